Context: an optimization exercise on an open-source flow, tuned for a short achievable clock period and few clock cycles. The choices shown serve that exercise and are no tape-out recipe. RTL that was checked went through simulation tests only; none was proved equivalent to the original. The runs stand in the order in which they began. Some may have run side by side, so a run need not build on the results above it, and the first need not be the original design. Some runs may be left out. An edit can pass the tests and still lose a function that they never use. Function not checked in run 2: the RTL went through the layout flow alone.

===== flow/run.sh =====
#!/bin/bash
# synth_recipe.tcl (not shown) runs the flow's synth.tcl, then flattens the netlist and writes it again
# the make line also repeats each setting of config.mk as NAME=value (left out here)
make -C /OpenROAD-flow-scripts/flow DESIGN_CONFIG=/design/flow/config.mk WORK_HOME=/design/flow/orfs CLKGATE_MAP_FILE= SYNTH_SCRIPT=/design/flow/synth_recipe.tcl finish

===== flow/config.mk =====
export PLATFORM = sky130hd
export DESIGN_NAME = CPU_wrapper
export DESIGN_NICKNAME = CPU_wrapper
export VERILOG_FILES = /design/flow/design.v
export SDC_FILE = /design/flow/constraint.sdc
export NUM_CORES = 4
export LEC_CHECK = 0
export CAP_MARGIN = 20
export CORE_MARGIN = 2
export CORE_UTILIZATION = 30
export SLEW_MARGIN = 20

===== flow/constraint.sdc =====
create_clock -name core_clock -period 11.0 [get_ports {clk}]
set_input_delay 2.2000 -clock core_clock [delete_from_list [all_inputs] [get_ports {clk}]]
set_output_delay 2.2000 -clock core_clock [all_outputs]
set_load 0.01 [all_outputs]

===== flow/design.v =====
module CPU_wrapper (
    input clk,   
    input rst,  
    output logic [4-1:0] AWID_M0,
    output logic [32-1:0] AWADDR_M0,
    output logic [4-1:0] AWLEN_M0,
    output logic [3-1:0] AWSIZE_M0,
    output logic [1:0] AWBURST_M0,
    output logic AWVALID_M0,
    input AWREADY_M0,
    output logic [32-1:0] WDATA_M0,
    output logic [4-1:0] WSTRB_M0,
    output logic WLAST_M0,
    output logic WVALID_M0,
    input WREADY_M0,
    input [4-1:0] BID_M0,
    input [1:0] BRESP_M0,
    input BVALID_M0,
    output logic BREADY_M0,
    output logic [4-1:0] AWID_M1,
    output logic [32-1:0] AWADDR_M1,
    output logic [4-1:0] AWLEN_M1,
    output logic [3-1:0] AWSIZE_M1,
    output logic [1:0] AWBURST_M1,
    output logic AWVALID_M1,
    input AWREADY_M1,
    output logic [32-1:0] WDATA_M1,
    output logic [4-1:0] WSTRB_M1,
    output logic WLAST_M1,
    output logic WVALID_M1,
    input WREADY_M1,
    input [4-1:0] BID_M1,
    input [1:0] BRESP_M1,
    input BVALID_M1,
    output logic BREADY_M1,
    output logic [4-1:0] ARID_M0,
    output logic [32-1:0] ARADDR_M0,
    output logic [4-1:0] ARLEN_M0,
    output logic [3-1:0] ARSIZE_M0,
    output logic [1:0] ARBURST_M0,
    output logic ARVALID_M0,
    input ARREADY_M0,
    input [4-1:0] RID_M0,
    input [32-1:0] RDATA_M0,
    input [1:0] RRESP_M0,
    input RLAST_M0,
    input RVALID_M0,
    output logic RREADY_M0,
    output logic [4-1:0] ARID_M1,
    output logic [32-1:0] ARADDR_M1,
    output logic [4-1:0] ARLEN_M1,
    output logic [3-1:0] ARSIZE_M1,
    output logic [1:0] ARBURST_M1,
    output logic ARVALID_M1,
    input ARREADY_M1,
    input [4-1:0] RID_M1,
    input [32-1:0] RDATA_M1,
    input [1:0] RRESP_M1,
    input RLAST_M1,
    input RVALID_M1,
    output logic RREADY_M1
);
    assign AWID_M0    = 4'b0;
    assign AWADDR_M0  = 32'b0;
    assign AWLEN_M0   = 4'b0;
    assign AWSIZE_M0  = 3'b0;
    assign AWBURST_M0 = 2'b0;
    assign AWVALID_M0 = 1'b0;
    assign WDATA_M0   = 32'b0;
    assign WSTRB_M0   = 4'b0;
    assign WLAST_M0   = 1'b0;
    assign WVALID_M0  = 1'b0;
    assign BREADY_M0  = 1'b0;
    assign ARID_M0    = 4'b0;
    assign ARLEN_M0   = 4'b0;
    assign ARSIZE_M0  = 3'b010;
    assign ARBURST_M0 = 2'h1;
    assign RREADY_M0  = 1'b1;
    assign ARID_M1    = 4'b0;
    assign ARLEN_M1   = 4'b0;
    assign ARSIZE_M1  = 3'b010;
    assign ARBURST_M1 = 2'h1;
    assign RREADY_M1  = 1'b1;
    assign AWID_M1    = 4'b0;
    assign AWLEN_M1   = 4'b0;
    assign AWSIZE_M1  = 3'b010;
    assign AWBURST_M1 = 2'h1;
    assign WLAST_M1   = 1'b1;
    assign BREADY_M1  = 1'b1;
    logic        e_valid, e_fixed;
    logic [31:0] e_pc4, e_pcimm, e_imm, e_a, e_b, e_pre;
    logic        e_fa_m, e_fa_w, e_fb_m, e_fb_w;
    logic [4:0]  e_rd;
    logic        e_rw, e_ld, e_st, e_br, e_jal, e_jalr, e_bimm, e_usepre, e_alt, e_pt;
    logic [2:0]  e_f3;
    logic [29:0] e_pcw;     
    logic        m_valid, m_rw, m_ld, m_st, m_ar_done, m_aw_done, m_w_done;
    logic [4:0]  m_rd;
    logic [2:0]  m_f3;
    logic [31:0] m_result, m_addr, m_wdata;
    logic [3:0]  m_strb;
    logic        w_valid, w_rw, w_ld, w_got;
    logic [4:0]  w_rd;
    logic [2:0]  w_f3;
    logic [1:0]  w_off;
    logic [31:0] w_result, w_ldbuf;
    logic        mem_stall;
    logic        redirect_e, redirect_d;
    logic [31:0] e_tgt, d_tgt;
    logic        f_arvalid, f_junk;
    logic [31:0] f_addr, f_redir;
    logic [3:0]  f_inflight, f_drop;
    logic [2:0]  ib_alloc, ib_fill, ib_head;
    logic [31:0] ib_ins [0:3];
    logic [31:0] ib_pc  [0:3];
    logic [3:0]  ib_pt;
    logic [7:0]  bt_v;
    logic [26:0] bt_tag [0:7];
    logic [31:0] bt_tgt [0:7];
    assign ARVALID_M0 = f_arvalid;
    assign ARADDR_M0  = f_addr;
    logic        f_ar_hs, f_r_hs, f_r_junk, flush;
    logic [31:0] flush_tgt;
    logic        bt_hit;
    logic [31:0] bt_pred;
    logic [2:0]  ib_count;
    logic        d_adv;
    assign f_ar_hs  = f_arvalid & ARREADY_M0;
    assign f_r_hs   = RVALID_M0;
    assign f_r_junk = (f_drop != 4'd0);
    assign flush    = redirect_e | redirect_d;
    assign flush_tgt = redirect_e ? e_tgt : d_tgt;
    assign bt_hit   = bt_v[f_addr[4:2]] & (bt_tag[f_addr[4:2]] == f_addr[31:5]);
    assign bt_pred  = bt_hit ? bt_tgt[f_addr[4:2]] : (f_addr + 32'd4);
    assign ib_count = ib_alloc - ib_head;
    logic [3:0] f_inflight_n;
    assign f_inflight_n = f_inflight + {3'b0, f_ar_hs} - {3'b0, f_r_hs};
    always_ff @(posedge clk or negedge rst) begin
        if (!rst) begin
            f_arvalid  <= 1'b0;
            f_junk     <= 1'b0;
            f_addr     <= 32'd0;
            f_redir    <= 32'd0;
            f_inflight <= 4'd0;
            f_drop     <= 4'd0;
            ib_alloc   <= 3'd0;
            ib_fill    <= 3'd0;
            ib_head    <= 3'd0;
        end else begin
            f_inflight <= f_inflight_n;
            if (flush) begin
                f_drop <= f_inflight_n;
                if (redirect_e) begin
                    ib_alloc <= 3'd0;
                    ib_fill  <= 3'd0;
                    ib_head  <= 3'd0;
                end else begin
                    ib_alloc <= ib_head + 3'd1;
                    ib_fill  <= ib_head + 3'd1;
                    ib_head  <= ib_head + {2'b0, d_adv};
                end
                if (f_arvalid & ~ARREADY_M0) begin
                    f_junk  <= 1'b1;
                    f_redir <= flush_tgt;
                end else begin
                    f_junk    <= 1'b0;
                    f_addr    <= flush_tgt;
                    f_arvalid <= 1'b1;
                end
            end else begin
                f_drop <= f_drop - {3'b0, f_r_hs & f_r_junk} + {3'b0, f_ar_hs & f_junk};
                if (f_r_hs & ~f_r_junk) ib_fill <= ib_fill + 3'd1;
                if (d_adv) ib_head <= ib_head + 3'd1;
                if (f_ar_hs) begin
                    if (f_junk) begin
                        f_junk    <= 1'b0;
                        f_addr    <= f_redir;
                        f_arvalid <= 1'b1;
                    end else begin
                        ib_alloc  <= ib_alloc + 3'd1;
                        f_addr    <= bt_pred;
                        f_arvalid <= (ib_count < 3'd3);
                    end
                end else if (!f_arvalid) begin
                    f_arvalid <= (ib_count < 3'd4);
                end
            end
        end
    end
    always_ff @(posedge clk) begin
        if (f_ar_hs & ~f_junk & ~flush) begin
            ib_pc[ib_alloc[1:0]] <= f_addr;
        end
        if (f_r_hs & ~f_r_junk & ~flush) begin
            ib_ins[ib_fill[1:0]] <= RDATA_M0;
        end
    end
    always_ff @(posedge clk or negedge rst) begin
        if (!rst) begin
            ib_pt <= 4'b0;
        end else begin
            if (f_ar_hs & ~f_junk & ~flush)
                ib_pt[ib_alloc[1:0]] <= bt_hit;
            if (redirect_d & ~redirect_e)
                ib_pt[ib_head[1:0]] <= ~ib_pt[ib_head[1:0]];
        end
    end
    logic        d_valid;
    logic [31:0] d_ins, d_pc;
    logic        d_pt;
    assign d_valid = (ib_fill != ib_head);
    assign d_ins   = ib_ins[ib_head[1:0]];
    assign d_pc    = ib_pc[ib_head[1:0]];
    assign d_pt    = ib_pt[ib_head[1:0]];
    logic [6:0] d_op;
    logic [4:0] d_rd, d_rs1, d_rs2;
    logic [2:0] d_f3;
    assign d_op  = d_ins[6:0];
    assign d_rd  = d_ins[11:7];
    assign d_f3  = d_ins[14:12];
    assign d_rs1 = d_ins[19:15];
    assign d_rs2 = d_ins[24:20];
    logic d_lui, d_auipc, d_jal, d_jalr, d_br, d_ld, d_st, d_opi, d_opr;
    assign d_lui   = (d_op == 7'b0110111);
    assign d_auipc = (d_op == 7'b0010111);
    assign d_jal   = (d_op == 7'b1101111);
    assign d_jalr  = (d_op == 7'b1100111);
    assign d_br    = (d_op == 7'b1100011);
    assign d_ld    = (d_op == 7'b0000011);
    assign d_st    = (d_op == 7'b0100011);
    assign d_opi   = (d_op == 7'b0010011);
    assign d_opr   = (d_op == 7'b0110011);
    logic d_use1, d_use2, d_rw;
    assign d_use1 = d_jalr | d_br | d_ld | d_st | d_opi | d_opr;
    assign d_use2 = d_br | d_st | d_opr;
    assign d_rw   = (d_lui | d_auipc | d_jal | d_jalr | d_ld | d_opi | d_opr) & (d_rd != 5'd0);
    logic [31:0] d_imm;
    always_comb begin
        if (d_lui | d_auipc)
            d_imm = {d_ins[31:12], 12'b0};
        else if (d_jal)
            d_imm = {{12{d_ins[31]}}, d_ins[19:12], d_ins[20], d_ins[30:21], 1'b0};
        else if (d_br)
            d_imm = {{20{d_ins[31]}}, d_ins[7], d_ins[30:25], d_ins[11:8], 1'b0};
        else if (d_st)
            d_imm = {{21{d_ins[31]}}, d_ins[30:25], d_ins[11:7]};
        else
            d_imm = {{21{d_ins[31]}}, d_ins[30:20]};
    end
    logic [31:0] d_pcimm, d_pc4;
    assign d_pcimm = d_pc + d_imm;
    assign d_pc4   = d_pc + 32'd4;
    logic d_taken;
    assign d_taken    = d_jal | (d_br & (d_pt | d_ins[31]));
    assign redirect_d = d_valid & ~redirect_e & (d_taken != d_pt);
    assign d_tgt      = d_taken ? d_pcimm : d_pc4;
    logic d_haz;
    assign d_haz = (e_valid & e_ld & e_rw & ((d_use1 & (d_rs1 == e_rd)) | (d_use2 & (d_rs2 == e_rd)))) |
                   (m_valid & m_ld & m_rw & ((d_use1 & (d_rs1 == m_rd)) | (d_use2 & (d_rs2 == m_rd))));
    assign d_adv = d_valid & ~d_haz & ~mem_stall & ~redirect_e;
    logic [31:0] rf [1:31];
    logic        w_we;
    logic [31:0] w_wdata;
    logic [31:0] d_a, d_b;
    assign d_a = (d_rs1 == 5'd0) ? 32'd0 : ((w_we & (w_rd == d_rs1)) ? w_wdata : rf[d_rs1]);
    assign d_b = (d_rs2 == 5'd0) ? 32'd0 : ((w_we & (w_rd == d_rs2)) ? w_wdata : rf[d_rs2]);
    logic [31:0] e_ra, e_rb, e_op2;
    assign e_ra  = e_fa_m ? m_result : (e_fa_w ? w_result : e_a);
    assign e_rb  = e_fb_m ? m_result : (e_fb_w ? w_result : e_b);
    assign e_op2 = e_bimm ? e_imm : e_rb;
    logic [31:0] e_sum, e_diff;
    logic        e_borrow, e_eq, e_ltu, e_lt;
    assign e_sum = e_ra + e_op2;
    assign {e_borrow, e_diff} = {1'b0, e_ra} - {1'b0, e_op2};
    assign e_eq  = (e_ra == e_op2);
    assign e_ltu = e_borrow;
    assign e_lt  = (e_ra[31] ^ e_op2[31]) ? e_ra[31] : e_diff[31];
    logic signed [31:0] e_ra_s;
    logic [31:0] e_sra;
    assign e_ra_s = e_ra;
    assign e_sra = e_ra_s >>> e_op2[4:0];
    logic [31:0] e_alu;
    always_comb begin
        case (e_f3)
            3'b000: e_alu = e_alt ? e_diff : e_sum;
            3'b001: e_alu = e_ra << e_op2[4:0];
            3'b010: e_alu = {31'b0, e_lt};
            3'b011: e_alu = {31'b0, e_ltu};
            3'b100: e_alu = e_ra ^ e_op2;
            3'b101: e_alu = e_alt ? e_sra : (e_ra >> e_op2[4:0]);
            3'b110: e_alu = e_ra | e_op2;
            default: e_alu = e_ra & e_op2;
        endcase
    end
    logic e_cond;
    always_comb begin
        case (e_f3)
            3'b000: e_cond = e_eq;
            3'b001: e_cond = ~e_eq;
            3'b100: e_cond = e_lt;
            3'b101: e_cond = ~e_lt;
            3'b110: e_cond = e_ltu;
            default: e_cond = ~e_ltu;
        endcase
    end
    logic e_br_mis, e_jalr_mis;
    assign e_br_mis   = e_br & (e_cond != e_pt);
    assign e_jalr_mis = e_jalr & (e_sum[31:1] != e_pc4[31:1]);
    assign redirect_e = e_valid & ~e_fixed & (e_br_mis | e_jalr_mis);
    assign e_tgt      = e_jalr ? {e_sum[31:1], 1'b0} : (e_cond ? e_pcimm : e_pc4);
    logic [31:0] e_result;
    assign e_result = e_usepre ? e_pre : e_alu;
    logic [3:0]  e_strb;
    logic [31:0] e_wdata;
    always_comb begin
        case (e_f3[1:0])
            2'b00: begin
                e_strb  = 4'b0001 << e_sum[1:0];
                e_wdata = {4{e_rb[7:0]}};
            end
            2'b01: begin
                e_strb  = e_sum[1] ? 4'b1100 : 4'b0011;
                e_wdata = {2{e_rb[15:0]}};
            end
            default: begin
                e_strb  = 4'b1111;
                e_wdata = e_rb;
            end
        endcase
    end
    always_ff @(posedge clk or negedge rst) begin
        if (!rst) bt_v <= 8'b0;
        else if (e_valid & ((e_br & e_cond) | e_jal)) bt_v[e_pcw[2:0]] <= 1'b1;
    end
    always_ff @(posedge clk) begin
        if (e_valid & ((e_br & e_cond) | e_jal)) begin
            bt_tag[e_pcw[2:0]] <= e_pcw[29:3];
            bt_tgt[e_pcw[2:0]] <= e_pcimm;
        end
    end
    logic [2:0] wr_out;
    logic       m_ar_hs, m_aw_hs, m_w_hs, m_wait;
    assign ARVALID_M1 = m_valid & m_ld & ~m_ar_done;
    assign ARADDR_M1  = m_addr;
    assign AWVALID_M1 = m_valid & m_st & ~m_aw_done & (wr_out != 3'd4);
    assign AWADDR_M1  = m_addr;
    assign WVALID_M1  = m_valid & m_st & ~m_w_done;
    assign WDATA_M1   = m_wdata;
    assign WSTRB_M1   = m_strb;
    assign m_ar_hs = ARVALID_M1 & ARREADY_M1;
    assign m_aw_hs = AWVALID_M1 & AWREADY_M1;
    assign m_w_hs  = WVALID_M1 & WREADY_M1;
    assign m_wait  = m_valid & ((m_ld & ~m_ar_done & ~ARREADY_M1) |
                                (m_st & (~(m_aw_done | m_aw_hs) | ~(m_w_done | WREADY_M1))));
    always_ff @(posedge clk or negedge rst) begin
        if (!rst) wr_out <= 3'd0;
        else wr_out <= wr_out + {2'b0, m_aw_hs} - {2'b0, BVALID_M1};
    end
    logic        w_wait;
    logic [31:0] w_raw, w_sh, w_lval;
    assign w_wait = w_valid & w_ld & ~w_got & ~RVALID_M1;
    assign w_raw  = w_got ? w_ldbuf : RDATA_M1;
    assign w_sh   = w_raw >> {w_off, 3'b000};
    always_comb begin
        case (w_f3)
            3'b000: w_lval = {{24{w_sh[7]}}, w_sh[7:0]};
            3'b001: w_lval = {{16{w_sh[15]}}, w_sh[15:0]};
            3'b100: w_lval = {24'b0, w_sh[7:0]};
            3'b101: w_lval = {16'b0, w_sh[15:0]};
            default: w_lval = w_raw;
        endcase
    end
    assign w_wdata = w_ld ? w_lval : w_result;
    assign w_we    = w_valid & w_rw;
    assign mem_stall = w_wait | m_wait;
    always_ff @(posedge clk) begin
        if (w_we & ~w_wait) rf[w_rd] <= w_wdata;
    end
    always_ff @(posedge clk or negedge rst) begin
        if (!rst) begin
            e_valid <= 1'b0;
            e_fixed <= 1'b0;
            m_valid <= 1'b0;
            m_ar_done <= 1'b0;
            m_aw_done <= 1'b0;
            m_w_done  <= 1'b0;
            w_valid <= 1'b0;
            w_got   <= 1'b0;
        end else if (mem_stall) begin
            if (redirect_e) e_fixed <= 1'b1;
            if (m_ar_hs) m_ar_done <= 1'b1;
            if (m_aw_hs) m_aw_done <= 1'b1;
            if (m_w_hs)  m_w_done  <= 1'b1;
            if (w_valid & w_ld & ~w_got & RVALID_M1) w_got <= 1'b1;
        end else begin
            e_valid <= d_adv;
            e_fixed <= 1'b0;
            m_valid <= e_valid;
            m_ar_done <= 1'b0;
            m_aw_done <= 1'b0;
            m_w_done  <= 1'b0;
            w_valid <= m_valid;
            w_got   <= 1'b0;
        end
    end
    always_ff @(posedge clk) begin
        if (mem_stall) begin
            if (~w_got) w_ldbuf <= RDATA_M1;
        end else begin
            e_pc4   <= d_pc4;
            e_pcimm <= d_pcimm;
            e_imm   <= d_imm;
            e_a     <= d_a;
            e_b     <= d_b;
            e_pre   <= d_lui ? d_imm : (d_auipc ? d_pcimm : d_pc4);
            e_usepre <= d_lui | d_auipc | d_jal | d_jalr;
            e_fa_m  <= e_valid & e_rw & (e_rd == d_rs1);
            e_fa_w  <= ~(e_valid & e_rw & (e_rd == d_rs1)) & m_valid & m_rw & (m_rd == d_rs1);
            e_fb_m  <= e_valid & e_rw & (e_rd == d_rs2);
            e_fb_w  <= ~(e_valid & e_rw & (e_rd == d_rs2)) & m_valid & m_rw & (m_rd == d_rs2);
            e_rd    <= d_rd;
            e_rw    <= d_rw;
            e_ld    <= d_ld;
            e_st    <= d_st;
            e_br    <= d_br;
            e_jal   <= d_jal;
            e_jalr  <= d_jalr;
            e_bimm  <= ~(d_br | d_opr);
            e_alt   <= d_ins[30] & (d_opr | (d_opi & (d_f3 == 3'b101)));
            e_f3    <= d_f3;
            e_pt    <= d_taken;
            e_pcw   <= d_pc[31:2];
            m_rw     <= e_rw;
            m_ld     <= e_ld;
            m_st     <= e_st;
            m_rd     <= e_rd;
            m_f3     <= e_f3;
            m_result <= e_result;
            m_addr   <= e_sum;
            m_wdata  <= e_wdata;
            m_strb   <= e_strb;
            w_rw     <= m_rw;
            w_ld     <= m_ld;
            w_rd     <= m_rd;
            w_f3     <= m_f3;
            w_off    <= m_addr[1:0];
            w_result <= m_result;
        end
    end
endmodule

==> key figures, run 1 <==
Outcome
  • Status: no timing/DRC/antenna violations

Place
  • Port Buf Inserts: 208
  • Placed Instances: between 10k and 15k
  • DP HPWL: 257 mm
  • Area after DPL: around 120000 um2
  • Final Wtd Congestion: slightly below 1

Flow run
  • Total of max-cap violations: 0

Route
  • Post-DRT Antenna Nets: 0
  • Vias/cell: 5.53
  • Vias: between 70k and 80k
  • # DRC: 0
  • DR iter-0 viols: 9497
  • Pre-antenna DRT Iters: 7
  • WL final: around 380 mm
  • WL per Instance: between 20 and 30 um

Clocking
  • TritonCTS Buffers: between 200 and 250
  • CTS Hold Bufs: 0
  • CTS resizes: 0
  • Deepest clock path buffer count: 4
  • Clk latency of the worst-skew pair: approximately 0.94 ns
  • Root Buffer: clkbuf_16
  • Clk sinks: between 2k and 2.5k
  • CTS tree: yes
  • Htree depth: 4
  • Postcts setup bufs: 0
  • Reg clk slew, reported paths: about 0.070 ns

STA
  • Endpoints failing setup: 0
  • Worst-margin pin slew: 1.28 ns
  • RSZ-0062 raised after global routing: no
  • Period utilization: 0.875
  • Slew Limit Fails: 0
  • Worst clock skew: between 0.09 and 0.1 ns
  • Rel. slew slack: 0.144
  • Achievable frequency: just over 100 MHz
  • Endpoints failing hold: 0
  • Final min period: slightly below 10 ns
  • Setup TNS: 0 ns

GRT
  • Initial antenna violation count: 51
  • First-pass GRT wire length: 535 mm
  • Aggregate global routing overflow: 0
  • Largest net degree at the start of global routing: ~170
  • Vias in the first global route: just over 70k
  • All-Layer GR Usage: 0.195

Setup path
  • Max incr delay on CP: ~0.92 ns
  • WP buf/inv: 2
  • Largest delay share family, worst path: compound AO/OA/AOI/OAI gates
  • Worst Path Required: about 11 ns
  • Setup crit start kind: flop
  • Worst Path Arrival: around 10 ns
  • Critical-path maximum fanout: 32
  • Crit Path Class: reg2reg
  • Critical Path Sink Type: flop
  • Slowest CP cell: edfxtp_1

Synth
  • Number of synthesized flops with an enable pin: ~2.2k
  • Syn Area/Cell: 14.5 um2
  • Count of cell types in the netlist: a little over 90
  • Part of the Yosys area used for sequential elements: 0.597
  • Ys flop type: edfxtp_1
  • Ys Warns: 1
  • Synthesized flop and latch total: between 2k and 2.5k
  • Mapped Area: about 110000 um2
  • Gate Count Post-Synth: slightly below 8k
  • Async SR Flop Fraction: 0.0470

Floorplan
  • Die X: between 600 and 700 um
  • Cell Rows: about 230
  • Core Box Area: 375000 um2
  • Initial core utilization: 0.301
  • Die area: between 300000 and 400000 um2
  • Die Y: just over 600 um
  • IO Pins: 366

Final layout
  • Syn-to-layout area delta: 13.7%
  • Share of cells above drive strength 1: 0.181
  • Finished Cell Area: 128000 um2
  • Fillers: between 30k and 40k
  • Post-Layout Cell Count: between 10k and 15k
  • # nets final: roughly 8.1k

Worst hold path
  • Hold WC Path Type: reg2reg
-- cell families after synthesis --
family	share of synthesized area
buffers and inverters	0.0369
DFF	0.597
xor gates and xnor gates	0.0187
AOI/OAI and AO/OA	0.0810
and+or+nand+nor	0.0577
muxes	0.190
adders and majority gates	0.0192
other	0.0000666
-- flip-flops by register name, indices dropped and copies added (netlist names), 128 cells and up --
signal  cells
bt_tag    216
bt_tgt    256
ib_ins    128
rf        992
ib_pc     128
-- synth_stat cells (10+ instances only) --
cell,instances,area [um2]
edfxtp_1,2151,64600
mux4_2,724,16300
nand2_1,577,2170
nor2_1,466,1750
mux2i_1,434,4340
o21ai_0,427,2140
a21oi_1,390,1950
clkbuf_1,353,1330
inv_1,233,875
buf_4,166,1250
xnor2_1,164,1440
ha_1,160,2000
a211oi_1,120,901
dfrtp_1,106,2650
buf_1,98,368
o211ai_1,98,736
nand3_1,93,465
xor2_1,71,622
nor3_1,68,340
mux2_2,67,754
buf_2,59,295
nor2b_1,56,350
o21a_1,54,405
a31oi_1,53,332
a22oi_1,50,375
and3_1,45,282
a21o_1,38,285
nand2b_1,32,200
o22ai_1,29,181
nor4_1,28,175
and2_1,24,150
nand4_1,22,138
o31ai_1,22,165
o221ai_1,18,158
o21bai_1,15,113
or3_1,15,93.8
a211o_1,11,96.3
a21boi_0,11,82.6
a221o_1,11,110
a221oi_1,10,87.6
o2111ai_1,10,87.6
-- through the flow --
step / utilization / setup slack (ns) / hold WS (ns)
after CTS: 0.342 / 1.45 / 0.426
final: 0.342 / 1.37 / 0.427
after detailed placement: 0.321 / 1.60 / 0.406
after floorplan: - / -0.0557 / 0.400
after global routing: 0.342 / 0.880 / 0.436
after global placement: 0.321 / 1.61 / 0.409
-- cell type report --
| type | count | area (um2) | area share |
|---|---|---|---|
| timing repair buffer | 413 | 3820 | 0.0298 |
| antenna | 12 | 30.0 | 0.000234 |
| tap | 4994 | 6250 | 0.0488 |
| inverter | 243 | 916 | 0.00715 |
| multi-input combinational | 4696 | 42300 | 0.330 |
| clock inverter | 146 | 1380 | 0.0108 |
| sequential | 2257 | 67300 | 0.525 |
| clock buffer | 292 | 6220 | 0.0485 |
-- layout by cell type (no fill, tap or decap), types with 98 or more instances in the layout --
| master | synthesis | layout |
|---|---|---|
| a211oi_1 | 120 | 119 |
| buf_4 | 166 | 188 |
| o211ai_1 | 98 | 98 |
| nand2_1 | 577 | 575 |
| edfxtp_1 | 2151 | 2151 |
| clkdlybuf4s50_1 | 0 | 207 |
| dfrtp_1 | 106 | 99 |
| ha_1 | 160 | 160 |
| conb_1 | 2 | 128 |
| mux4_2 | 724 | 720 |
| nor2_1 | 466 | 430 |
| mux2i_1 | 434 | 432 |
| a21oi_1 | 390 | 389 |
| xnor2_1 | 164 | 163 |
| inv_1 | 233 | 232 |
| o21ai_0 | 427 | 424 |
| clkbuf_16 | 0 | 237 |
-- path summary, 6_finish.rpt --
check,from,end,slack [ns],cells after the start
setup / recovery,e_fa_w$_DFFE_PP_,ib_pc[0][16]$_DFFE_PP_,1.37,26
hold / removal,m_f3[2]$_DFFE_PP_,w_f3[2]$_DFFE_PP_,0.43,0
setup reg to reg,e_fa_w$_DFFE_PP_,ib_pc[0][16]$_DFFE_PP_,1.37,26
hold reg to reg,m_f3[2]$_DFFE_PP_,w_f3[2]$_DFFE_PP_,0.43,0
max in group asynchronous,rst,ib_head[0]$_DFFE_PN0P_,8.36,2
min in group asynchronous,rst,bt_v[5]$_DFFE_PN0P_,1.22,1
-- per-layer routing --
metal	global-route usage	vias up	wire length, um
li1	-	30300	-
met1	0.250	37100	146000
met2	0.320	3930	182000
met3	0.0312	786	31800
met4	0.0959	10	21600
met5	0	-	69
Testbench counts, summed over its fixed seeds: cycles 65,946.
Power of run 1 is not shown: the default activity estimate is doubtful for this run.
==> inputs of run 2 (changes only) <==
==> flow/design.v (replaced) <==
module ks_add32 (
    input  logic [31:0] a,
    input  logic [31:0] b,
    input  logic        cin,
    output logic [31:0] s
);
    logic [31:0] p0, g0;
    logic [31:0] p1, g1, p2, g2, p3, g3, p4, g4, g5;
    assign p0 = a ^ b;
    assign g0 = {a[31:1] & b[31:1], (a[0] & b[0]) | (p0[0] & cin)};
    genvar i;
    generate
        for (i = 0; i < 32; i = i + 1) begin : g_l1
            if (i >= 1) begin : g_c
                assign g1[i] = g0[i] | (p0[i] & g0[i-1]);
                assign p1[i] = p0[i] & p0[i-1];
            end else begin : g_p
                assign g1[i] = g0[i];
                assign p1[i] = p0[i];
            end
        end
        for (i = 0; i < 32; i = i + 1) begin : g_l2
            if (i >= 2) begin : g_c
                assign g2[i] = g1[i] | (p1[i] & g1[i-2]);
                assign p2[i] = p1[i] & p1[i-2];
            end else begin : g_p
                assign g2[i] = g1[i];
                assign p2[i] = p1[i];
            end
        end
        for (i = 0; i < 32; i = i + 1) begin : g_l3
            if (i >= 4) begin : g_c
                assign g3[i] = g2[i] | (p2[i] & g2[i-4]);
                assign p3[i] = p2[i] & p2[i-4];
            end else begin : g_p
                assign g3[i] = g2[i];
                assign p3[i] = p2[i];
            end
        end
        for (i = 0; i < 32; i = i + 1) begin : g_l4
            if (i >= 8) begin : g_c
                assign g4[i] = g3[i] | (p3[i] & g3[i-8]);
                assign p4[i] = p3[i] & p3[i-8];
            end else begin : g_p
                assign g4[i] = g3[i];
                assign p4[i] = p3[i];
            end
        end
        for (i = 0; i < 32; i = i + 1) begin : g_l5
            if (i >= 16) begin : g_c
                assign g5[i] = g4[i] | (p4[i] & g4[i-16]);
            end else begin : g_p
                assign g5[i] = g4[i];
            end
        end
    endgenerate
    assign s = p0 ^ {g5[30:0], cin};
endmodule
module CPU_wrapper (
    input clk,   
    input rst,  
    output logic [4-1:0] AWID_M0,
    output logic [32-1:0] AWADDR_M0,
    output logic [4-1:0] AWLEN_M0,
    output logic [3-1:0] AWSIZE_M0,
    output logic [1:0] AWBURST_M0,
    output logic AWVALID_M0,
    input AWREADY_M0,
    output logic [32-1:0] WDATA_M0,
    output logic [4-1:0] WSTRB_M0,
    output logic WLAST_M0,
    output logic WVALID_M0,
    input WREADY_M0,
    input [4-1:0] BID_M0,
    input [1:0] BRESP_M0,
    input BVALID_M0,
    output logic BREADY_M0,
    output logic [4-1:0] AWID_M1,
    output logic [32-1:0] AWADDR_M1,
    output logic [4-1:0] AWLEN_M1,
    output logic [3-1:0] AWSIZE_M1,
    output logic [1:0] AWBURST_M1,
    output logic AWVALID_M1,
    input AWREADY_M1,
    output logic [32-1:0] WDATA_M1,
    output logic [4-1:0] WSTRB_M1,
    output logic WLAST_M1,
    output logic WVALID_M1,
    input WREADY_M1,
    input [4-1:0] BID_M1,
    input [1:0] BRESP_M1,
    input BVALID_M1,
    output logic BREADY_M1,
    output logic [4-1:0] ARID_M0,
    output logic [32-1:0] ARADDR_M0,
    output logic [4-1:0] ARLEN_M0,
    output logic [3-1:0] ARSIZE_M0,
    output logic [1:0] ARBURST_M0,
    output logic ARVALID_M0,
    input ARREADY_M0,
    input [4-1:0] RID_M0,
    input [32-1:0] RDATA_M0,
    input [1:0] RRESP_M0,
    input RLAST_M0,
    input RVALID_M0,
    output logic RREADY_M0,
    output logic [4-1:0] ARID_M1,
    output logic [32-1:0] ARADDR_M1,
    output logic [4-1:0] ARLEN_M1,
    output logic [3-1:0] ARSIZE_M1,
    output logic [1:0] ARBURST_M1,
    output logic ARVALID_M1,
    input ARREADY_M1,
    input [4-1:0] RID_M1,
    input [32-1:0] RDATA_M1,
    input [1:0] RRESP_M1,
    input RLAST_M1,
    input RVALID_M1,
    output logic RREADY_M1
);
    assign AWID_M0    = 4'b0;
    assign AWADDR_M0  = 32'b0;
    assign AWLEN_M0   = 4'b0;
    assign AWSIZE_M0  = 3'b0;
    assign AWBURST_M0 = 2'b0;
    assign AWVALID_M0 = 1'b0;
    assign WDATA_M0   = 32'b0;
    assign WSTRB_M0   = 4'b0;
    assign WLAST_M0   = 1'b0;
    assign WVALID_M0  = 1'b0;
    assign BREADY_M0  = 1'b0;
    assign ARID_M0    = 4'b0;
    assign ARLEN_M0   = 4'b0;
    assign ARSIZE_M0  = 3'b010;
    assign ARBURST_M0 = 2'h1;
    assign RREADY_M0  = 1'b1;
    assign ARID_M1    = 4'b0;
    assign ARLEN_M1   = 4'b0;
    assign ARSIZE_M1  = 3'b010;
    assign ARBURST_M1 = 2'h1;
    assign RREADY_M1  = 1'b1;
    assign AWID_M1    = 4'b0;
    assign AWLEN_M1   = 4'b0;
    assign AWSIZE_M1  = 3'b010;
    assign AWBURST_M1 = 2'h1;
    assign WLAST_M1   = 1'b1;
    assign BREADY_M1  = 1'b1;
    logic        e_valid, e_fixed;
    logic [1:0]  e_skip;         
    logic [31:0] e_pc4, e_pcimm, e_pre;
    logic [31:0] e_a, e_b, e_s;  
    logic        e_fa_m, e_fa_w, e_fb_m, e_fb_w, e_fs_m, e_fs_w;
    logic [4:0]  e_rd;
    logic        e_rw, e_ld, e_st, e_jal, e_jalr, e_pt, e_short;
    logic [1:0]  e_k;
    logic [1:0]  e_sz;           
    logic        e_uns;          
    logic [29:0] e_pcw;          
    logic        e_s_add, e_s_sub, e_s_sll, e_s_slt, e_s_sltu, e_s_xor, e_s_srl, e_s_sra,
                 e_s_or, e_s_and, e_s_pre;
    logic        e_b_eq, e_b_ne, e_b_lt, e_b_ge, e_b_ltu, e_b_geu;
    logic        m_valid, m_rw, m_ld, m_jalr, m_jmis, m_fixed;
    logic        m_arv, m_need_aw, m_awv, m_wv;
    logic [4:0]  m_rd;
    logic [2:0]  m_f3;
    logic [31:0] m_result, m_addr, m_wdata;
    logic [3:0]  m_strb;
    logic        w_valid, w_rw, w_ld, w_needr, w_got;
    logic [4:0]  w_rd;
    logic [2:0]  w_f3;
    logic [1:0]  w_off;
    logic [31:0] w_result, w_ldbuf;
    logic        mem_stall;
    logic        redirect_m, redirect_e, redirect_d;
    logic [31:0] e_tgt, d_tgt;
    logic        e_live;
    logic        f_arvalid, f_junk;
    logic [31:0] f_addr, f_redir;
    logic [3:0]  f_inflight, f_drop;
    logic [2:0]  ib_na, ib_nf;   
    logic [31:0] ib_ins [0:3];
    logic [31:0] ib_pc  [0:3];
    logic [3:0]  ib_pt;          
    logic [7:0]  bt_v;
    logic [26:0] bt_tag [0:7];
    logic [31:0] bt_tgt [0:7];
    assign ARVALID_M0 = f_arvalid;
    assign ARADDR_M0  = f_addr;
    logic        f_ar_hs, f_r_hs, f_r_junk, flush, flush_me;
    logic [31:0] flush_tgt;
    logic        bt_hit;
    logic [31:0] f_addr4, bt_pred;
    logic        d_adv, d_taken;
    logic [2:0]  ib_na_p, ib_nf_p;
    logic        ib_alloc, ib_fillw;
    assign f_ar_hs   = f_arvalid & ARREADY_M0;
    assign f_r_hs    = RVALID_M0;
    assign f_r_junk  = (f_drop != 4'd0);
    assign flush_me  = redirect_m | redirect_e;
    assign flush     = flush_me | redirect_d;
    assign flush_tgt = redirect_m ? {m_addr[31:1], 1'b0} : (redirect_e ? e_tgt : d_tgt);
    assign bt_hit    = bt_v[f_addr[4:2]] & (bt_tag[f_addr[4:2]] == f_addr[31:5]);
    ks_add32 u_fadd (.a(f_addr), .b(32'd4), .cin(1'b0), .s(f_addr4));
    assign bt_pred   = bt_hit ? bt_tgt[f_addr[4:2]] : f_addr4;
    logic d_pop;
    assign ib_na_p  = d_pop ? ib_na - 3'd1 : ib_na;
    assign ib_nf_p  = d_pop ? ib_nf - 3'd1 : ib_nf;
    assign ib_alloc = f_ar_hs & ~f_junk;
    assign ib_fillw = f_r_hs & ~f_r_junk;
    logic [3:0] f_inflight_n;
    assign f_inflight_n = f_inflight + {3'b0, f_ar_hs} - {3'b0, f_r_hs};
    always_ff @(posedge clk or negedge rst) begin
        if (!rst) begin
            f_arvalid  <= 1'b0;
            f_junk     <= 1'b0;
            f_addr     <= 32'd0;
            f_redir    <= 32'd0;
            f_inflight <= 4'd0;
            f_drop     <= 4'd0;
            ib_na      <= 3'd0;
            ib_nf      <= 3'd0;
        end else begin
            f_inflight <= f_inflight_n;
            if (flush) begin
                f_drop <= f_inflight_n;
                if (flush_me | d_pop) begin
                    ib_na <= 3'd0;
                    ib_nf <= 3'd0;
                end else begin
                    ib_na <= 3'd1;
                    ib_nf <= 3'd1;
                end
                if (f_arvalid & ~ARREADY_M0) begin
                    f_junk  <= 1'b1;
                    f_redir <= flush_tgt;
                end else begin
                    f_junk    <= 1'b0;
                    f_addr    <= flush_tgt;
                    f_arvalid <= 1'b1;
                end
            end else begin
                f_drop <= f_drop - {3'b0, f_r_hs & f_r_junk} + {3'b0, f_ar_hs & f_junk};
                ib_na  <= ib_na_p + {2'b0, ib_alloc};
                ib_nf  <= ib_nf_p + {2'b0, ib_fillw};
                if (f_ar_hs) begin
                    if (f_junk) begin
                        f_junk    <= 1'b0;
                        f_addr    <= f_redir;
                        f_arvalid <= 1'b1;
                    end else begin
                        f_addr    <= bt_pred;
                        f_arvalid <= (ib_na < 3'd3);
                    end
                end else if (!f_arvalid) begin
                    f_arvalid <= (ib_na < 3'd4);
                end
            end
        end
    end
    genvar gq;
    generate
        for (gq = 0; gq < 4; gq = gq + 1) begin : g_ib
            always_ff @(posedge clk) begin
                if (ib_fillw & (d_pop ? (ib_nf == gq + 1) : (ib_nf == gq))) ib_ins[gq] <= RDATA_M0;
                else if (d_pop) ib_ins[gq] <= ib_ins[(gq + 1) % 4];
                if (ib_alloc & (d_pop ? (ib_na == gq + 1) : (ib_na == gq))) ib_pc[gq] <= f_addr;
                else if (d_pop) ib_pc[gq] <= ib_pc[(gq + 1) % 4];
            end
            always_ff @(posedge clk or negedge rst) begin
                if (!rst) ib_pt[gq] <= 1'b0;
                else if (ib_alloc & (d_pop ? (ib_na == gq + 1) : (ib_na == gq))) ib_pt[gq] <= bt_hit;
                else if (d_pop) ib_pt[gq] <= ib_pt[(gq + 1) % 4];
                else if ((gq == 0) & redirect_d) ib_pt[gq] <= d_taken;
            end
        end
    endgenerate
    logic        d_valid;
    logic [31:0] d_ins, d_pc;
    logic        d_pt;
    assign d_valid = (ib_nf != 3'd0);
    assign d_ins   = ib_ins[0];
    assign d_pc    = ib_pc[0];
    assign d_pt    = ib_pt[0];
    logic [6:0] d_op;
    logic [4:0] d_rd, d_rs1, d_rs2;
    logic [2:0] d_f3;
    assign d_op  = d_ins[6:0];
    assign d_rd  = d_ins[11:7];
    assign d_f3  = d_ins[14:12];
    assign d_rs1 = d_ins[19:15];
    assign d_rs2 = d_ins[24:20];
    logic d_lui, d_auipc, d_jal, d_jalr, d_br, d_ld, d_st, d_opi, d_opr;
    assign d_lui   = (d_op == 7'b0110111);
    assign d_auipc = (d_op == 7'b0010111);
    assign d_jal   = (d_op == 7'b1101111);
    assign d_jalr  = (d_op == 7'b1100111);
    assign d_br    = (d_op == 7'b1100011);
    assign d_ld    = (d_op == 7'b0000011);
    assign d_st    = (d_op == 7'b0100011);
    assign d_opi   = (d_op == 7'b0010011);
    assign d_opr   = (d_op == 7'b0110011);
    logic d_use1, d_use2, d_rw;
    assign d_use1 = d_jalr | d_br | d_ld | d_st | d_opi | d_opr;
    assign d_use2 = d_br | d_st | d_opr;
    assign d_rw   = (d_lui | d_auipc | d_jal | d_jalr | d_ld | d_opi | d_opr) & (d_rd != 5'd0);
    logic [31:0] d_imm;
    always_comb begin
        if (d_lui | d_auipc)
            d_imm = {d_ins[31:12], 12'b0};
        else if (d_jal)
            d_imm = {{12{d_ins[31]}}, d_ins[19:12], d_ins[20], d_ins[30:21], 1'b0};
        else if (d_br)
            d_imm = {{20{d_ins[31]}}, d_ins[7], d_ins[30:25], d_ins[11:8], 1'b0};
        else if (d_st)
            d_imm = {{21{d_ins[31]}}, d_ins[30:25], d_ins[11:7]};
        else
            d_imm = {{21{d_ins[31]}}, d_ins[30:20]};
    end
    logic [31:0] d_pcimm, d_pc4;
    ks_add32 u_dadd (.a(d_pc), .b(d_imm), .cin(1'b0), .s(d_pcimm));
    ks_add32 u_dinc (.a(d_pc), .b(32'd4), .cin(1'b0), .s(d_pc4));
    logic       d_fwd_small;
    logic [2:0] d_offs;
    logic       d_short;
    assign d_offs      = d_imm[4:2];
    assign d_fwd_small = (d_imm[31:5] == 27'd0) & (d_imm[1:0] == 2'd0);
    assign d_short     = d_fwd_small & ((d_offs == 3'd1) | (d_offs == 3'd2) | (d_offs == 3'd3) |
                                        ((d_offs == 3'd4) & d_br));
    assign d_taken    = (d_jal & (~d_short | d_pt)) | (d_br & (d_pt | d_ins[31]));
    assign redirect_d = d_valid & (d_taken != d_pt);
    assign d_tgt      = d_taken ? d_pcimm : d_pc4;
    logic d_haz;
    assign d_haz = (e_live & e_ld & e_rw & ((d_use1 & (d_rs1 == e_rd)) | (d_use2 & (d_rs2 == e_rd)))) |
                   (m_valid & m_ld & m_rw & ((d_use1 & (d_rs1 == m_rd)) | (d_use2 & (d_rs2 == m_rd))));
    assign d_pop = d_valid & ~d_haz & ~mem_stall;
    assign d_adv = d_pop & ~flush_me;
    logic [31:0] rf [1:31];
    logic        w_we;
    logic [31:0] w_wdata;
    logic [31:0] d_a, d_b;
    assign d_a = (d_rs1 == 5'd0) ? 32'd0 : ((w_we & (w_rd == d_rs1)) ? w_wdata : rf[d_rs1]);
    assign d_b = (d_rs2 == 5'd0) ? 32'd0 : ((w_we & (w_rd == d_rs2)) ? w_wdata : rf[d_rs2]);
    logic d_bimm;
    assign d_bimm = ~(d_br | d_opr);
    logic d_fm1, d_fw1, d_fm2, d_fw2;
    assign d_fm1 = e_live & e_rw & (e_rd == d_rs1);
    assign d_fw1 = ~d_fm1 & m_valid & m_rw & (m_rd == d_rs1);
    assign d_fm2 = e_live & e_rw & (e_rd == d_rs2);
    assign d_fw2 = ~d_fm2 & m_valid & m_rw & (m_rd == d_rs2);
    logic [31:0] e_ra, e_op2, e_rs;
    assign e_ra  = e_fa_m ? m_result : (e_fa_w ? w_result : e_a);
    assign e_op2 = e_fb_m ? m_result : (e_fb_w ? w_result : e_b);
    assign e_rs  = e_fs_m ? m_result : (e_fs_w ? w_result : e_s);
    logic [31:0] e_sum, e_diff;
    ks_add32 u_eadd (.a(e_ra), .b(e_op2), .cin(1'b0), .s(e_sum));
    ks_add32 u_esub (.a(e_ra), .b(~e_op2), .cin(1'b1), .s(e_diff));
    logic        e_eq, e_ltu, e_lt;
    logic [30:0] c0_lt, c0_eq;
    logic [15:0] c1_lt, c1_eq;
    logic [7:0]  c2_lt, c2_eq;
    logic [3:0]  c3_lt, c3_eq;
    logic [1:0]  c4_lt, c4_eq;
    logic        c5_lt, c5_eq;
    assign c0_lt = ~e_ra[30:0] & e_op2[30:0];
    assign c0_eq = ~(e_ra[30:0] ^ e_op2[30:0]);
    genvar gi;
    generate
        for (gi = 0; gi < 15; gi = gi + 1) begin : g_c1
            assign c1_lt[gi] = c0_lt[2*gi+1] | (c0_eq[2*gi+1] & c0_lt[2*gi]);
            assign c1_eq[gi] = c0_eq[2*gi+1] & c0_eq[2*gi];
        end
        for (gi = 0; gi < 8; gi = gi + 1) begin : g_c2
            assign c2_lt[gi] = c1_lt[2*gi+1] | (c1_eq[2*gi+1] & c1_lt[2*gi]);
            assign c2_eq[gi] = c1_eq[2*gi+1] & c1_eq[2*gi];
        end
        for (gi = 0; gi < 4; gi = gi + 1) begin : g_c3
            assign c3_lt[gi] = c2_lt[2*gi+1] | (c2_eq[2*gi+1] & c2_lt[2*gi]);
            assign c3_eq[gi] = c2_eq[2*gi+1] & c2_eq[2*gi];
        end
        for (gi = 0; gi < 2; gi = gi + 1) begin : g_c4
            assign c4_lt[gi] = c3_lt[2*gi+1] | (c3_eq[2*gi+1] & c3_lt[2*gi]);
            assign c4_eq[gi] = c3_eq[2*gi+1] & c3_eq[2*gi];
        end
    endgenerate
    assign c1_lt[15] = c0_lt[30];
    assign c1_eq[15] = c0_eq[30];
    assign c5_lt = c4_lt[1] | (c4_eq[1] & c4_lt[0]);
    assign c5_eq = c4_eq[1] & c4_eq[0];
    assign e_eq  = c5_eq & ~(e_ra[31] ^ e_op2[31]);
    assign e_ltu = (~e_ra[31] & e_op2[31]) | (~(e_ra[31] ^ e_op2[31]) & c5_lt);
    assign e_lt  = (e_ra[31] & ~e_op2[31]) | (~(e_ra[31] ^ e_op2[31]) & c5_lt);
    logic signed [31:0] e_ra_s;
    logic [31:0] e_sll, e_srl, e_sra;
    assign e_ra_s = e_ra;
    assign e_sll  = e_ra << e_op2[4:0];
    assign e_srl  = e_ra >> e_op2[4:0];
    assign e_sra  = e_ra_s >>> e_op2[4:0];
    logic [31:0] e_result;
    assign e_result = ({32{e_s_add}}  & e_sum) |
                      ({32{e_s_sub}}  & e_diff) |
                      ({32{e_s_sll}}  & e_sll) |
                      ({32{e_s_slt}}  & {31'b0, e_lt}) |
                      ({32{e_s_sltu}} & {31'b0, e_ltu}) |
                      ({32{e_s_xor}}  & (e_ra ^ e_op2)) |
                      ({32{e_s_srl}}  & e_srl) |
                      ({32{e_s_sra}}  & e_sra) |
                      ({32{e_s_or}}   & (e_ra | e_op2)) |
                      ({32{e_s_and}}  & (e_ra & e_op2)) |
                      ({32{e_s_pre}}  & e_pre);
    logic e_killed, e_taken;
    assign e_live     = e_valid & (e_skip == 2'd0);
    assign e_killed   = e_valid & (e_skip != 2'd0);
    assign e_taken    = (e_b_eq & e_eq) | (e_b_ne & ~e_eq) | (e_b_lt & e_lt) | (e_b_ge & ~e_lt) |
                        (e_b_ltu & e_ltu) | (e_b_geu & ~e_ltu) | e_jal;
    assign redirect_e = e_valid & ~e_fixed & ~redirect_m &
                        (e_killed ? e_pt : (e_pt ? ~e_taken : (e_taken & ~e_short)));
    assign e_tgt      = (e_killed | e_pt) ? e_pc4 : e_pcimm;
    logic [3:0]  e_strb;
    logic [31:0] e_wdata;
    always_comb begin
        case (e_sz)
            2'b00: begin
                e_strb  = 4'b0001 << e_sum[1:0];
                e_wdata = {4{e_rs[7:0]}};
            end
            2'b01: begin
                e_strb  = e_sum[1] ? 4'b1100 : 4'b0011;
                e_wdata = {2{e_rs[15:0]}};
            end
            default: begin
                e_strb  = 4'b1111;
                e_wdata = e_rs;
            end
        endcase
    end
    always_ff @(posedge clk or negedge rst) begin
        if (!rst) bt_v <= 8'b0;
        else if (e_live & e_taken) bt_v[e_pcw[2:0]] <= 1'b1;
    end
    always_ff @(posedge clk) begin
        if (e_live & e_taken) begin
            bt_tag[e_pcw[2:0]] <= e_pcw[29:3];
            bt_tgt[e_pcw[2:0]] <= e_pcimm;
        end
    end
    logic [2:0] wr_out, wr_out_n;
    logic       m_aw_hs;
    assign ARVALID_M1 = m_arv;
    assign ARADDR_M1  = m_addr;
    assign AWVALID_M1 = m_awv;
    assign AWADDR_M1  = m_addr;
    assign WVALID_M1  = m_wv;
    assign WDATA_M1   = m_wdata;
    assign WSTRB_M1   = m_strb;
    assign m_aw_hs    = m_awv & AWREADY_M1;
    assign wr_out_n   = wr_out + {2'b0, m_aw_hs} - {2'b0, BVALID_M1};
    assign redirect_m = m_valid & m_jalr & m_jmis & ~m_fixed;
    always_ff @(posedge clk or negedge rst) begin
        if (!rst) wr_out <= 3'd0;
        else wr_out <= wr_out_n;
    end
    logic        w_wait;
    logic [31:0] w_raw, w_sh, w_lval;
    assign w_wait = w_needr & ~RVALID_M1;
    assign w_raw  = w_got ? w_ldbuf : RDATA_M1;
    assign w_sh   = w_raw >> {w_off, 3'b000};
    always_comb begin
        case (w_f3)
            3'b000: w_lval = {{24{w_sh[7]}}, w_sh[7:0]};
            3'b001: w_lval = {{16{w_sh[15]}}, w_sh[15:0]};
            3'b100: w_lval = {24'b0, w_sh[7:0]};
            3'b101: w_lval = {16'b0, w_sh[15:0]};
            default: w_lval = w_raw;
        endcase
    end
    assign w_wdata = w_ld ? w_lval : w_result;
    assign w_we    = w_valid & w_rw;
    assign mem_stall = (m_arv & ~ARREADY_M1) | (m_need_aw & ~m_aw_hs) | (m_wv & ~WREADY_M1) | w_wait;
    always_ff @(posedge clk) begin
        if (w_we & ~w_wait) rf[w_rd] <= w_wdata;
    end
    logic e_go;      
    assign e_go = e_live & ~redirect_m;
    always_ff @(posedge clk or negedge rst) begin
        if (!rst) begin
            e_valid   <= 1'b0;
            e_fixed   <= 1'b0;
            e_skip    <= 2'd0;
            m_valid   <= 1'b0;
            m_fixed   <= 1'b0;
            m_arv     <= 1'b0;
            m_need_aw <= 1'b0;
            m_awv     <= 1'b0;
            m_wv      <= 1'b0;
            w_valid   <= 1'b0;
            w_needr   <= 1'b0;
            w_got     <= 1'b0;
        end else if (mem_stall) begin
            if (redirect_e) e_fixed <= 1'b1;
            if (redirect_m) begin
                m_fixed <= 1'b1;
                e_valid <= 1'b0;
                e_skip  <= 2'd0;
            end
            m_arv     <= m_arv & ~ARREADY_M1;
            m_need_aw <= m_need_aw & ~m_aw_hs;
            m_awv     <= m_need_aw & ~m_aw_hs & (wr_out_n != 3'd4);
            m_wv      <= m_wv & ~WREADY_M1;
            if (w_needr & RVALID_M1) begin
                w_needr <= 1'b0;
                w_got   <= 1'b1;
            end
        end else begin
            e_valid <= d_adv;
            e_fixed <= 1'b0;
            if (redirect_m)
                e_skip <= 2'd0;
            else if (e_killed)
                e_skip <= e_skip - 2'd1;
            else if (e_live & ~e_pt & e_taken & e_short)
                e_skip <= e_k;
            m_valid   <= e_go;
            m_fixed   <= 1'b0;
            m_arv     <= e_go & e_ld;
            m_need_aw <= e_go & e_st;
            m_awv     <= e_go & e_st & (wr_out_n != 3'd4);
            m_wv      <= e_go & e_st;
            w_valid   <= m_valid;
            w_needr   <= m_valid & m_ld;
            w_got     <= 1'b0;
        end
    end
    always_ff @(posedge clk) begin
        if (mem_stall) begin
            if (~w_got) w_ldbuf <= RDATA_M1;
        end else begin
            e_pc4    <= d_pc4;
            e_pcimm  <= d_pcimm;
            e_a      <= d_a;
            e_b      <= d_bimm ? d_imm : d_b;
            e_s      <= d_b;
            e_pre    <= d_lui ? d_imm : (d_auipc ? d_pcimm : d_pc4);
            e_fa_m   <= d_fm1;
            e_fa_w   <= d_fw1;
            e_fb_m   <= d_fm2 & ~d_bimm;
            e_fb_w   <= d_fw2 & ~d_bimm;
            e_fs_m   <= d_fm2;
            e_fs_w   <= d_fw2;
            e_rd     <= d_rd;
            e_rw     <= d_rw;
            e_ld     <= d_ld;
            e_st     <= d_st;
            e_jal    <= d_jal;
            e_jalr   <= d_jalr;
            e_pt     <= d_taken;
            e_short  <= d_short;
            e_k      <= d_offs[1:0] - 2'd1;
            e_sz     <= d_f3[1:0];
            e_uns    <= d_f3[2];
            e_pcw    <= d_pc[31:2];
            e_s_add  <= (d_opr & (d_f3 == 3'b000) & ~d_ins[30]) | (d_opi & (d_f3 == 3'b000));
            e_s_sub  <= d_opr & (d_f3 == 3'b000) & d_ins[30];
            e_s_sll  <= (d_opr | d_opi) & (d_f3 == 3'b001);
            e_s_slt  <= (d_opr | d_opi) & (d_f3 == 3'b010);
            e_s_sltu <= (d_opr | d_opi) & (d_f3 == 3'b011);
            e_s_xor  <= (d_opr | d_opi) & (d_f3 == 3'b100);
            e_s_srl  <= (d_opr | d_opi) & (d_f3 == 3'b101) & ~d_ins[30];
            e_s_sra  <= (d_opr | d_opi) & (d_f3 == 3'b101) & d_ins[30];
            e_s_or   <= (d_opr | d_opi) & (d_f3 == 3'b110);
            e_s_and  <= (d_opr | d_opi) & (d_f3 == 3'b111);
            e_s_pre  <= d_lui | d_auipc | d_jal | d_jalr;
            e_b_eq   <= d_br & (d_f3 == 3'b000);
            e_b_ne   <= d_br & (d_f3 == 3'b001);
            e_b_lt   <= d_br & (d_f3 == 3'b100);
            e_b_ge   <= d_br & (d_f3 == 3'b101);
            e_b_ltu  <= d_br & (d_f3 == 3'b110);
            e_b_geu  <= d_br & (d_f3 == 3'b111);
            m_rw     <= e_rw;
            m_ld     <= e_ld;
            m_jalr   <= e_jalr;
            m_jmis   <= (e_sum[31:1] != e_pc4[31:1]);
            m_rd     <= e_rd;
            m_f3     <= {e_uns, e_sz};
            m_result <= e_result;
            m_addr   <= e_sum;
            m_wdata  <= e_wdata;
            m_strb   <= e_strb;
            w_rw     <= m_rw;
            w_ld     <= m_ld;
            w_rd     <= m_rd;
            w_f3     <= m_f3;
            w_off    <= m_addr[1:0];
            w_result <= m_result;
        end
    end
endmodule
==> flow/flow/run.sh (new file) <==
#!/bin/bash
set -euo pipefail
sed 's/SETUP_SLACK_MARGIN=[0-9.]*/SETUP_SLACK_MARGIN=7/' standard.sh > standard_margin.sh
bash standard_margin.sh > standard_margin.log 2>&1
==> flow/standard.sh (new file) <==
#!/bin/bash
# synth_recipe.tcl (not shown) runs the flow's synth.tcl, then flattens the netlist and writes it again
# the make line also repeats each setting of config.mk as NAME=value (left out here)
make -C /OpenROAD-flow-scripts/flow DESIGN_CONFIG=/design/flow/config.mk WORK_HOME=/design/flow/orfs CLKGATE_MAP_FILE= SYNTH_SCRIPT=/design/flow/synth_recipe.tcl "${@:-finish}"
--- a/flow/config.mk
+++ b/flow/config.mk
@@ -8,4 +8,6 @@
 export CAP_MARGIN = 20
 export CORE_MARGIN = 2
 export CORE_UTILIZATION = 30
+export SETUP_SLACK_MARGIN = 5
 export SLEW_MARGIN = 20
+export TNS_END_PERCENT = 100
removed: flow/run.sh
==> run 2 against run 1 <==
  * Critical path depth decreased by 6
  * Still clean
  * Synthesized cell count increased by 2.7%
  * Hold slack got worse by 0.0089 ns
  * Die area grew 2.8%
  * Maximum frequency grew 82%
  * Clock skew up 0.021 ns
  * Cell count increased by 7.5%
  * Sequential share of layout area shrank 6.1 points
  * Highest routed layer unchanged
==> key figures, run 2 <==
Synth
  • Area contributors post-synth: edfxtp_1 56%, mux4_2 13%, mux2i_1 3.9%, mux2_2 3.4%, dfrtp_1 2.3%
  • Area share of the largest cell type after synthesis: 0.562
  • Synthesized flop and latch total: roughly 2.3k
  • Mapped Area: 116000 um2
  • Count of cell types in the netlist: 94
  • Most instantiated library cell after synthesis: edfxtp_1
  • Ys Warns: 3
  • Gate Count Post-Synth: roughly 8.0k
  • Yosys top cell by area: edfxtp_1
  • Post-synth top cells: 2170 x edfxtp_1, 668 x mux4_2, 505 x nand2_1
  • Syn Area/Cell: 14.6 um2
  • Async SR Flop Fraction: 0.0473
  • Number of synthesized flops with an enable pin: between 2k and 2.5k
  • Part of the Yosys area used for sequential elements: 0.587
  • Ys flop type: edfxtp_1

GRT
  • Initial antenna violation count: 62
  • Vias in the first global route: 77.7k
  • Aggregate global routing overflow: 0
  • Largest net degree at the start of global routing: approximately 140
  • First-pass GRT wire length: 612 mm
  • All-Layer GR Usage: 0.220

Place
  • Worst slack, placed: 3.06 ns
  • Area after DPL: between 100000 and 150000 um2
  • DP HPWL: ~260 mm
  • Final Wtd Congestion: between 0.9 and 1
  • Port Buf Inserts: 208

Clocking
  • Htree depth: 5
  • TritonCTS Buffers: between 200 and 300
  • Clk latency of the worst-skew pair: ~0.96 ns
  • CTS Hold Bufs: 0
  • CTS tree: yes
  • Reg clk slew, reported paths: approximately 0.06 ns
  • Deepest clock path buffer count: 4
  • Clk sinks: approximately 2.3k
  • Root Buffer: clkbuf_16

STA
  • Final WS setup: 5.71 ns
  • Rel. slew slack: 0.225
  • Setup TNS: 0 ns
  • Endpoints failing setup: 0
  • Endpoints failing hold: 0
  • Period utilization: 0.481
  • RSZ-0062 raised after global routing: yes
  • Worst clock skew: 0.116 ns
  • Final min period: 5.29 ns
  • Worst-margin pin slew: about 1.2 ns
  • Achievable frequency: around 190 MHz
  • Slew Limit Fails: 0

Setup path
  • Worst Path Arrival: 6.01 ns
  • Critical-path maximum fanout: 7
  • Setup crit start kind: flop
  • Worst Path Required: between 10 and 15 ns
  • Crit Path Class: reg2reg
  • Critical Path Sink Type: flop

Floorplan
  • Die Y: approximately 630 um
  • IO Pins: around 370
  • Initial core utilization: 0.301
  • Die area: 391000 um2
  • Die X: about 630 um
  • Core Box Area: roughly 390000 um2
  • Cell Rows: roughly 230

Route
  • Vias: 80.8k
  • Pre-antenna DRT Iters: 8
  • Vias/cell: about 5.8
  • DR iter-0 viols: between 10k and 15k
  • WL final: 450 mm
  • Post-DRT Antenna Nets: 0
  • # DRC: 0
  • WL per Instance: roughly 32 um

Final layout
  • Share of cells above drive strength 1: 0.346
  • Commonest non-fill, non-tap cell in the layout: edfxtp_1
  • Max reg flops: 992
  • Commonest cells after routing, fill and taps aside: 2170 x edfxtp_1, 668 x mux4_2, 504 x buf_4
  • Fillers: roughly 35k
  • # nets final: just over 9k
  • Syn-to-layout area delta: 26.5%
  • Most flop-heavy register: rf
  • Finished Cell Area: roughly 150000 um2

Worst hold path
  • Hold WC Path Type: reg2reg

Flow run
  • Total of max-cap violations: 0

Outcome
  • Status: no timing/DRC/antenna violations
-- run 2: worst max-delay path, stage by stage, from the launching register on --
cell and delay [ns]:
edfxtp_1 0.43, buf_6 0.17, bufbuf_16 0.28, mux2i_1 0.23, o21a_2 0.34, ha_4 0.28, nor4_4 0.24, nand4_1 0.14
buf_6 0.15, nor4_4 0.56, mux2i_2 0.32, nand3_2 0.15, or4_4 0.48, a31oi_4 0.26, or2_4 0.24, buf_4 0.13
buf_6 0.08, buf_6 0.10, o21ai_1 0.08, o22ai_2 0.32, o21ai_1 0.14
-- run 2: logic make-up after synthesis --
family / count (synthesis) / synth area share
xor+xnor: 219 / 0.0166
compound gates: 1395 / 0.0791
buf+inv: 927 / 0.0361
fa+ha+maj: 201 / 0.0221
mux: 1473 / 0.203
simple gates: 1454 / 0.0564
flops: 2283 / 0.587
other cells: 2 / 0.0000648
-- run 2: path summary, 6_finish.rpt --
kind / start / endpoint / slack (ns) / cells past startpoint
worst min register to register: e_jalr$_DFFE_PP_ / m_jalr$_DFFE_PP_ / 0.42 / 0
min in group asynchronous: rst / f_addr[19]$_DFFE_PN0P_ / 1.29 / 1
worst min-delay path: e_jalr$_DFFE_PP_ / m_jalr$_DFFE_PP_ / 0.42 / 0
worst max register to register: e_fa_w$_DFFE_PP_ / f_redir[28]$_DFFE_PN0P_ / 5.71 / 20
max in group asynchronous: rst / w_got$_DFFE_PN0P_ / 8.23 / 2
worst max-delay path: e_fa_w$_DFFE_PP_ / f_redir[28]$_DFFE_PN0P_ / 5.71 / 20
-- run 2: per-layer routing --
metal	track usage	vias up	routed length, um
met5	0	-	88
met4	0.114	14	29500
met3	0.0433	1172	45500
met2	0.350	5006	207000
met1	0.283	41800	168000
li1	-	32800	-
-- run 2: final cells by class --
type	instances	area [um2]	area share
diodes	12	30.0	0.000205
inverters	219	936	0.00638
flip-flops and latches	2283	68000	0.464
repair inverters	9	65.1	0.000444
multi-input cells	4894	49400	0.337
well taps	5060	6330	0.0432
clock inverters	144	1520	0.0104
repair buffers	1106	13400	0.0914
clock buffers	311	6910	0.0471
-- run 2: what timing repair did --
| item | in CTS | in global routing |
|---|---|---|
| setup buffers | 422 | 176 |
| setup endpoints to repair | 3187 | 1479 |
| pin swaps | 194 | 200 |
| gates cloned | 121 | 20 |
| gates resized for setup | 1167 | 381 |
-- run 2: per-stage QoR --
stage,hold WS (ns),instances,utilization
after floorplan,0.400,8080,-
after global placement,0.407,12800,0.322
after detailed placement,0.410,12800,0.322
after CTS,0.418,13800,0.371
after global routing,0.438,14000,0.381
final,0.418,14000,0.381
Power of run 2 is not shown: the default activity estimate is doubtful for this run.
==> inputs of run 3 (changes only) <==
--- a/flow/design.v
+++ b/flow/design.v
@@ -145,11 +145,11 @@
     assign AWBURST_M1 = 2'h1;
     assign WLAST_M1   = 1'b1;
     assign BREADY_M1  = 1'b1;
-    logic        e_valid, e_fixed;
+    logic        e_valid;
     logic [1:0]  e_skip;         
     logic [31:0] e_pc4, e_pcimm, e_pre;
     logic [31:0] e_a, e_b, e_s;  
-    logic        e_fa_m, e_fa_w, e_fb_m, e_fb_w, e_fs_m, e_fs_w;
+    logic        e_fa_m, e_fb_m, e_fs_m;
     logic [4:0]  e_rd;
     logic        e_rw, e_ld, e_st, e_jal, e_jalr, e_pt, e_short;
     logic [1:0]  e_k;
@@ -159,7 +159,9 @@
     logic        e_s_add, e_s_sub, e_s_sll, e_s_slt, e_s_sltu, e_s_xor, e_s_srl, e_s_sra,
                  e_s_or, e_s_and, e_s_pre;
     logic        e_b_eq, e_b_ne, e_b_lt, e_b_ge, e_b_ltu, e_b_geu;
-    logic        m_valid, m_rw, m_ld, m_jalr, m_jmis, m_fixed;
+    logic        m_valid, m_rw, m_ld, m_mis, m_fixed, m_btw, m_jt;
+    logic [31:0] m_tgt, m_btt;
+    logic [29:0] m_pcw;
     logic        m_arv, m_need_aw, m_awv, m_wv;
     logic [4:0]  m_rd;
     logic [2:0]  m_f3;
@@ -171,7 +173,7 @@
     logic [1:0]  w_off;
     logic [31:0] w_result, w_ldbuf;
     logic        mem_stall;
-    logic        redirect_m, redirect_e, redirect_d;
+    logic        redirect_m, redirect_d;
     logic [31:0] e_tgt, d_tgt;
     logic        e_live;
     logic        f_arvalid, f_junk;
@@ -180,7 +182,30 @@
     logic [2:0]  ib_na, ib_nf;   
     logic [31:0] ib_ins [0:3];
     logic [31:0] ib_pc  [0:3];
+    logic [31:0] ib_imm [0:3];   
+    logic [8:0]  ib_cls [0:3];   
     logic [3:0]  ib_pt;          
+    logic [6:0]  r_op;
+    logic [8:0]  r_cls;
+    logic [31:0] r_imm;
+    logic [31:0] r_ins;
+    assign r_ins = RDATA_M0;
+    assign r_op  = r_ins[6:0];
+    assign r_cls = {(r_op == 7'b0110011), (r_op == 7'b0010011), (r_op == 7'b0100011),
+                    (r_op == 7'b0000011), (r_op == 7'b1100011), (r_op == 7'b1100111),
+                    (r_op == 7'b1101111), (r_op == 7'b0010111), (r_op == 7'b0110111)};
+    always_comb begin
+        if (r_cls[0] | r_cls[1])
+            r_imm = {r_ins[31:12], 12'b0};
+        else if (r_cls[2])
+            r_imm = {{12{r_ins[31]}}, r_ins[19:12], r_ins[20], r_ins[30:21], 1'b0};
+        else if (r_cls[4])
+            r_imm = {{20{r_ins[31]}}, r_ins[7], r_ins[30:25], r_ins[11:8], 1'b0};
+        else if (r_cls[6])
+            r_imm = {{21{r_ins[31]}}, r_ins[30:25], r_ins[11:7]};
+        else
+            r_imm = {{21{r_ins[31]}}, r_ins[30:20]};
+    end
     logic [7:0]  bt_v;
     logic [26:0] bt_tag [0:7];
     logic [31:0] bt_tgt [0:7];
@@ -196,9 +221,9 @@
     assign f_ar_hs   = f_arvalid & ARREADY_M0;
     assign f_r_hs    = RVALID_M0;
     assign f_r_junk  = (f_drop != 4'd0);
-    assign flush_me  = redirect_m | redirect_e;
+    assign flush_me  = redirect_m;
     assign flush     = flush_me | redirect_d;
-    assign flush_tgt = redirect_m ? {m_addr[31:1], 1'b0} : (redirect_e ? e_tgt : d_tgt);
+    assign flush_tgt = redirect_m ? (m_jt ? {m_addr[31:1], 1'b0} : m_tgt) : d_tgt;
     assign bt_hit    = bt_v[f_addr[4:2]] & (bt_tag[f_addr[4:2]] == f_addr[31:5]);
     ks_add32 u_fadd (.a(f_addr), .b(32'd4), .cin(1'b0), .s(f_addr4));
     assign bt_pred   = bt_hit ? bt_tgt[f_addr[4:2]] : f_addr4;
@@ -261,8 +286,15 @@
     generate
         for (gq = 0; gq < 4; gq = gq + 1) begin : g_ib
             always_ff @(posedge clk) begin
-                if (ib_fillw & (d_pop ? (ib_nf == gq + 1) : (ib_nf == gq))) ib_ins[gq] <= RDATA_M0;
-                else if (d_pop) ib_ins[gq] <= ib_ins[(gq + 1) % 4];
+                if (ib_fillw & (d_pop ? (ib_nf == gq + 1) : (ib_nf == gq))) begin
+                    ib_ins[gq] <= r_ins;
+                    ib_imm[gq] <= r_imm;
+                    ib_cls[gq] <= r_cls;
+                end else if (d_pop) begin
+                    ib_ins[gq] <= ib_ins[(gq + 1) % 4];
+                    ib_imm[gq] <= ib_imm[(gq + 1) % 4];
+                    ib_cls[gq] <= ib_cls[(gq + 1) % 4];
+                end
                 if (ib_alloc & (d_pop ? (ib_na == gq + 1) : (ib_na == gq))) ib_pc[gq] <= f_addr;
                 else if (d_pop) ib_pc[gq] <= ib_pc[(gq + 1) % 4];
             end
@@ -290,32 +322,13 @@
     assign d_rs1 = d_ins[19:15];
     assign d_rs2 = d_ins[24:20];
     logic d_lui, d_auipc, d_jal, d_jalr, d_br, d_ld, d_st, d_opi, d_opr;
-    assign d_lui   = (d_op == 7'b0110111);
-    assign d_auipc = (d_op == 7'b0010111);
-    assign d_jal   = (d_op == 7'b1101111);
-    assign d_jalr  = (d_op == 7'b1100111);
-    assign d_br    = (d_op == 7'b1100011);
-    assign d_ld    = (d_op == 7'b0000011);
-    assign d_st    = (d_op == 7'b0100011);
-    assign d_opi   = (d_op == 7'b0010011);
-    assign d_opr   = (d_op == 7'b0110011);
+    assign {d_opr, d_opi, d_st, d_ld, d_br, d_jalr, d_jal, d_auipc, d_lui} = ib_cls[0];
     logic d_use1, d_use2, d_rw;
     assign d_use1 = d_jalr | d_br | d_ld | d_st | d_opi | d_opr;
     assign d_use2 = d_br | d_st | d_opr;
     assign d_rw   = (d_lui | d_auipc | d_jal | d_jalr | d_ld | d_opi | d_opr) & (d_rd != 5'd0);
     logic [31:0] d_imm;
-    always_comb begin
-        if (d_lui | d_auipc)
-            d_imm = {d_ins[31:12], 12'b0};
-        else if (d_jal)
-            d_imm = {{12{d_ins[31]}}, d_ins[19:12], d_ins[20], d_ins[30:21], 1'b0};
-        else if (d_br)
-            d_imm = {{20{d_ins[31]}}, d_ins[7], d_ins[30:25], d_ins[11:8], 1'b0};
-        else if (d_st)
-            d_imm = {{21{d_ins[31]}}, d_ins[30:25], d_ins[11:7]};
-        else
-            d_imm = {{21{d_ins[31]}}, d_ins[30:20]};
-    end
+    assign d_imm = ib_imm[0];
     logic [31:0] d_pcimm, d_pc4;
     ks_add32 u_dadd (.a(d_pc), .b(d_imm), .cin(1'b0), .s(d_pcimm));
     ks_add32 u_dinc (.a(d_pc), .b(32'd4), .cin(1'b0), .s(d_pc4));
@@ -338,19 +351,22 @@
     logic        w_we;
     logic [31:0] w_wdata;
     logic [31:0] d_a, d_b;
-    assign d_a = (d_rs1 == 5'd0) ? 32'd0 : ((w_we & (w_rd == d_rs1)) ? w_wdata : rf[d_rs1]);
-    assign d_b = (d_rs2 == 5'd0) ? 32'd0 : ((w_we & (w_rd == d_rs2)) ? w_wdata : rf[d_rs2]);
+    logic        d_mf1, d_mf2;    
+    assign d_mf1 = m_valid & m_rw & (m_rd == d_rs1);
+    assign d_mf2 = m_valid & m_rw & (m_rd == d_rs2);
+    assign d_a = (d_rs1 == 5'd0) ? 32'd0 : (d_mf1 ? m_result :
+                 ((w_we & (w_rd == d_rs1)) ? w_wdata : rf[d_rs1]));
+    assign d_b = (d_rs2 == 5'd0) ? 32'd0 : (d_mf2 ? m_result :
+                 ((w_we & (w_rd == d_rs2)) ? w_wdata : rf[d_rs2]));
     logic d_bimm;
     assign d_bimm = ~(d_br | d_opr);
-    logic d_fm1, d_fw1, d_fm2, d_fw2;
+    logic d_fm1, d_fm2;
     assign d_fm1 = e_live & e_rw & (e_rd == d_rs1);
-    assign d_fw1 = ~d_fm1 & m_valid & m_rw & (m_rd == d_rs1);
     assign d_fm2 = e_live & e_rw & (e_rd == d_rs2);
-    assign d_fw2 = ~d_fm2 & m_valid & m_rw & (m_rd == d_rs2);
     logic [31:0] e_ra, e_op2, e_rs;
-    assign e_ra  = e_fa_m ? m_result : (e_fa_w ? w_result : e_a);
-    assign e_op2 = e_fb_m ? m_result : (e_fb_w ? w_result : e_b);
-    assign e_rs  = e_fs_m ? m_result : (e_fs_w ? w_result : e_s);
+    assign e_ra  = e_fa_m ? m_result : e_a;
+    assign e_op2 = e_fb_m ? m_result : e_b;
+    assign e_rs  = e_fs_m ? m_result : e_s;
     logic [31:0] e_sum, e_diff;
     ks_add32 u_eadd (.a(e_ra), .b(e_op2), .cin(1'b0), .s(e_sum));
     ks_add32 u_esub (.a(e_ra), .b(~e_op2), .cin(1'b1), .s(e_diff));
@@ -407,13 +423,20 @@
                       ({32{e_s_or}}   & (e_ra | e_op2)) |
                       ({32{e_s_and}}  & (e_ra & e_op2)) |
                       ({32{e_s_pre}}  & e_pre);
-    logic e_killed, e_taken;
+    logic e_killed, e_taken, e_mis;
     assign e_live     = e_valid & (e_skip == 2'd0);
     assign e_killed   = e_valid & (e_skip != 2'd0);
     assign e_taken    = (e_b_eq & e_eq) | (e_b_ne & ~e_eq) | (e_b_lt & e_lt) | (e_b_ge & ~e_lt) |
                         (e_b_ltu & e_ltu) | (e_b_geu & ~e_ltu) | e_jal;
-    assign redirect_e = e_valid & ~e_fixed & ~redirect_m &
-                        (e_killed ? e_pt : (e_pt ? ~e_taken : (e_taken & ~e_short)));
+    logic [31:0] e_jc, e_jx, e_jk;
+    logic        e_jhit;
+    assign e_jc   = {e_pc4[31:1], e_ra[0] ^ e_op2[0]};
+    assign e_jx   = e_ra ^ e_op2 ^ e_jc;
+    assign e_jk   = (e_ra & e_op2) | ((e_ra | e_op2) & ~e_jc);
+    assign e_jhit = (e_jx == {e_jk[30:0], 1'b0});
+    assign e_mis      = e_valid & (e_killed ? e_pt :
+                                   (e_jalr ? ~e_jhit :
+                                    (e_pt ? ~e_taken : (e_taken & ~e_short))));
     assign e_tgt      = (e_killed | e_pt) ? e_pc4 : e_pcimm;
     logic [3:0]  e_strb;
     logic [31:0] e_wdata;
@@ -435,12 +458,12 @@
     end
     always_ff @(posedge clk or negedge rst) begin
         if (!rst) bt_v <= 8'b0;
-        else if (e_live & e_taken) bt_v[e_pcw[2:0]] <= 1'b1;
+        else if (m_btw) bt_v[m_pcw[2:0]] <= 1'b1;
     end
     always_ff @(posedge clk) begin
-        if (e_live & e_taken) begin
-            bt_tag[e_pcw[2:0]] <= e_pcw[29:3];
-            bt_tgt[e_pcw[2:0]] <= e_pcimm;
+        if (m_btw) begin
+            bt_tag[m_pcw[2:0]] <= m_pcw[29:3];
+            bt_tgt[m_pcw[2:0]] <= m_btt;
         end
     end
     logic [2:0] wr_out, wr_out_n;
@@ -454,7 +477,7 @@
     assign WSTRB_M1   = m_strb;
     assign m_aw_hs    = m_awv & AWREADY_M1;
     assign wr_out_n   = wr_out + {2'b0, m_aw_hs} - {2'b0, BVALID_M1};
-    assign redirect_m = m_valid & m_jalr & m_jmis & ~m_fixed;
+    assign redirect_m = m_mis & ~m_fixed;
     always_ff @(posedge clk or negedge rst) begin
         if (!rst) wr_out <= 3'd0;
         else wr_out <= wr_out_n;
@@ -484,10 +507,11 @@
     always_ff @(posedge clk or negedge rst) begin
         if (!rst) begin
             e_valid   <= 1'b0;
-            e_fixed   <= 1'b0;
             e_skip    <= 2'd0;
             m_valid   <= 1'b0;
+            m_mis     <= 1'b0;
             m_fixed   <= 1'b0;
+            m_btw     <= 1'b0;
             m_arv     <= 1'b0;
             m_need_aw <= 1'b0;
             m_awv     <= 1'b0;
@@ -496,11 +520,10 @@
             w_needr   <= 1'b0;
             w_got     <= 1'b0;
         end else if (mem_stall) begin
-            if (redirect_e) e_fixed <= 1'b1;
+            m_btw <= 1'b0;
             if (redirect_m) begin
                 m_fixed <= 1'b1;
                 e_valid <= 1'b0;
-                e_skip  <= 2'd0;
             end
             m_arv     <= m_arv & ~ARREADY_M1;
             m_need_aw <= m_need_aw & ~m_aw_hs;
@@ -512,15 +535,16 @@
             end
         end else begin
             e_valid <= d_adv;
-            e_fixed <= 1'b0;
             if (redirect_m)
-                e_skip <= 2'd0;
+                e_skip <= e_skip;
             else if (e_killed)
                 e_skip <= e_skip - 2'd1;
             else if (e_live & ~e_pt & e_taken & e_short)
                 e_skip <= e_k;
             m_valid   <= e_go;
+            m_mis     <= e_mis & ~redirect_m;
             m_fixed   <= 1'b0;
+            m_btw     <= e_go & e_taken;
             m_arv     <= e_go & e_ld;
             m_need_aw <= e_go & e_st;
             m_awv     <= e_go & e_st & (wr_out_n != 3'd4);
@@ -541,11 +565,8 @@
             e_s      <= d_b;
             e_pre    <= d_lui ? d_imm : (d_auipc ? d_pcimm : d_pc4);
             e_fa_m   <= d_fm1;
-            e_fa_w   <= d_fw1;
             e_fb_m   <= d_fm2 & ~d_bimm;
-            e_fb_w   <= d_fw2 & ~d_bimm;
             e_fs_m   <= d_fm2;
-            e_fs_w   <= d_fw2;
             e_rd     <= d_rd;
             e_rw     <= d_rw;
             e_ld     <= d_ld;
@@ -577,8 +598,10 @@
             e_b_geu  <= d_br & (d_f3 == 3'b111);
             m_rw     <= e_rw;
             m_ld     <= e_ld;
-            m_jalr   <= e_jalr;
-            m_jmis   <= (e_sum[31:1] != e_pc4[31:1]);
+            m_tgt    <= e_tgt;
+            m_jt     <= e_jalr & ~e_killed;
+            m_btt    <= e_pcimm;
+            m_pcw    <= e_pcw;
             m_rd     <= e_rd;
             m_f3     <= {e_uns, e_sz};
             m_result <= e_result;
==> run 3 against run 2 <==
  * Register-to-register slack improved by 0.80 ns
  * Sequential cell count rose by 212
  * Highest routed layer unchanged
  * Synthesized area rose by 6.2%
==> key figures, run 3 <==
GRT
  • Aggregate global routing overflow: 0
  • First-pass GRT wire length: 620 mm
  • Largest net degree at the start of global routing: between 150 and 200
  • Vias in the first global route: slightly below 80k
  • All-Layer GR Usage: 0.209
  • Initial antenna violation count: 57

Setup path
  • Worst reg2reg startpoint: e_fa_m$_DFFE_PP_
  • Critical Path Sink Type: flop
  • Worst Path Required: about 12 ns
  • Crit. Startpoint: e_fa_m$_DFFE_PP_
  • Worst Path Arrival: between 5 and 6 ns
  • Critical path endpoint: m_result[22]$_DFFE_PP_
  • Crit Path Class: reg2reg
  • Setup crit start kind: flop
  • Critical-path maximum fanout: 7
  • R2R Setup Slk: roughly 6.5 ns
  • Worst r2r path cells: 12
  • Worst R2R End: m_result[22]$_DFFE_PP_

Route
  • WL per Instance: ~30 um
  • WL final: between 400 and 500 mm
  • Vias: a little over 80k
  • DR iter-0 viols: 10.8k
  • Pre-antenna DRT Iters: 6
  • # DRC: 0
  • Vias/cell: between 5 and 6
  • Post-DRT Antenna Nets: 0

Worst hold path
  • Hold WC Path Type: reg2reg

STA
  • Slew Limit Fails: 0
  • Worst-margin pin slew: approximately 1.2 ns
  • Setup TNS: 0 ns
  • Final WS setup: around 6.5 ns
  • RSZ-0062 raised after global routing: yes
  • Final min period: 4.49 ns
  • Worst clock skew: between 0.07 and 0.08 ns
  • Period utilization: 0.408
  • Rel. slew slack: 0.209
  • Endpoints failing setup: 0
  • Endpoints failing hold: 0
  • Achievable frequency: around 220 MHz

Floorplan
  • IO Pins: about 370
  • Cell Rows: ~240
  • Die X: 644 um
  • Initial core utilization: 0.301
  • Die area: roughly 420000 um2
  • Core Box Area: a little over 400000 um2
  • Die Y: 644 um

Final layout
  • Most flop-heavy register: rf
  • # nets final: roughly 9.5k
  • Commonest cells after routing, fill and taps aside: 2376 x edfxtp_1, 952 x nand2_1, 689 x mux4_2
  • Syn-to-layout area delta: 21.8%
  • Max reg flops: around 990
  • Share of cells above drive strength 1: 0.280
  • Commonest non-fill, non-tap cell in the layout: edfxtp_1

Clocking
  • Deepest clock path buffer count: 4
  • Clk sinks: roughly 2.5k
  • Clk latency of the worst-skew pair: 0.94 ns
  • CTS Hold Bufs: 0
  • Reg clk slew, reported paths: 0.06 ns
  • Root Buffer: clkbuf_16
  • Htree depth: 5
  • CTS tree: yes
  • TritonCTS Buffers: 281

Synth
  • Syn Area/Cell: about 14 um2
  • Post-synth top cells: 2376 x edfxtp_1, 975 x nand2_1, 689 x mux4_2
  • Gate Count Post-Synth: approximately 8.5k
  • Async SR Flop Fraction: 0.0437
  • Area contributors post-synth: edfxtp_1 58%, mux4_2 13%, mux2i_1 3.2%, nand2_1 3.0%, mux2_2 2.3%
  • Mapped Area: 123000 um2
  • Count of cell types in the netlist: between 80 and 90
  • Yosys top cell by area: edfxtp_1
  • Ys Warns: 5
  • Ys flop type: edfxtp_1
  • Number of synthesized flops with an enable pin: 2376
  • Synthesized flop and latch total: around 2.5k
  • Part of the Yosys area used for sequential elements: 0.604
  • Most instantiated library cell after synthesis: edfxtp_1
  • Area share of the largest cell type after synthesis: 0.580

Place
  • DP HPWL: between 200 and 300 mm
  • Port Buf Inserts: ~210
  • Final Wtd Congestion: 0.969
  • Worst slack, placed: 3.95 ns

Outcome
  • Status: no timing/DRC/antenna violations

Flow run
  • Total of max-cap violations: 0
## run 3: worst max-delay path, cell delays in order, from the launching register on
cell	delay [ns]
edfxtp_1	0.41
buf_12	0.16
buf_12	0.14
buf_4	0.15
mux2i_4	0.32
inv_1	0.29
mux2i_2	0.41
mux2i_1	0.32
mux2_2	0.37
nor2_1	0.62
a211oi_2	0.24
a221o_1	0.42
a221o_1	0.35
## run 3: final cells by class
type | count | area [um2]
antenna | 13 | 32.5
clock buffer | 353 | 7500
clock inverter | 156 | 1370
fill | 38100 | 259000
inverter | 228 | 948
multi-input combinational | 5224 | 48400
sequential | 2495 | 74400
tap | 5451 | 6820
timing repair buffer | 927 | 10400
timing repair inverter | 9 | 60.1
## run 3: logic make-up (layout without fill, tap and decap cells)
family,after synthesis,count (layout),synth area share
AND/OR/NAND/NOR,1815,1819,0.0625
multiplexers,1332,1332,0.181
flip-flops,2495,2495,0.604
XOR/XNOR,225,225,0.0160
other,2,141,0.0000610
AO/OA/AOI/OAI,1475,1487,0.0750
adder cells (fa/ha/maj),233,233,0.0259
buffers and inverters,963,1673,0.0360
## run 3: how the worst min path moves through the flow
stage                         from                  end  slack (ns)  cells past startpoint
2_1_floorplan      e_uns$_DFFE_PP_    m_f3[2]$_DFFE_PP_        0.40                      0
3_3_place_gp   e_pcw[20]$_DFFE_PP_  m_pcw[20]$_DFFE_PP_        0.40                      0
3_5_place_dp   e_pcw[22]$_DFFE_PP_  m_pcw[22]$_DFFE_PP_        0.40                      0
4_1_cts        e_pcw[15]$_DFFE_PP_  m_pcw[15]$_DFFE_PP_        0.41                      0
5_1_grt        e_pcw[22]$_DFFE_PP_  m_pcw[22]$_DFFE_PP_        0.42                      0
6_report       e_pcw[15]$_DFFE_PP_  m_pcw[15]$_DFFE_PP_        0.41                      0
## run 3: repair_timing
action,in CTS,in global routing
setup endpoints to repair,3313,1347
gates cloned,64,18
pin swaps,89,120
resized for setup,831,241
buffers inserted,294,144
## run 3: per-layer routing
| layer | vias to the layer above | global-route usage | part of all wire |
|---|---|---|---|
| met5 | - | 0 | 0.00018 |
| met4 | 14 | 0.120 | 0.067 |
| met3 | 1002 | 0.0365 | 0.087 |
| met2 | 4553 | 0.342 | 0.48 |
| met1 | 42700 | 0.259 | 0.37 |
| li1 | 34100 | - | - |
## run 3: stage by stage
| stage | hold WS (ns) | cell area (um2) | instances | utilization |
|---|---|---|---|---|
| 2_1_floorplan | 0.400 | 124000 | 8666 | - |
| 3_3_place_gp | 0.401 | 131000 | 13800 | 0.321 |
| 3_5_place_dp | 0.405 | 131000 | 13800 | 0.321 |
| 4_1_cts | 0.411 | 147000 | 14700 | 0.360 |
| 5_1_grt | 0.422 | 150000 | 14800 | 0.366 |
| 6_report | 0.411 | 150000 | 14900 | 0.366 |
Testbench counts for the RTL of run 3, summed over its fixed seeds: cycles 65,807.
Power of run 3 is not shown: the default activity estimate is doubtful for this run.
==> inputs of run 4 (changes only) <==
--- a/flow/design.v
+++ b/flow/design.v
@@ -152,6 +152,7 @@
     logic        e_fa_m, e_fb_m, e_fs_m;
     logic [4:0]  e_rd;
     logic        e_rw, e_ld, e_st, e_jal, e_jalr, e_pt, e_short;
+    logic        e_zv, e_zf;     
     logic [1:0]  e_k;
     logic [1:0]  e_sz;           
     logic        e_uns;          
@@ -339,7 +340,12 @@
     assign d_fwd_small = (d_imm[31:5] == 27'd0) & (d_imm[1:0] == 2'd0);
     assign d_short     = d_fwd_small & ((d_offs == 3'd1) | (d_offs == 3'd2) | (d_offs == 3'd3) |
                                         ((d_offs == 3'd4) & d_br));
-    assign d_taken    = (d_jal & (~d_short | d_pt)) | (d_br & (d_pt | d_ins[31]));
+    logic       d_ez, d_ez_taken;
+    assign d_ez   = d_br & (d_f3[2:1] == 2'b00) & e_live & e_rw & e_zv &
+                    (((d_rs2 == 5'd0) & (d_rs1 == e_rd)) | ((d_rs1 == 5'd0) & (d_rs2 == e_rd)));
+    assign d_ez_taken = d_f3[0] ^ e_zf;
+    assign d_taken    = (d_jal & (~d_short | d_pt)) |
+                        (d_br & (d_ez ? d_ez_taken : (d_pt | d_ins[31])));
     assign redirect_d = d_valid & (d_taken != d_pt);
     assign d_tgt      = d_taken ? d_pcimm : d_pc4;
     logic d_haz;
@@ -360,9 +366,21 @@
                  ((w_we & (w_rd == d_rs2)) ? w_wdata : rf[d_rs2]));
     logic d_bimm;
     assign d_bimm = ~(d_br | d_opr);
+    logic [31:0] d_za, d_zb;
+    logic        d_zero, d_zv, d_wl1, d_wl2;
+    assign d_wl1  = w_we & w_ld & (w_rd == d_rs1);
+    assign d_wl2  = w_we & w_ld & (w_rd == d_rs2);
+    assign d_za   = (d_rs1 == 5'd0) ? 32'd0 : (d_mf1 ? m_result :
+                    ((w_we & (w_rd == d_rs1)) ? w_result : rf[d_rs1]));
+    assign d_zb   = d_bimm ? d_imm : ((d_rs2 == 5'd0) ? 32'd0 : (d_mf2 ? m_result :
+                    ((w_we & (w_rd == d_rs2)) ? w_result : rf[d_rs2])));
+    assign d_zero = ((d_za ^ d_zb) == {d_za[30:0] | d_zb[30:0], 1'b0});
     logic d_fm1, d_fm2;
     assign d_fm1 = e_live & e_rw & (e_rd == d_rs1);
     assign d_fm2 = e_live & e_rw & (e_rd == d_rs2);
+    assign d_zv  = (d_f3 == 3'b000) & (d_opi | (d_opr & ~d_ins[30])) &
+                   ~d_fm1 & ~(d_wl1 & ~d_mf1 & (d_rs1 != 5'd0)) &
+                   (d_opi | (~d_fm2 & ~(d_wl2 & ~d_mf2 & (d_rs2 != 5'd0))));
     logic [31:0] e_ra, e_op2, e_rs;
     assign e_ra  = e_fa_m ? m_result : e_a;
     assign e_op2 = e_fb_m ? m_result : e_b;
@@ -564,6 +582,8 @@
             e_b      <= d_bimm ? d_imm : d_b;
             e_s      <= d_b;
             e_pre    <= d_lui ? d_imm : (d_auipc ? d_pcimm : d_pc4);
+            e_zv     <= d_zv;
+            e_zf     <= d_zero;
             e_fa_m   <= d_fm1;
             e_fb_m   <= d_fm2 & ~d_bimm;
             e_fs_m   <= d_fm2;
==> run 4 against run 3 <==
  * Final area rose by 3.3%
  * Cell count rose by 2.2%
  * Die area rose by 1.5%
  * Global-route usage rose by 0.97 points
  * Via count rose by 4.0%
  * First-iteration DRC count rose by 4.1%
  * Synthesized area rose by 1.5%
  * Hold slack improved by 0.0044 ns
  * Worst setup slack improved by 0.033 ns
  * Still clean
  * Critical path depth rose by 2
  * Sequential share of layout area fell by 1.5 points
  * Core utilization rose by 0.75 points
==> key figures, run 4 <==
Outcome
  • Status: no timing/DRC/antenna violations

Floorplan
  • IO Pins: about 370
  • Core Box Area: ~410000 um2
  • Initial core utilization: 0.302
  • Die X: ~650 um
  • Cell Rows: ~240
  • Die Y: approximately 650 um
  • Die area: 422000 um2

Synth
  • Async SR Flop Fraction: 0.0437
  • Area contributors post-synth: edfxtp_1 57%, mux4_2 13%, mux2i_1 3.3%, nand2_1 2.5%, mux2_2 2.4%
  • Ys flop type: edfxtp_1
  • Gate Count Post-Synth: slightly below 9k
  • Ys Warns: 5
  • Most instantiated library cell after synthesis: edfxtp_1
  • Part of the Yosys area used for sequential elements: 0.595
  • Area share of the largest cell type after synthesis: 0.572
  • Syn Area/Cell: between 10 and 15 um2
  • Yosys top cell by area: edfxtp_1
  • Post-synth top cells: 2378 x edfxtp_1, 837 x nand2_1, 699 x mux4_2
  • Synthesized flop and latch total: 2497
  • Count of cell types in the netlist: 100
  • Number of synthesized flops with an enable pin: 2378
  • Mapped Area: about 120000 um2

Place
  • Worst slack, placed: 3.88 ns
  • DP HPWL: between 200 and 300 mm
  • Port Buf Inserts: about 210
  • Area after DPL: about 130000 um2
  • Placed Instances: approximately 14k
  • Final Wtd Congestion: around 0.95

Route
  • WL per Instance: approximately 32 um
  • # DRC: 0
  • Vias: around 86k
  • Vias/cell: approximately 5.6
  • Post-DRT Antenna Nets: 0
  • WL final: about 480 mm
  • Pre-antenna DRT Iters: 8
  • DR iter-0 viols: between 10k and 15k

STA
  • RSZ-0062 raised after global routing: yes
  • Endpoints failing hold: 0
  • Worst-margin pin slew: 1.20 ns
  • Final WS setup: about 6.5 ns
  • Period utilization: 0.405
  • Endpoints failing setup: 0
  • Worst clock skew: ~0.076 ns
  • Rel. slew slack: 0.179
  • Slew Limit Fails: 0
  • Achievable frequency: about 220 MHz
  • Setup TNS: 0 ns
  • Final min period: between 4 and 5 ns

GRT
  • First-pass GRT wire length: 658 mm
  • Largest net degree at the start of global routing: 81
  • Aggregate global routing overflow: 0
  • Vias in the first global route: about 83k
  • Initial antenna violation count: between 40 and 50
  • All-Layer GR Usage: 0.218

Setup path
  • Cell Chain, Critical Path: buf_12 > buf_4 > buf_16 > mux4_2 > mux4_2 > mux2i_4 > o21ai_0 > a21oi_1 > o21a_1 > ha_1 > xnor2_4 > nor4_4 > nand4_1 > nor3_4
  • Crit Path Class: reg2reg
  • Worst Path Arrival: roughly 5.2 ns
  • Setup crit start kind: flop
  • Critical-path maximum fanout: 11
  • WP buf/inv: 3
  • Largest delay share family, worst path: multiplexers
  • Max incr delay on CP: 0.54 ns
  • Critical Path Most Common Cell: mux4_2
  • Worst Path Required: about 12 ns
  • Critical Path Sink Type: flop
  • Slowest CP cell: mux4_2

Worst hold path
  • Hold Startpoint: e_pcw[28]$_DFFE_PP_
  • Hold WC Path Type: reg2reg

Clocking
  • CTS tree: yes
  • Deepest clock path buffer count: 4
  • Root Buffer: clkbuf_16
  • TritonCTS Buffers: about 280
  • Clk latency of the worst-skew pair: 0.94 ns
  • Htree depth: 5
  • Reg clk slew, reported paths: 0.06 ns
  • Clk sinks: approximately 2.5k
  • CTS Hold Bufs: 0

Final layout
  • Commonest non-fill, non-tap cell in the layout: edfxtp_1
  • Share of cells above drive strength 1: 0.301
  • Max reg flops: roughly 990
  • Most flop-heavy register: rf
  • Finished Cell Area: 155000 um2
  • # nets final: just under 10k
  • Fillers: just under 40k
  • Post-Layout Cell Count: approximately 15k
  • Commonest cells after routing, fill and taps aside: 2378 x edfxtp_1, 819 x nand2_1, 699 x mux4_2
  • Syn-to-layout area delta: 23.9%

Flow run
  • Total of max-cap violations: 0
run 4: changes by cell type in the layout (fill, tap and decap cells not counted), sizes merged, moves of 19 or more:
cell | before | now
o211ai | 73 | 39
nor2 | 447 | 513
a211oi | 120 | 72
or2 | 8 | 47
mux2i | 393 | 420
xnor2 | 170 | 190
buf | 695 | 789
o21ai | 444 | 547
ha | 197 | 228
nor3 | 61 | 103
clkdlybuf4s50 | 64 | 45
a21oi | 437 | 491
mux2 | 250 | 270
nand2 | 978 | 842
run 4: kinds of logic after synthesis:
kind of cell               synth area share
muxes                                 0.184
adders and majority gates            0.0286
and+or+nand+nor                      0.0636
AOI/OAI and AO/OA                    0.0748
DFF                                   0.595
other                             0.0000601
xor gates and xnor gates             0.0181
buffers and inverters                0.0356
run 4: per-stage QoR:
step | hold slack (ns) | util
final | 0.415 | 0.374
after global routing | 0.424 | 0.374
after CTS | 0.417 | 0.367
after detailed placement | 0.405 | 0.323
after global placement | 0.401 | 0.323
after floorplan | 0.400 | -
run 4: area by class of cell:
cell class / instances / area, um2 / share of cell area
flip-flops and latches: 2497 / 74400 / 0.481
multi-input cells: 5429 / 51300 / 0.331
repair buffers: 1025 / 12300 / 0.0796
clock buffers: 346 / 7380 / 0.0477
well taps: 5474 / 6850 / 0.0442
clock inverters: 157 / 1480 / 0.00953
diodes: 20 / 50.0 / 0.000323
inverters: 234 / 986 / 0.00637
repair inverters: 6 / 45.0 / 0.000291
run 4: worst paths after layout:
kind,slack (ns),cells past startpoint,end
worst min register to register,0.42,0,m_pcw[28]$_DFFE_PP_
min in group asynchronous,1.32,1,f_addr[27]$_DFFE_PN0P_
worst max register to register,6.54,14,e_zf$_DFFE_PP_
worst max-delay path,6.54,14,e_zf$_DFFE_PP_
max in group asynchronous,8.36,2,f_addr[3]$_DFFE_PN0P_
worst min-delay path,0.42,0,m_pcw[28]$_DFFE_PP_
run 4: repair_timing:
item / 4_1_cts / 5_1_grt
gates resized for setup: 1102 / 307
endpoints found under the hold margin: 0 / 0
pin swaps: 125 / 123
setup buffers: 346 / 122
setup endpoints to repair: 2832 / 949
gates cloned: 95 / 27
run 4: layer usage:
layer	share of wire	GRT usage	routed length [um]
met5	0.00016	0	75
met4	0.071	0.128	34400
met2	0.47	0.357	228000
met3	0.086	0.0359	41500
met1	0.37	0.274	180000
Testbench counts for the RTL of run 4, summed over its fixed seeds: cycles 62,779.
Power of run 4 is not shown: the default activity estimate is doubtful for this run.
==> inputs of run 5 (changes only) <==
--- a/flow/design.v
+++ b/flow/design.v
@@ -235,6 +235,19 @@
     assign ib_fillw = f_r_hs & ~f_r_junk;
     logic [3:0] f_inflight_n;
     assign f_inflight_n = f_inflight + {3'b0, f_ar_hs} - {3'b0, f_r_hs};
+    logic [31:0] r_pc, r_immj, r_immb, r_tgtj, r_tgtb, r_tgt, f_tgt;
+    logic        r_ptk, r_take, redirect_r, f_redirect;
+    assign r_pc   = ib_pc[ib_nf[1:0]];
+    assign r_ptk  = ib_pt[ib_nf[1:0]];
+    assign r_immj = {{12{r_ins[31]}}, r_ins[19:12], r_ins[20], r_ins[30:21], 1'b0};
+    assign r_immb = {{20{r_ins[31]}}, r_ins[7], r_ins[30:25], r_ins[11:8], 1'b0};
+    ks_add32 u_raddj (.a(r_pc), .b(r_immj), .cin(1'b0), .s(r_tgtj));
+    ks_add32 u_raddb (.a(r_pc), .b(r_immb), .cin(1'b0), .s(r_tgtb));
+    assign r_tgt  = r_cls[2] ? r_tgtj : r_tgtb;
+    assign r_take = (r_cls[2] & (r_immj != 32'd4)) | (r_cls[4] & r_ins[31]);
+    assign redirect_r = ib_fillw & ~r_ptk & r_take & ~flush;
+    assign f_redirect = flush | redirect_r;
+    assign f_tgt      = flush ? flush_tgt : r_tgt;
     always_ff @(posedge clk or negedge rst) begin
         if (!rst) begin
             f_arvalid  <= 1'b0;
@@ -247,9 +260,12 @@
             ib_nf      <= 3'd0;
         end else begin
             f_inflight <= f_inflight_n;
-            if (flush) begin
+            if (f_redirect) begin
                 f_drop <= f_inflight_n;
-                if (flush_me | d_pop) begin
+                if (~flush) begin
+                    ib_na <= ib_nf_p + 3'd1;
+                    ib_nf <= ib_nf_p + 3'd1;
+                end else if (flush_me | d_pop) begin
                     ib_na <= 3'd0;
                     ib_nf <= 3'd0;
                 end else begin
@@ -258,11 +274,11 @@
                 end
                 if (f_arvalid & ~ARREADY_M0) begin
                     f_junk  <= 1'b1;
-                    f_redir <= flush_tgt;
+                    f_redir <= f_tgt;
                 end else begin
                     f_junk    <= 1'b0;
-                    f_addr    <= flush_tgt;
-                    f_arvalid <= 1'b1;
+                    f_addr    <= f_tgt;
+                    f_arvalid <= flush | (ib_nf < 3'd3);
                 end
             end else begin
                 f_drop <= f_drop - {3'b0, f_r_hs & f_r_junk} + {3'b0, f_ar_hs & f_junk};
@@ -272,7 +288,7 @@
                     if (f_junk) begin
                         f_junk    <= 1'b0;
                         f_addr    <= f_redir;
-                        f_arvalid <= 1'b1;
+                        f_arvalid <= (ib_na < 3'd4);
                     end else begin
                         f_addr    <= bt_pred;
                         f_arvalid <= (ib_na < 3'd3);
@@ -302,6 +318,7 @@
             always_ff @(posedge clk or negedge rst) begin
                 if (!rst) ib_pt[gq] <= 1'b0;
                 else if (ib_alloc & (d_pop ? (ib_na == gq + 1) : (ib_na == gq))) ib_pt[gq] <= bt_hit;
+                else if (redirect_r & (d_pop ? (ib_nf == gq + 1) : (ib_nf == gq))) ib_pt[gq] <= 1'b1;
                 else if (d_pop) ib_pt[gq] <= ib_pt[(gq + 1) % 4];
                 else if ((gq == 0) & redirect_d) ib_pt[gq] <= d_taken;
             end
--- a/flow/config.mk
+++ b/flow/config.mk
@@ -7,7 +7,7 @@
 export LEC_CHECK = 0
 export CAP_MARGIN = 20
 export CORE_MARGIN = 2
-export CORE_UTILIZATION = 30
+export CORE_UTILIZATION = 50
 export SETUP_SLACK_MARGIN = 5
 export SLEW_MARGIN = 20
 export TNS_END_PERCENT = 100
==> run 5 against run 4 <==
  * Still clean on timing, DRC and antenna
  * Sequential share of layout area decreased by 0.74 points
  * Clock skew about the same
  * Non-clock buffer count increased by 138
  * Synthesized area increased by 2.5%
  * Core utilization increased by 24 points
  * Cell count decreased by 9.9%
  * Synthesized cell count increased by 6.0%
  * Global-route usage increased by 15 points
  * Critical path type unchanged
==> key figures, run 5 <==
Setup path
  • Critical-path maximum fanout: 6
  • Worst Path Arrival: roughly 5.1 ns
  • R2R Setup Slk: ~6.6 ns
  • Worst r2r path cells: 18
  • Slowest CP cell: a2111oi_4
  • Crit. Startpoint: e_fa_m$_DFFE_PP_
  • Cell count along the critical path: 18
  • Setup crit start kind: flop
  • Largest delay share family, worst path: compound AO/OA/AOI/OAI gates
  • Critical Path Sink Type: flop
  • Critical path endpoint: m_result[30]$_DFFE_PP_
  • Cell Chain, Critical Path: buf_6 > buf_8 > buf_16 > mux2i_2 > buf_6 > buf_6 > ha_4 > fa_2 > o21bai_1 > a21oi_2 > o21ai_2 > a311o_1 > a2111oi_4 > o41ai_2 > a21oi_2 > o21ai_2 > nand2b_4 > a32oi_4
  • Crit Path Class: reg2reg
  • Critical Path Most Common Cell: buf_6
  • Worst reg2reg startpoint: e_fa_m$_DFFE_PP_
  • Max incr delay on CP: around 0.47 ns
  • Worst R2R End: m_result[30]$_DFFE_PP_
  • Worst Path Required: approximately 12 ns
  • WP buf/inv: 5

Clocking
  • TritonCTS Buffers: 289
  • Reg clk slew, reported paths: roughly 0.060 ns
  • Deepest clock path buffer count: 4
  • Clk latency of the worst-skew pair: about 0.95 ns
  • Htree depth: 5
  • CTS Hold Bufs: 0
  • Clk sinks: 2497
  • Root Buffer: clkbuf_16
  • CTS tree: yes

Route
  • Vias: around 91k
  • Post-DRT Antenna Nets: 0
  • Pre-antenna DRT Iters: 8
  • WL per Instance: ~36 um
  • # DRC: 0
  • WL final: ~490 mm
  • Vias/cell: roughly 6.6
  • DR iter-0 viols: between 10k and 15k

GRT
  • Aggregate global routing overflow: 0
  • First-pass GRT wire length: ~670 mm
  • Largest net degree at the start of global routing: 132
  • Initial antenna violation count: 30
  • Vias in the first global route: ~87k
  • All-Layer GR Usage: 0.370

Synth
  • Part of the Yosys area used for sequential elements: 0.580
  • Ys Warns: 5
  • Syn Area/Cell: 13.8 um2
  • Most instantiated library cell after synthesis: edfxtp_1
  • Area contributors post-synth: edfxtp_1 56%, mux4_2 12%, mux2i_1 3.4%, nand2_1 2.7%, ha_1 2.6%
  • Synthesized flop and latch total: 2497
  • Ys flop type: edfxtp_1
  • Number of synthesized flops with an enable pin: between 2k and 2.5k
  • Area share of the largest cell type after synthesis: 0.558
  • Gate Count Post-Synth: slightly above 9k
  • Async SR Flop Fraction: 0.0437
  • Yosys top cell by area: edfxtp_1
  • Post-synth top cells: 2378 x edfxtp_1, 926 x nand2_1, 697 x mux4_2
  • Count of cell types in the netlist: 100
  • Mapped Area: around 130000 um2

Final layout
  • Register area: 74400 um2
  • Share of cells above drive strength 1: 0.308
  • Max reg flops: roughly 1000
  • # nets final: between 10k and 15k
  • Syn-to-layout area delta: 22.8%
  • Commonest non-fill, non-tap cell in the layout: edfxtp_1
  • Fillers: 19.1k
  • Multi-input gate area: 55400 um2
  • Most flop-heavy register: rf
  • Commonest cells after routing, fill and taps aside: 2378 x edfxtp_1, 905 x nand2_1, 697 x mux4_2

STA
  • Worst clock skew: about 0.076 ns
  • Setup TNS: 0 ns
  • Worst-margin pin slew: between 1 and 1.5 ns
  • Period utilization: 0.396
  • Rel. slew slack: 0.144
  • Achievable frequency: 230 MHz
  • Slew Limit Fails: 0
  • Endpoints failing setup: 0
  • Endpoints failing hold: 0
  • Final min period: between 4 and 5 ns
  • RSZ-0062 raised after global routing: yes

Place
  • Final Wtd Congestion: roughly 1.0
  • Port Buf Inserts: between 200 and 250
  • DP HPWL: slightly below 300 mm

Floorplan
  • Core Box Area: around 250000 um2
  • Die X: approximately 510 um
  • IO Pins: roughly 370
  • Cell Rows: roughly 190
  • Die area: around 260000 um2
  • Die Y: about 510 um
  • Initial core utilization: 0.503

Flow run
  • Total of max-cap violations: 0

Outcome
  • Status: no timing/DRC/antenna violations

Worst hold path
  • Hold WC Path Type: reg2reg
[run 5: metal layers]
layer,up-vias,share of wire,track usage
met5,-,0.00032,0
met4,24,0.085,0.256
met3,1448,0.094,0.0747
met2,5623,0.47,0.585
met1,46100,0.36,0.459
li1,37400,-,-
[run 5: worst register-to-register path, delay by kind of cell, from the launching register on]
kind	cells	cell delay, ns
buffers and inverters	5	0.75
adders and majority gates	2	0.34
and+or+nand+nor	1	0.16
DFF	1	0.45
AOI/OAI and AO/OA	9	2.26
muxes	1	0.19
[run 5: cell type report]
cell class	count	area share
tap	3366	0.0268
antenna	13	0.000207
timing repair buffer	1163	0.0839
clock buffer	346	0.0480
inverter	244	0.00625
sequential	2497	0.473
multi-input combinational	5907	0.352
clock inverter	143	0.00923
timing repair inverter	5	0.000239
[run 5: cells by family after synthesis]
logic type / synth area share
AO/OA/AOI/OAI: 0.0859
other: 0.0000586
XOR/XNOR: 0.0202
flip-flops: 0.580
multiplexers: 0.178
AND/OR/NAND/NOR: 0.0680
buffers and inverters: 0.0350
adder cells (fa/ha/maj): 0.0324
[run 5: timing repair]
action                      CTS  global route
buffers inserted            412           200
setup endpoints to repair  2946           492
pin swaps                   198           197
cloned                       80            21
gates resized for setup    1348           402
[run 5: how the worst min path moves through the flow]
stage / cells after the start / slack, ns / end / from
6_report: 0 / 0.40 / m_f3[2]$_DFFE_PP_ / e_uns$_DFFE_PP_
5_1_grt: 0 / 0.42 / m_f3[2]$_DFFE_PP_ / e_uns$_DFFE_PP_
4_1_cts: 0 / 0.40 / m_f3[2]$_DFFE_PP_ / e_uns$_DFFE_PP_
3_5_place_dp: 0 / 0.40 / m_pcw[19]$_DFFE_PP_ / e_pcw[19]$_DFFE_PP_
3_3_place_gp: 0 / 0.40 / m_pcw[3]$_DFFE_PP_ / e_pcw[3]$_DFFE_PP_
2_1_floorplan: 0 / 0.40 / m_f3[2]$_DFFE_PP_ / e_uns$_DFFE_PP_
[run 5: through the flow]
| stage | setup WS [ns] | area [um2] | utilization | hold WS [ns] | std cells |
|---|---|---|---|---|---|
| global route | 6.59 | 157000 | 0.618 | 0.416 | 13700 |
| CTS | 6.68 | 153000 | 0.603 | 0.402 | 13500 |
| global placement | 3.31 | 134000 | 0.527 | 0.403 | 12500 |
| floorplan | 0.221 | 129000 | - | 0.400 | 9396 |
| finish | 6.65 | 157000 | 0.618 | 0.403 | 13700 |
| detailed placement | 3.25 | 134000 | 0.527 | 0.405 | 12500 |
Testbench counts for the RTL of run 5, summed over its fixed seeds: cycles 61,637.
Power of run 5 is not shown: the default activity estimate is doubtful for this run.
==> inputs of run 6 (changes only) <==
--- a/flow/design.v
+++ b/flow/design.v
@@ -148,6 +148,7 @@
     logic        e_valid;
     logic [1:0]  e_skip;         
     logic [31:0] e_pc4, e_pcimm, e_pre;
+    logic [31:0] e_pc8, e_pc12, e_pc16;
     logic [31:0] e_a, e_b, e_s;  
     logic        e_fa_m, e_fb_m, e_fs_m;
     logic [4:0]  e_rd;
@@ -161,6 +162,7 @@
                  e_s_or, e_s_and, e_s_pre;
     logic        e_b_eq, e_b_ne, e_b_lt, e_b_ge, e_b_ltu, e_b_geu;
     logic        m_valid, m_rw, m_ld, m_mis, m_fixed, m_btw, m_jt;
+    logic [1:0]  m_jsk;          
     logic [31:0] m_tgt, m_btt;
     logic [29:0] m_pcw;
     logic        m_arv, m_need_aw, m_awv, m_wv;
@@ -350,6 +352,10 @@
     logic [31:0] d_pcimm, d_pc4;
     ks_add32 u_dadd (.a(d_pc), .b(d_imm), .cin(1'b0), .s(d_pcimm));
     ks_add32 u_dinc (.a(d_pc), .b(32'd4), .cin(1'b0), .s(d_pc4));
+    logic [31:0] d_pc8, d_pc12, d_pc16;
+    ks_add32 u_dinc8  (.a(d_pc), .b(32'd8),  .cin(1'b0), .s(d_pc8));
+    ks_add32 u_dinc12 (.a(d_pc), .b(32'd12), .cin(1'b0), .s(d_pc12));
+    ks_add32 u_dinc16 (.a(d_pc), .b(32'd16), .cin(1'b0), .s(d_pc16));
     logic       d_fwd_small;
     logic [2:0] d_offs;
     logic       d_short;
@@ -358,7 +364,7 @@
     assign d_short     = d_fwd_small & ((d_offs == 3'd1) | (d_offs == 3'd2) | (d_offs == 3'd3) |
                                         ((d_offs == 3'd4) & d_br));
     logic       d_ez, d_ez_taken;
-    assign d_ez   = d_br & (d_f3[2:1] == 2'b00) & e_live & e_rw & e_zv &
+    assign d_ez   = d_br & (d_f3[2:1] == 2'b00) & e_lived & e_rw & e_zv &
                     (((d_rs2 == 5'd0) & (d_rs1 == e_rd)) | ((d_rs1 == 5'd0) & (d_rs2 == e_rd)));
     assign d_ez_taken = d_f3[0] ^ e_zf;
     assign d_taken    = (d_jal & (~d_short | d_pt)) |
@@ -366,7 +372,8 @@
     assign redirect_d = d_valid & (d_taken != d_pt);
     assign d_tgt      = d_taken ? d_pcimm : d_pc4;
     logic d_haz;
-    assign d_haz = (e_live & e_ld & e_rw & ((d_use1 & (d_rs1 == e_rd)) | (d_use2 & (d_rs2 == e_rd)))) |
+    logic e_lived;
+    assign d_haz = (e_lived & e_ld & e_rw & ((d_use1 & (d_rs1 == e_rd)) | (d_use2 & (d_rs2 == e_rd)))) |
                    (m_valid & m_ld & m_rw & ((d_use1 & (d_rs1 == m_rd)) | (d_use2 & (d_rs2 == m_rd))));
     assign d_pop = d_valid & ~d_haz & ~mem_stall;
     assign d_adv = d_pop & ~flush_me;
@@ -393,8 +400,8 @@
                     ((w_we & (w_rd == d_rs2)) ? w_result : rf[d_rs2])));
     assign d_zero = ((d_za ^ d_zb) == {d_za[30:0] | d_zb[30:0], 1'b0});
     logic d_fm1, d_fm2;
-    assign d_fm1 = e_live & e_rw & (e_rd == d_rs1);
-    assign d_fm2 = e_live & e_rw & (e_rd == d_rs2);
+    assign d_fm1 = e_lived & e_rw & (e_rd == d_rs1);
+    assign d_fm2 = e_lived & e_rw & (e_rd == d_rs2);
     assign d_zv  = (d_f3 == 3'b000) & (d_opi | (d_opr & ~d_ins[30])) &
                    ~d_fm1 & ~(d_wl1 & ~d_mf1 & (d_rs1 != 5'd0)) &
                    (d_opi | (~d_fm2 & ~(d_wl2 & ~d_mf2 & (d_rs2 != 5'd0))));
@@ -469,8 +476,22 @@
     assign e_jx   = e_ra ^ e_op2 ^ e_jc;
     assign e_jk   = (e_ra & e_op2) | ((e_ra | e_op2) & ~e_jc);
     assign e_jhit = (e_jx == {e_jk[30:0], 1'b0});
+    logic [31:0] e_jc1, e_jc2, e_jc3;
+    logic        e_jh1, e_jh2, e_jh3;
+    logic [1:0]  e_jsk;
+    assign e_jc1 = {e_pc8[31:1],  e_ra[0] ^ e_op2[0]};
+    assign e_jc2 = {e_pc12[31:1], e_ra[0] ^ e_op2[0]};
+    assign e_jc3 = {e_pc16[31:1], e_ra[0] ^ e_op2[0]};
+    logic [31:0] e_jk1, e_jk2, e_jk3;
+    assign e_jk1 = (e_ra & e_op2) | ((e_ra | e_op2) & ~e_jc1);
+    assign e_jk2 = (e_ra & e_op2) | ((e_ra | e_op2) & ~e_jc2);
+    assign e_jk3 = (e_ra & e_op2) | ((e_ra | e_op2) & ~e_jc3);
+    assign e_jh1 = ((e_ra ^ e_op2 ^ e_jc1) == {e_jk1[30:0], 1'b0});
+    assign e_jh2 = ((e_ra ^ e_op2 ^ e_jc2) == {e_jk2[30:0], 1'b0});
+    assign e_jh3 = ((e_ra ^ e_op2 ^ e_jc3) == {e_jk3[30:0], 1'b0});
+    assign e_jsk = e_jh1 ? 2'd1 : (e_jh2 ? 2'd2 : (e_jh3 ? 2'd3 : 2'd0));
     assign e_mis      = e_valid & (e_killed ? e_pt :
-                                   (e_jalr ? ~e_jhit :
+                                   (e_jalr ? ~(e_jhit | e_jh1 | e_jh2 | e_jh3) :
                                     (e_pt ? ~e_taken : (e_taken & ~e_short))));
     assign e_tgt      = (e_killed | e_pt) ? e_pc4 : e_pcimm;
     logic [3:0]  e_strb;
@@ -512,7 +533,10 @@
     assign WSTRB_M1   = m_strb;
     assign m_aw_hs    = m_awv & AWREADY_M1;
     assign wr_out_n   = wr_out + {2'b0, m_aw_hs} - {2'b0, BVALID_M1};
-    assign redirect_m = m_mis & ~m_fixed;
+    logic m_jkill, kill_e;
+    assign redirect_m = ~m_fixed & (m_mis | ((m_jsk != 2'd0) & e_valid & e_pt));
+    assign m_jkill    = ~m_fixed & (m_jsk != 2'd0) & ~(e_valid & e_pt);
+    assign kill_e     = redirect_m | m_jkill;
     always_ff @(posedge clk or negedge rst) begin
         if (!rst) wr_out <= 3'd0;
         else wr_out <= wr_out_n;
@@ -538,7 +562,8 @@
         if (w_we & ~w_wait) rf[w_rd] <= w_wdata;
     end
     logic e_go;      
-    assign e_go = e_live & ~redirect_m;
+    assign e_go    = e_live & ~kill_e;
+    assign e_lived = e_live & ~m_jkill;
     always_ff @(posedge clk or negedge rst) begin
         if (!rst) begin
             e_valid   <= 1'b0;
@@ -547,6 +572,7 @@
             m_mis     <= 1'b0;
             m_fixed   <= 1'b0;
             m_btw     <= 1'b0;
+            m_jsk     <= 2'd0;
             m_arv     <= 1'b0;
             m_need_aw <= 1'b0;
             m_awv     <= 1'b0;
@@ -559,6 +585,10 @@
             if (redirect_m) begin
                 m_fixed <= 1'b1;
                 e_valid <= 1'b0;
+            end else if (m_jkill) begin
+                m_fixed <= 1'b1;
+                e_valid <= 1'b0;
+                e_skip  <= e_valid ? m_jsk - 2'd1 : m_jsk;
             end
             m_arv     <= m_arv & ~ARREADY_M1;
             m_need_aw <= m_need_aw & ~m_aw_hs;
@@ -572,12 +602,15 @@
             e_valid <= d_adv;
             if (redirect_m)
                 e_skip <= e_skip;
+            else if (m_jkill)
+                e_skip <= e_valid ? m_jsk - 2'd1 : m_jsk;
             else if (e_killed)
                 e_skip <= e_skip - 2'd1;
             else if (e_live & ~e_pt & e_taken & e_short)
                 e_skip <= e_k;
             m_valid   <= e_go;
-            m_mis     <= e_mis & ~redirect_m;
+            m_mis     <= e_mis & ~kill_e;
+            m_jsk     <= (e_go & e_jalr) ? e_jsk : 2'd0;
             m_fixed   <= 1'b0;
             m_btw     <= e_go & e_taken;
             m_arv     <= e_go & e_ld;
@@ -594,6 +627,9 @@
             if (~w_got) w_ldbuf <= RDATA_M1;
         end else begin
             e_pc4    <= d_pc4;
+            e_pc8    <= d_pc8;
+            e_pc12   <= d_pc12;
+            e_pc16   <= d_pc16;
             e_pcimm  <= d_pcimm;
             e_a      <= d_a;
             e_b      <= d_bimm ? d_imm : d_b;
==> run 6 against run 5 <==
  * Core utilization increased by 0.39 points
  * Maximum frequency decreased by 7.8%
  * Synthesized cell count increased by 6.9%
  * Critical path depth increased by 2
  * Clock skew increased by 0.00059 ns
  * Synthesized area increased by 5.7%
  * First-iteration DRC count increased by 16%
  * Hold slack improved by 0.015 ns
  * Cell count increased by 7.5%
  * Via count increased by 9.0%
  * Routed wire length increased by 11%
  * Largest cell class unchanged
==> key figures, run 6 <==
Worst hold path
  • Hold WC Path Type: reg2reg
  • Hold Path Cell Cnt: 0
  • Hold EP: m_pcw[8]$_DFFE_PP_
  • Hold Startpoint: e_pcw[8]$_DFFE_PP_

Clocking
  • Clk sinks: 2585
  • Clk latency of the worst-skew pair: ~0.95 ns
  • CTS tree: yes
  • Reg clk slew, reported paths: ~0.070 ns
  • TritonCTS Buffers: approximately 290
  • Htree depth: 5
  • Root Buffer: clkbuf_16
  • Deepest clock path buffer count: 4

STA
  • Final WS setup: 6.27 ns
  • Slew Limit Fails: 0
  • Rel. slew slack: 0.175
  • Endpoints failing setup: 0
  • Period utilization: 0.430
  • Worst hold margin: 0.418 ns
  • Worst clock skew: between 0.07 and 0.08 ns
  • Endpoints failing hold: 0
  • Achievable frequency: around 210 MHz
  • Setup TNS: 0 ns
  • RSZ-0062 raised after global routing: yes
  • Final min period: 4.73 ns
  • Worst-margin pin slew: approximately 1.2 ns

GRT
  • Largest net degree at the start of global routing: between 90 and 100
  • Vias in the first global route: 93.8k
  • Aggregate global routing overflow: 0
  • First-pass GRT wire length: roughly 730 mm
  • All-Layer GR Usage: 0.384
  • Initial antenna violation count: 44

Route
  • # DRC: 0
  • Post-DRT Antenna Nets: 0
  • WL final: 548 mm
  • DR iter-0 viols: ~14k
  • Vias/cell: between 6 and 7
  • Vias: around 99k
  • Pre-antenna DRT Iters: 8
  • WL per Instance: approximately 37 um

Final layout
  • Syn-to-layout area delta: 24.1%
  • Share of cells above drive strength 1: 0.311
  • Post-layout util: 0.622
  • # nets final: approximately 11k
  • Commonest non-fill, non-tap cell in the layout: edfxtp_1
  • Max reg flops: approximately 990
  • Commonest cells after routing, fill and taps aside: 2464 x edfxtp_1, 866 x nand2_1, 705 x buf_4
  • Most flop-heavy register: rf

Setup path
  • Worst r2r path cells: 20
  • Worst R2R End: f_addr[23]$_DFFE_PN0P_
  • Worst Path Required: about 12 ns
  • Critical-path maximum fanout: 34
  • R2R Setup Slk: roughly 6.3 ns
  • Critical Path Sink Type: flop
  • Setup crit start kind: flop
  • Worst Path Arrival: about 5.5 ns
  • Worst reg2reg startpoint: ib_nf[1]$_DFF_PN0_
  • Crit Path Class: reg2reg

Synth
  • Mapped Area: 135000 um2
  • Async SR Flop Fraction: 0.0429
  • Yosys top cell by area: edfxtp_1
  • Part of the Yosys area used for sequential elements: 0.568
  • Syn Area/Cell: 13.7 um2
  • Synthesized flop and latch total: 2585
  • Ys flop type: edfxtp_1
  • Post-synth top cells: 2464 x edfxtp_1, 939 x nand2_1, 698 x mux4_2
  • Most instantiated library cell after synthesis: edfxtp_1
  • Area share of the largest cell type after synthesis: 0.546
  • Ys Warns: 5
  • Area contributors post-synth: edfxtp_1 55%, mux4_2 12%, mux2i_1 3.2%, nand2_1 2.6%, ha_1 2.6%
  • Number of synthesized flops with an enable pin: about 2.5k
  • Gate Count Post-Synth: slightly below 10k
  • Count of cell types in the netlist: between 90 and 100

Floorplan
  • Die Y: ~520 um
  • Cell Rows: 191
  • Die area: between 200000 and 300000 um2
  • Core Box Area: about 270000 um2
  • IO Pins: about 370
  • Die X: ~520 um
  • Initial core utilization: 0.501

Flow run
  • Total of max-cap violations: 0

Place
  • Final Wtd Congestion: between 1 and 1.5
  • Port Buf Inserts: 208
  • Worst slack, placed: 3.25 ns
  • DP HPWL: about 330 mm

Outcome
  • Status: no timing/DRC/antenna violations
[run 6: cell types whose count changed after synthesis, moves of 29 or more]
cell	before	now
buf_2	33	78
xnor2_1	210	332
a21oi_1	544	573
inv_1	235	330
fa_1	38	123
xor2_1	85	124
edfxtp_1	2378	2464
[run 6: kinds of logic after synthesis]
| kind of cell | count (synthesis) | share of synthesized area |
|---|---|---|
| mux | 1383 | 0.169 |
| fa+ha+maj | 399 | 0.0437 |
| flops | 2585 | 0.568 |
| buf+inv | 1150 | 0.0375 |
| simple gates | 2101 | 0.0683 |
| xor+xnor | 456 | 0.0295 |
| other cells | 2 | 0.0000555 |
| compound gates | 1831 | 0.0835 |
[run 6: final cells by class]
cell class | instances | area, um2
Fill cell | 20100 | 102000
Sequential cell | 2585 | 77100
Multi-Input combinational cell | 6348 | 60300
Timing Repair Buffer | 1311 | 15100
Clock buffer | 350 | 7560
Tap cell | 3570 | 4470
Clock inverter | 167 | 1850
Inverter | 342 | 1460
Timing Repair inverter | 8 | 81.3
Antenna cell | 23 | 57.6
[run 6: through the flow]
stage,cell area [um2],instances
after floorplan,136000,10000
after global placement,142000,13300
after detailed placement,142000,13300
after CTS,163000,14400
after global routing,168000,14700
final,168000,14700
[run 6: critical path, stage by stage, from the launching register on]
cell and delay, ns:
dfrtp_2 0.45, ha_1 0.24, buf_12 0.20, a222oi_1 0.68, mux2i_1 0.24, ha_4 0.30, buf_12 0.13, a21oi_2 0.16
nor2_4 0.08, nor4b_4 0.37, nor4_2 0.07, buf_4 0.16, o311ai_4 0.38, a221oi_4 0.15, buf_4 0.18, buf_6 0.11
buf_12 0.12, xnor2_4 0.14, o221ai_4 0.16, a22oi_1 0.17, nand2_1 0.07
[run 6: layer usage]
layer	share of wire	up-vias	global-route usage
met5	0.00040	-	0
met2	0.45	6651	0.590
li1	-	39800	-
met1	0.35	50500	0.486
met3	0.11	1765	0.0882
met4	0.089	22	0.266
[run 6: worst max-delay path by stage]
stage	startpoint	end	slack, ns	depth (start not counted)
2_1_floorplan	ARREADY_M1	ib_cls[2][0]$_DFFE_PP_	5.41	13
3_3_place_gp	AWREADY_M1	m_addr[26]$_DFFE_PP_	3.40	9
3_5_place_dp	AWREADY_M1	e_pc12[31]$_DFFE_PP_	3.25	9
4_1_cts	RDATA_M0[14]	f_addr[31]$_DFFE_PN0P_	6.46	11
5_1_grt	ib_nf[0]$_DFF_PN0_	f_addr[23]$_DFFE_PN0P_	6.18	21
6_report	ib_nf[1]$_DFF_PN0_	f_addr[23]$_DFFE_PN0P_	6.27	20
[run 6: repair_timing]
| action | CTS | global route |
|---|---|---|
| buffers inserted | 504 | 194 |
| endpoints found under the setup margin | 2800 | 881 |
| cloned | 116 | 48 |
| gates resized for setup | 1338 | 545 |
| hold buffers | 0 | 0 |
| pin swaps | 243 | 249 |
| endpoints found under the hold margin | 0 | 0 |
Testbench counts for the RTL of run 6, summed over its fixed seeds: cycles 60,911.
Power of run 6 is not shown: the default activity estimate is doubtful for this run.
==> inputs of run 7 (changes only) <==
--- a/flow/design.v
+++ b/flow/design.v
@@ -237,16 +237,25 @@
     assign ib_fillw = f_r_hs & ~f_r_junk;
     logic [3:0] f_inflight_n;
     assign f_inflight_n = f_inflight + {3'b0, f_ar_hs} - {3'b0, f_r_hs};
-    logic [31:0] r_pc, r_immj, r_immb, r_tgtj, r_tgtb, r_tgt, f_tgt;
-    logic        r_ptk, r_take, redirect_r, f_redirect;
-    assign r_pc   = ib_pc[ib_nf[1:0]];
-    assign r_ptk  = ib_pt[ib_nf[1:0]];
-    assign r_immj = {{12{r_ins[31]}}, r_ins[19:12], r_ins[20], r_ins[30:21], 1'b0};
-    assign r_immb = {{20{r_ins[31]}}, r_ins[7], r_ins[30:25], r_ins[11:8], 1'b0};
-    ks_add32 u_raddj (.a(r_pc), .b(r_immj), .cin(1'b0), .s(r_tgtj));
-    ks_add32 u_raddb (.a(r_pc), .b(r_immb), .cin(1'b0), .s(r_tgtb));
-    assign r_tgt  = r_cls[2] ? r_tgtj : r_tgtb;
-    assign r_take = (r_cls[2] & (r_immj != 32'd4)) | (r_cls[4] & r_ins[31]);
+    logic [31:0] r_pc, r_pc8, r_pc12, r_pc16, r_tgtb, r_tgt, f_tgt;
+    logic [18:0] r_pchm1;
+    logic [13:0] r_lo;
+    logic [12:0] r_immb;
+    logic        r_ptk, r_take, r_jshort, redirect_r, f_redirect;
+    assign r_pc    = ib_pc[ib_nf[1:0]];
+    assign r_ptk   = ib_pt[ib_nf[1:0]];
+    ks_add32 u_rinc8  (.a(r_pc), .b(32'd8),  .cin(1'b0), .s(r_pc8));
+    ks_add32 u_rinc12 (.a(r_pc), .b(32'd12), .cin(1'b0), .s(r_pc12));
+    ks_add32 u_rinc16 (.a(r_pc), .b(32'd16), .cin(1'b0), .s(r_pc16));
+    assign r_pchm1 = r_pc[31:13] - 19'd1;
+    assign r_immb  = {r_ins[31], r_ins[7], r_ins[30:25], r_ins[11:8], 1'b0};
+    assign r_lo    = {1'b0, r_pc[12:0]} + {1'b0, r_immb};
+    assign r_tgtb  = {r_lo[13] ? r_pc[31:13] : r_pchm1, r_lo[12:0]};
+    assign r_jshort = (r_ins[31] == 1'b0) & (r_ins[19:12] == 8'd0) & (r_ins[20] == 1'b0) &
+                      (r_ins[30:25] == 6'd0) &
+                      ((r_ins[24:21] == 4'b0100) | (r_ins[24:21] == 4'b0110) | (r_ins[24:21] == 4'b1000));
+    assign r_tgt  = r_cls[2] ? (r_ins[24] ? r_pc16 : (r_ins[22] ? r_pc12 : r_pc8)) : r_tgtb;
+    assign r_take = (r_cls[2] & r_jshort) | (r_cls[4] & r_ins[31]);
     assign redirect_r = ib_fillw & ~r_ptk & r_take & ~flush;
     assign f_redirect = flush | redirect_r;
     assign f_tgt      = flush ? flush_tgt : r_tgt;
==> run 7 against run 6 <==
  * First-iteration DRC count is 3.3% lower
  * Synthesized cell count shrank 1.7%
  * Global-route usage is 0.53 points higher
  * Count of clock-buffer cells in the layout shrank 1
  * Largest cell class unchanged
  * Die area shrank 0.66%
  * Register-to-register slack improved by 0.02 ns
  * Cell count down 2.2%
  * Synthesized area is 0.67% lower
  * Core utilization is 0.91 points lower
  * Still clean
  * Sequential cell count stayed put
==> key figures, run 7 <==
Route
  • # DRC: 0
  • DR iter-0 viols: approximately 14k
  • Vias: ~96k
  • Post-DRT Antenna Nets: 0
  • Vias/cell: roughly 6.7
  • WL per Instance: 38.0 um
  • WL final: 547 mm
  • Pre-antenna DRT Iters: 8

GRT
  • Met2 Usage GRT: 0.610
  • First-pass GRT wire length: 737 mm
  • All-Layer GR Usage: 0.390
  • Initial antenna violation count: 46
  • GR met3 Demand/Resource: 0.0816
  • Met1 Usage GRT: 0.503
  • Vias in the first global route: 91.3k
  • Aggregate global routing overflow: 0
  • Gr busiest metal: met2
  • Largest net degree at the start of global routing: 90

Setup path
  • Worst Path Required: ~12 ns
  • Setup crit start kind: flop
  • Worst reg2reg startpoint: ib_nf[0]$_DFF_PN0_
  • Worst R2R End: f_addr[11]$_DFFE_PN0P_
  • Worst Path Arrival: 5.50 ns
  • Crit Path Class: reg2reg
  • R2R Setup Slk: between 6 and 7 ns
  • Critical Path Sink Type: flop
  • Worst r2r path cells: 16
  • Critical-path maximum fanout: 34

STA
  • Endpoints failing setup: 0
  • Worst clock skew: 0.0768 ns
  • RSZ-0062 raised after global routing: yes
  • Endpoints failing hold: 0
  • Slew Limit Fails: 0
  • Final min period: roughly 4.7 ns
  • Final WS setup: between 6 and 7 ns
  • Rel. slew slack: 0.158
  • Period utilization: 0.428
  • Worst hold margin: 0.417 ns
  • Worst-margin pin slew: roughly 1.2 ns
  • Achievable frequency: about 210 MHz

Clocking
  • TritonCTS Buffers: roughly 290
  • Htree depth: 5
  • CTS tree: yes
  • Reg clk slew, reported paths: 0.06 ns
  • Clk latency of the worst-skew pair: between 0.9 and 1 ns
  • CTS Hold Bufs: 0
  • Deepest clock path buffer count: 4
  • Clk sinks: ~2.6k
  • Root Buffer: clkbuf_16

Floorplan
  • Initial core utilization: 0.502
  • Die Y: ~520 um
  • Cell Rows: 190
  • IO Pins: 366
  • Die X: 523 um
  • Core Box Area: about 270000 um2
  • Die area: around 270000 um2

Synth
  • Syn Area/Cell: 13.8 um2
  • Number of synthesized flops with an enable pin: around 2.5k
  • Area share of the largest cell type after synthesis: 0.550
  • Part of the Yosys area used for sequential elements: 0.572
  • Count of cell types in the netlist: 99
  • Async SR Flop Fraction: 0.0429
  • Synthesized flop and latch total: between 2k and 3k
  • Yosys top cell by area: edfxtp_1
  • Gate Count Post-Synth: 9739
  • Ys Warns: 5
  • Area contributors post-synth: edfxtp_1 55%, mux4_2 12%, mux2i_1 3.1%, nand2_1 2.5%, mux2_2 2.5%
  • Most instantiated library cell after synthesis: edfxtp_1
  • Ys flop type: edfxtp_1
  • Mapped Area: ~130000 um2
  • Post-synth top cells: 2464 x edfxtp_1, 904 x nand2_1, 697 x mux4_2

Worst hold path
  • Hold Startpoint: e_pcw[24]$_DFFE_PP_
  • Hold EP: m_pcw[24]$_DFFE_PP_
  • Hold Path Cell Cnt: 0
  • Hold WC Path Type: reg2reg

Place
  • DP HPWL: ~340 mm
  • Final Wtd Congestion: between 1 and 1.5
  • Port Buf Inserts: roughly 210
  • Worst slack, placed: between 3 and 4 ns

Outcome
  • Status: no timing/DRC/antenna violations

Final layout
  • Most flop-heavy register: rf
  • Fillers: about 20k
  • Commonest non-fill, non-tap cell in the layout: edfxtp_1
  • Max reg flops: about 990
  • Share of cells above drive strength 1: 0.299
  • Post-layout util: 0.613
  • # nets final: approximately 11k
  • Syn-to-layout area delta: 22.0%
  • Commonest cells after routing, fill and taps aside: 2464 x edfxtp_1, 869 x nand2_1, 697 x mux4_2

Flow run
  • Total of max-cap violations: 0
==> run 7: cell types whose count changed in the layout (fill, tap and decap cells not counted), moves of 22 or more <==
cell and change:
buf_4 -40, nor2_1 +40, xnor2_1 -38, mux2_2 +35, buf_12 -32, nand2_2 -31, xor2_1 +31, o21ai_1 -27
clkdlybuf4s50_1 +26, nand2b_4 -24, buf_6 -23, inv_1 -22, nand3_1 -22, o21ai_0 -22
==> run 7: metal layers <==
metal | vias up | share of wire | wire (um)
li1 | 38800 | - | -
met1 | 49700 | 0.36 | 197000
met2 | 6287 | 0.46 | 252000
met3 | 1456 | 0.10 | 56800
met4 | 32 | 0.073 | 40200
met5 | - | 0.00037 | 205
==> run 7: metrics by stage <==
stage / std cells / cell area (um2) / setup TNS [ns]
final: 14400 / 164000 / 0
after global routing: 14400 / 164000 / 0
after CTS: 14200 / 161000 / 0
after detailed placement: 13100 / 141000 / 0
after global placement: 13100 / 141000 / 0
after floorplan: 9865 / 136000 / -8842.48
==> run 7: logic make-up after synthesis <==
| group | share of synthesized area |
|---|---|
| AOI/OAI and AO/OA | 0.0791 |
| DFF | 0.572 |
| buffers and inverters | 0.0367 |
| xor gates and xnor gates | 0.0300 |
| adders and majority gates | 0.0415 |
| muxes | 0.173 |
| and+or+nand+nor | 0.0678 |
| other | 0.0000558 |
==> run 7: final cells by class <==
cell class,count,area (um2),share of cell area
sequential,2585,77100,0.470
timing repair inverter,7,56.3,0.000343
multi-input combinational,6193,58700,0.358
antenna,16,40.0,0.000244
inverter,316,1360,0.00827
clock inverter,165,1620,0.00988
timing repair buffer,1194,13300,0.0808
tap,3552,4440,0.0271
clock buffer,349,7520,0.0458
==> run 7: worst max path at each step <==
stage / to / from / cells after the start / slack (ns)
6_report: f_addr[11]$_DFFE_PN0P_ / ib_nf[0]$_DFF_PN0_ / 16 / 6.29
5_1_grt: f_addr[11]$_DFFE_PN0P_ / ib_nf[1]$_DFF_PN0_ / 17 / 6.19
4_1_cts: m_result[24]$_DFFE_PP_ / e_fb_m$_DFFE_PP_ / 20 / 6.58
3_5_place_dp: ib_ins[1][23]$_DFFE_PP_ / RVALID_M1 / 11 / 3.67
3_3_place_gp: ib_ins[1][23]$_DFFE_PP_ / RVALID_M1 / 11 / 3.77
2_1_floorplan: ib_cls[2][0]$_DFFE_PP_ / RVALID_M1 / 11 / -7.42
==> run 7: what timing repair did <==
action	CTS	global route
cloned	96	22
setup endpoints to repair	3237	953
buffers inserted	438	180
resized for setup	1173	386
pin swaps	206	195
==> run 7: worst max-delay path, cell delays in order, from the launching register on <==
cell	delay, ns
dfrtp_2	0.46
ha_2	0.22
buf_12	0.18
a222oi_1	0.77
mux2i_1	0.23
ha_2	0.28
fa_2	0.40
a211oi_4	0.25
o21ai_2	0.10
o2111ai_2	0.11
nand2b_1	0.10
a21o_1	0.20
a21oi_2	0.17
xnor2_2	0.10
o211ai_1	0.29
o211ai_1	0.31
a221o_1	0.38
Testbench counts for the RTL of run 7, summed over its fixed seeds: cycles 60,911.
Power of run 7 is not shown: the default activity estimate is doubtful for this run.

[static timing again, ports no longer ideal]
The results above use ideal ports. As a check the final layouts listed here were re-extracted and re-timed, cells and wires unchanged.
Step 1 sets driving cells, clkbuf_16 on the clock port and buf_2 on the other inputs (assumed; they add their load-dependent delay and slew).
Step 2 also shifts input and output timing later by t, the mid clock arrival at the registers, as if the neighbouring blocks saw the same clock.
Slacks: ideal ports / drivers / drivers and shift; pairs: ideal ports / drivers.
run	t (ns)	setup WS [ns]	hold WS [ns]	clock arrival spread, ns	worst data-port slew with drivers (ns)
run 1	1.012	1.370 / 1.370 / 1.370	0.427 / 0.427 / 0.427	0.117 / 0.117	0.17
run 2	1.001	5.714 / 5.714 / 5.714	0.418 / 0.418 / 0.418	0.120 / 0.120	0.16
run 3	0.998	6.510 / 6.510 / 6.068	0.411 / 0.411 / 0.411	0.089 / 0.089	0.16
run 4	0.990	6.543 / 6.543 / 5.907	0.415 / 0.415 / 0.415	0.077 / 0.076	0.16
run 5	1.020	6.646 / 6.646 / 5.781	0.403 / 0.403 / 0.403	0.083 / 0.083	0.06
run 6	1.026	6.275 / 6.275 / 5.359	0.418 / 0.418 / 0.418	0.077 / 0.077	0.19
run 7	1.001	6.290 / 6.290 / 5.548	0.417 / 0.417 / 0.417	0.080 / 0.080	0.26
After both steps setup and hold are still met in every run listed. For run 6, which loses most, drivers alone change the setup slack by 0.000 ns; drivers and shift together by -0.916 ns.
